Background: an optimization exercise with open tools, aiming at small area. Do not read the settings as production practice. At most, simulation tests tie the RTL to the original design; equivalence was not proved. The runs stand in the order in which they began. Some may have run side by side, so a run need not build on the results above it, and the first need not be the original design. Some runs may be left out. An edit can pass the tests and still lose a function that they never use. Function not checked in run 2: the RTL went through the layout flow alone. No activity file was given, so power comes from the tool's default toggle rates.

[design/flow/design.v]
`timescale 1ns / 1ps
module LCA_32(
    input [31:0] A,
    input [31:0] B,
    input C0,
    output [31:0] F,
    output C2       );
    wire [2:0] C;
    reg [1:0] P, G;
    reg [7:0] P_t, G_t;
    wire [31:0] p,g;
    assign p = A | B;
    assign g = A & B;
    task cal_PG_4;
        input [3:0] p,g;
        output reg P,G;
        begin
            P = p[3] & p[2] & p[1] & p[0];
            G = g[3] | p[3] & g[2] | p[3] & p[2] & g[1] | p[3] & p[2] & p[1] & g[0];
        end
    endtask
    always @* begin
        cal_PG_4(p[3:0],g[3:0],P_t[0],G_t[0]);
        cal_PG_4(p[7:4],g[7:4],P_t[1],G_t[1]);
        cal_PG_4(p[11:8],g[11:8],P_t[2],G_t[2]);
        cal_PG_4(p[15:12],g[15:12],P_t[3],G_t[3]);
        cal_PG_4(p[19:16],g[19:16],P_t[4],G_t[4]);
        cal_PG_4(p[23:20],g[23:20],P_t[5],G_t[5]);
        cal_PG_4(p[27:24],g[27:24],P_t[6],G_t[6]);
        cal_PG_4(p[31:28],g[31:28],P_t[7],G_t[7]);
        cal_PG_4(P_t[3:0],G_t[3:0],P[0],G[0]);
        cal_PG_4(P_t[7:4],G_t[7:4],P[1],G[1]);
    end
    assign C[0] = C0;
    assign C[1] = G[0] | P[0] & C[0];
    assign C[2] = G[1] | P[1] & G[0] | P[1] & P[0] & C[0];
    LCA_16 uu1(A[15:0], B[15:0], C[0], F[15:0], );
    LCA_16 uu2(A[31:16], B[31:16], C[1], F[31:16], );
    assign C2 = C[2];
endmodule
module LCA_16(    
    input [15:0] A,
    input [15:0] B,
    input C0,
    output [15:0] F,
    output C4       );
    wire [4:0] C;
    reg [3:0] P, G;
    wire [15:0] p, g;
    assign p = A | B;
    assign g = A & B;
    task cal_PG;
        input [3:0] p,g;
        output reg P,G;
        begin
            P = p[3] & p[2] & p[1] & p[0];
            G = g[3] | p[3] & g[2] | p[3] & p[2] & g[1] | p[3] & p[2] & p[1] & g[0];
        end
    endtask
    always @* begin
        cal_PG(p[3:0],g[3:0],P[0],G[0]);
        cal_PG(p[7:4],g[7:4],P[1],G[1]);
        cal_PG(p[11:8],g[11:8],P[2],G[2]);
        cal_PG(p[15:12],g[15:12],P[3],G[3]);        
    end    
    assign C[0] = C0;
    assign C[1] = G[0] | P[0] & C[0];
    assign C[2] = G[1] | P[1] & G[0] | P[1] & P[0] & C[0];
    assign C[3] = G[2] | P[2] & G[1] | P[2] & P[1] & G[0] | P[2] & P[1] & P[0] & C[0];
    assign C[4] = G[3] | P[3] & G[2] | P[3] & P[2] & G[1] | P[3] & P[2] & P[1] & G[0] | P[3] & P[2] & P[1] & P[0] & C[0];
    LCA_Adder uu1(A[3:0], B[3:0], C[0], F[3:0], );
    LCA_Adder uu2(A[7:4], B[7:4], C[1], F[7:4], );
    LCA_Adder uu3(A[11:8], B[11:8], C[2], F[11:8], );
    LCA_Adder uu4(A[15:12], B[15:12], C[3], F[15:12], );
    assign C4 = C[4];
endmodule
module LCA_Adder(
    input [3:0] A,
    input [3:0] B,
    input C0,
    output [3:0] F,
    output C4       );
    wire [4:0] C;
    wire [3:0] P, G;
    assign P = A | B;
    assign G = A & B;
    assign C[0] = C0;
    assign C[1] = G[0] | P[0] & C[0];
    assign C[2] = G[1] | P[1] & G[0] | P[1] & P[0] & C[0];
    assign C[3] = G[2] | P[2] & G[1] | P[2] & P[1] & G[0] | P[2] & P[1] & P[0] & C[0];
    assign C[4] = G[3] | P[3] & G[2] | P[3] & P[2] & G[1] | P[3] & P[2] & P[1] & G[0] | P[3] & P[2] & P[1] & P[0] & C[0];
    full_adder uu1(A[0], B[0], C[0], F[0], );
    full_adder uu2(A[1], B[1], C[1], F[1], );
    full_adder uu3(A[2], B[2], C[2], F[2], );
    full_adder uu4(A[3], B[3], C[3], F[3], );
    assign C4 = C[4];
endmodule
module full_adder(A, B, Cin, Sum, Cout);
    input A, B, Cin;
    output Sum, Cout;
    wire S1, T1, T2, T3;
    xor uu1(S1, A, B);
    xor uu2(Sum, S1, Cin);
    and uu3(T1, A, B);
    and uu4(T2, A, Cin);
    and uu5(T3, B, Cin);
    or  uu6(Cout, T1, T2, T3);
endmodule
`timescale 1ns / 1ps
module ALU(
    input [3:0] ALU_OP,
    input [31:0] A,
    input [31:0] B,
    output [31:0] F,
    output ZF,
    output OF,
    output SF,
    output CF,
    output PF
    );
    reg [31:0] F_reg;
    reg Cout, OF_reg;
    wire C0_add, C0_sub;
    wire Cout_add, Cout_sub;
    wire [31:0] F_add, F_sub;
    assign C0_add = 1'b0;
    assign C0_sub = 1'b1;
    always @* begin
        Cout = 1'b0;
        OF_reg = 1'b0;
        F_reg = 32'h0000_0000;
        case(ALU_OP)
            4'b0000: F_reg = A & B;   
            4'b0001: F_reg = A | B;    
            4'b0010: F_reg = A ^ B;    
            4'b0011: F_reg = ~(A | B);    
            4'b0100: begin F_reg = F_add; Cout = Cout_add; OF_reg = A[31]^B[31]^F_add[31]^Cout_add; end    
            4'b0101: begin F_reg = F_sub; Cout = Cout_sub; OF_reg = A[31]^(~B[31])^F_sub[31]^Cout_sub; end    
            4'b0110: F_reg = (A < B);    
            4'b0111: F_reg = B << A;    
            default: ;
        endcase
    end
    LCA_32 Adder(.A(A), .B(B), .C0(C0_add), .F(F_add), .C2(Cout_add));
    LCA_32 Suber(.A(A), .B(~B), .C0(C0_sub), .F(F_sub), .C2(Cout_sub));
    assign F = F_reg;
    assign ZF = (F==32'h0000_0000);
    assign OF = OF_reg;
    assign SF = A[31];
    assign CF = Cout;
    assign PF = ~^F;
endmodule
`timescale 1ns / 1ps
module RegisterFile(
    input [4:0] R_Addr_A,
    input [4:0] R_Addr_B,
    input [4:0] W_Addr,
    input [31:0] W_Data,
    input reset,
    input clk,
    input Write_Reg,
    output [31:0] R_Data_A,
    output [31:0] R_Data_B
    );
    reg [31:0] REG_Files[0:31];
    integer i;
    always  @(posedge clk or posedge reset) begin
        if(reset)
            for (i=0;i<=31;i=i+1)
                REG_Files[i] <= 32'h0000_0000;
        else begin
            if (Write_Reg && W_Addr!=0)
                REG_Files[W_Addr] <= W_Data;
        end
    end
    assign R_Data_A = REG_Files[R_Addr_A];
    assign R_Data_B = REG_Files[R_Addr_B];
endmodule
`timescale 1ns / 1ps
module decode(
    input [5:0] OP,
    input [5:0] func,
    output [3:0] ALU_OP,
    output Write_Wire
    );
    reg Write_Reg;
    reg [3:0] ALU_OP_reg;
    always @* begin
        ALU_OP_reg = 4'b0000;
        Write_Reg = 0;
        if(OP == 6'b000000) begin
            case(func)
                6'b100000: begin ALU_OP_reg = 4'b0100; Write_Reg = 1; end
                6'b100010: begin ALU_OP_reg = 4'b0101; Write_Reg = 1; end
                6'b100100: begin ALU_OP_reg = 4'b0000; Write_Reg = 1; end
                6'b100101: begin ALU_OP_reg = 4'b0001; Write_Reg = 1; end
                6'b100110: begin ALU_OP_reg = 4'b0010; Write_Reg = 1; end
                6'b100111: begin ALU_OP_reg = 4'b0011; Write_Reg = 1; end
                6'b101011: begin ALU_OP_reg = 4'b0110; Write_Reg = 1; end
                6'b000100: begin ALU_OP_reg = 4'b0111; Write_Reg = 1; end
                default: ;
            endcase
        end
    end
    assign ALU_OP = ALU_OP_reg;
    assign Write_Wire = Write_Reg;
endmodule
`timescale 1ns / 1ps
module fetch(
    input clk,
    input reset,
    output [31:0] PC
    );
    reg [31:0] PC_reg;
    always @(posedge clk or posedge reset) begin
        if (reset) begin
            PC_reg <= 0;
        end
        else begin
            PC_reg <= PC_reg + 4;
        end
    end
    assign PC = PC_reg;
endmodule
`timescale 1ns / 1ps
module R_CPU(
    input clk,
    input reset,
    input [31:0] Inst_code,
    output [31:0] PC,
    output [31:0] ALU_F,
    output OF,
    output ZF
    );
    wire [5:0] OP, func;
    wire [4:0] rs, rt, rd;
    wire [31:0] ALU_A, ALU_B, F_wire;
    wire [3:0] ALU_OP;
    wire Write_Wire, OF_wire, ZF_wire;
    assign OP = Inst_code[31:26];
    assign rs = Inst_code[25:21];
    assign rt = Inst_code[20:16];
    assign rd = Inst_code[15:11];
    assign func = Inst_code[5:0];
    fetch fetch_inst(
        .clk(clk),
        .reset(reset),
        .PC(PC)
    );
    decode decode_inst(
        .OP(OP),
        .func(func),
        .ALU_OP(ALU_OP),
        .Write_Wire(Write_Wire)
    );
    RegisterFile RF_inst(
        .R_Addr_A(rs),
        .R_Addr_B(rt),
        .W_Addr(rd),
        .W_Data(F_wire),
        .reset(reset),
        .clk(clk),
        .Write_Reg(Write_Wire),
        .R_Data_A(ALU_A),
        .R_Data_B(ALU_B)
    );
    ALU ALU_inst(
        .ALU_OP(ALU_OP),
        .A(ALU_A),
        .B(ALU_B),
        .F(F_wire),
        .OF(OF_wire),
        .ZF(ZF_wire)
    );
    assign ALU_F = F_wire;
    assign OF = OF_wire;
    assign ZF = ZF_wire;
endmodule
[design/flow/run.sh]
#!/bin/bash
# synth_recipe.tcl (not shown) runs the flow's synth.tcl, then flattens the netlist and writes it again
# the make line also repeats each setting of config.mk as NAME=value (left out here)
make -C /OpenROAD-flow-scripts/flow DESIGN_CONFIG=/design/flow/config.mk WORK_HOME=/design/flow/orfs CLKGATE_MAP_FILE= SYNTH_SCRIPT=/design/flow/synth_recipe.tcl finish
[design/flow/config.mk]
export PLATFORM = sky130hd
export DESIGN_NAME = R_CPU
export DESIGN_NICKNAME = R_CPU
export VERILOG_FILES = /design/flow/design.v
export SDC_FILE = /design/flow/constraint.sdc
export NUM_CORES = 4
export LEC_CHECK = 0
export ABC_CLOCK_PERIOD_IN_PS = 10000
export CAP_MARGIN = 20
export CORE_MARGIN = 2
export CORE_UTILIZATION = 40
export SLEW_MARGIN = 20
[design/flow/constraint.sdc]
create_clock -name core_clock -period 14.0 [get_ports {clk}]
set_input_delay 2.8000 -clock core_clock [delete_from_list [all_inputs] [get_ports {clk}]]
set_output_delay 2.8000 -clock core_clock [all_outputs]
set_load 0.01 [all_outputs]
==> impl_metrics.csv, run 1 <==
group,metric,value,unit
status,status,"timing/DRC/antenna clean",
setup_path,cp.required,11.20,ns
global_route,antenna_found_initial,39,
global_route,grt_pass1_vias,62450,
sta,min_period_over_period,0.9693,
final_layout,drive_gt1_frac,0.1967,
route,drtIter0Drc,11220,
sta,finalSetupViolCount,0,
route,vias_per_cell,6.878,
setup_path,cp.depth,32,
final_layout,multi_input_area,32420,µm²
route,drt-total-wl,353900,µm
cts,cts_hold_buf,0,
placement,dp_slack,-0.6396,ns
cts,cts-root-buf,"clkbuf_16",
pwr,vdd_ir_drop_max,0.0001128,V
pwr,powerDensity,93.56,nW/µm²
final_layout,fillers,14530,
final_layout,fin_area,74830,µm²
logic_synthesis,synth-seq-cells,1054,
final_layout,regArea,26380,µm²
logic_synthesis,synth.avg_cell_area,8.517,µm²
logic_synthesis,ys.warnings.count,7,
cts,htree_levels,3,
route,route.detailed.wl_per_inst,36.32,µm
global_route,grt_pass1_wl,488500,µm
pwr,finalPower,7.001,mW
setup_path,cp_top_family,"simple AND/OR/NAND/NOR gates",
global_route,grt.total_usage,0.4409,
cts,cts_tree,"built",
placement,io_buffers,92,
route,num_vias,67020,
setup_path,end_kind,"output pin",
logic_synthesis,netlist_area,61000,µm²
flow_run,max_cap_viol_count,0,
logic_synthesis,synth.distinct_cells,98,
setup_path,crit_start,"Inst_code[19]",
setup_path,critPathLaunchType,"primary input",
logic_synthesis,netlist_instances,7163,
cts,clock_sinks,1054,
sta,tightestPinTransition,1.157,ns
setup_path,max_stage_delay,0.62,ns
setup_path,crit_type,"in -> out",
global_route,grt_overflow,0,
sta,fin_worst_skew,0.09179,ns
logic_synthesis,yosysSeqAreaShare,0.4323,
setup_path,rr_worst_depth,30,
floorplanning,start_util,0.4021,
sta,slew_violations,0,
final_layout,finish.net_count,7760,
sta,hold_ws,0.4035,ns
floorplanning,io_pins,100,
cts,clock_latency,0.86,ns
sta,finalHoldViolations,0,
setup_path,rr_endpoint,"RF_inst.REG_Files[25][28]",
sta,clock.fmax,0.07369,GHz
placement,place_inst,9494,
final_layout,final_cell_mix,"dfrtp_1, nor2_1, a21oi_1, buf_4, nand3_1",
logic_synthesis,synth_top_flop_cell,"dfrtp_1",
setup_path,path_common_cell,"buf_4",
sta,rsz0062_at_grt,"no",
setup_path,crit_path_end,"ZF",
worst_hold_path,whs_path_depth,0,
sta,layout_setup_ws,0.4296,ns
cts,cts_buffer_depth,3,
floorplanning,die_h,394.5,µm
setup_path,r2r_slack,7.13,ns
floorplanning,core-area,151700,µm²
setup_path,worst_ep_arrival_time,10.77,ns
pwr,total_leakage_power,35.79,nW
final_layout,synthToLayoutAreaGrowth,22.66,%
final_layout,final_common_cell,"dfrtp_1",
setup_path,cp_max_fo,12,
placement,placed_cell_area,70200,µm²
setup_path,reg2reg_from,"RF_inst.REG_Files[15][0]",
setup_path,crit_slowest_cell,"nor4_1",
cts,cts.reportedPaths.clkPinSlew,0.07,ns
floorplanning,die-area,155700,µm²
sta,relSlewSlack,0.2284,
logic_synthesis,synth_enable_flop_cells,0,
floorplanning,num_rows,143,
logic_synthesis,ys_async_sr_fraction,1.000,
cts,cts_buffers,111,
final_layout,largest_register_ffs,1024,
setup_path,path_buf_inv,9,
placement,post-dp-hpwl,245500,µm
floorplanning,die_x,394.5,µm
route,postRouteAntennaNets,0,
global_route,grt_max_degree,186,
placement,gp_congestion,1.059,
sta,fin_crit,13.57,ns
route,post-route-drc-count,0,
route,dr.pass1.iters,7,
worst_hold_path,hp-class,"reg -> reg",
final_layout,fin_cells,9743,
[how the worst min path moves through the flow]
stage	from	end	slack (ns)
6_report	RF_inst.REG_Files[0][24]	RF_inst.REG_Files[0][24]	0.40
3_3_place_gp	RF_inst.REG_Files[0][6]	RF_inst.REG_Files[0][6]	0.38
5_1_grt	RF_inst.REG_Files[0][26]	RF_inst.REG_Files[0][26]	0.42
3_5_place_dp	RF_inst.REG_Files[0][24]	RF_inst.REG_Files[0][24]	0.39
2_1_floorplan	RF_inst.REG_Files[0][8]	RF_inst.REG_Files[0][8]	0.44
4_1_cts	RF_inst.REG_Files[0][24]	RF_inst.REG_Files[0][24]	0.40
[cell type report]
cell class	count	share of cell area
flip-flops and latches	1054	0.3525
multi-input cells	5249	0.4332
clock inverters	50	0.009699
inverters	155	0.007826
clock buffers	156	0.04339
well taps	2030	0.03394
diodes	31	0.001037
repair buffers	1018	0.1184
[power breakdown]
| part | switching [mW] | internal [mW] |
|---|---|---|
| registers | 0.0120 | 3.06 |
| logic | 0.475 | 0.187 |
| clock network | 1.43 | 1.84 |
[per-stage QoR]
stage / util / TNS [ns]
after floorplan: - / -3513.57
after global placement: 0.4627 / -0.6365
after detailed placement: 0.4627 / -0.6396
after CTS: 0.4899 / 0
after global routing: 0.4927 / 0
final: 0.4932 / 0
[routing by layer]
metal,vias up,routed length (µm),global-route usage
li1,27070,-,-
met1,32230,123600,0.5394
met2,5899,143500,0.6203
met3,1793,52290,0.1733
met4,28,34230,0.3370
met5,-,335,0.001232
[Yosys cell counts (all sizes together), types with 29 or more instances]
cell	count	area share
or3	34	0.0035
a21oi	1024	0.084
ha	121	0.025
inv	154	0.0095
mux2i	38	0.0062
nor3	52	0.0043
buf	89	0.0071
a22oi	305	0.038
nand2	183	0.011
and2	31	0.0032
mux2	148	0.027
dfrtp	1054	0.43
and4	29	0.0042
nor2	1119	0.069
nand3	570	0.047
clkbuf	617	0.038
o21ai	95	0.0078
nand4	204	0.021
nor4	65	0.0068
a2111oi	137	0.020
a221oi	51	0.0073
a211oi	40	0.0050
and3	476	0.049
[worst reg2reg max path: cells and delay by family (launching register included)]
| kind | cells | cell delay, ns |
|---|---|---|
| DFF | 1 | 0.44 |
| and+or+nand+nor | 6 | 0.89 |
| adders and majority gates | 2 | 0.62 |
| buffers and inverters | 6 | 1.22 |
| AOI/OAI and AO/OA | 16 | 3.60 |
[repair_timing]
| action | CTS | global route |
|---|---|---|
| setup endpoints to repair | 1 | 1 |
| hold endpoints to repair | 0 | 0 |
| gates resized for setup | 42 | 81 |
| buffers inserted | 2 | 8 |
| pin swaps | 4 | 9 |
[logic make-up (layout without fill, tap and decap cells)]
logic type / count (synthesis) / in the layout / synth area share
adders and majority gates: 141 / 141 / 0.03074
other: 1 / 33 / 0.00006147
buffers and inverters: 861 / 1379 / 0.05456
muxes: 187 / 187 / 0.03392
AOI/OAI and AO/OA: 1958 / 1958 / 0.2044
xor gates and xnor gates: 34 / 34 / 0.004881
and+or+nand+nor: 2927 / 2927 / 0.2391
DFF: 1054 / 1054 / 0.4323
==> run 2, diff against run 1 <==
==> design/flow/design.v (replaced) <==
`timescale 1ns / 1ps
module LCA_32(
    input [31:0] A,
    input [31:0] B,
    input C0,
    output [31:0] F,
    output C2
    );
    assign {C2, F} = A + B + C0;
endmodule
`timescale 1ns / 1ps
module ALU(
    input op_add,
    input op_sub,
    input op_and,
    input op_or,
    input op_xor,
    input op_nor,
    input op_sltu,
    input op_sll,
    input [31:0] A,
    input [31:0] B,
    output [31:0] F,
    output ZF,
    output OF
    );
    wire sub = op_sub | op_sltu;
    wire [31:0] Bx = B ^ {32{sub}};
    wire [31:0] S;
    wire cout;
    LCA_32 adder(.A(A), .B(Bx), .C0(sub), .F(S), .C2(cout));
    wire [31:0] sh = (|A[31:5]) ? 32'd0 : (B << A[4:0]);
    assign F = ({32{op_add | op_sub}} & S)
             | ({32{op_and}} & (A & B))
             | ({32{op_or}}  & (A | B))
             | ({32{op_xor}} & (A ^ B))
             | ({32{op_nor}} & ~(A | B))
             | {31'd0, op_sltu & ~cout}
             | ({32{op_sll}} & sh);
    assign OF = (op_add | op_sub) & (A[31] == Bx[31]) & (S[31] != A[31]);
    assign ZF = ~|F;
endmodule
`timescale 1ns / 1ps
module RegisterFile(
    input [4:0] R_Addr_A, input [4:0] R_Addr_B, input [4:0] W_Addr, input [31:0] W_Data,
    input reset, input clk, input Write_Reg, output [31:0] R_Data_A, output [31:0] R_Data_B);
    reg [31:0] valid;
    wire [31:0] wsel = Write_Reg ? (32'd1 << W_Addr) : 32'd0;
    always @(posedge clk or posedge reset)
        if (reset) valid <= 32'd0; else valid <= valid | {wsel[31:1], 1'b0};
    wire [31:0] q [0:31];
    assign q[0] = 32'd0;
    genvar i;
    generate for (i = 1; i < 32; i = i + 1) begin : r
        reg [31:0] d;
        always @(posedge clk) if (wsel[i]) d <= W_Data;
        assign q[i] = d;
    end endgenerate
    assign R_Data_A = valid[R_Addr_A] ? q[R_Addr_A] : 32'd0;
    assign R_Data_B = valid[R_Addr_B] ? q[R_Addr_B] : 32'd0;
endmodule
`timescale 1ns / 1ps
module decode(
    input [5:0] OP,
    input [5:0] func,
    output op_add,
    output op_sub,
    output op_and,
    output op_or,
    output op_xor,
    output op_nor,
    output op_sltu,
    output op_sll,
    output Write_Wire
    );
    wire r = (OP == 6'b000000);
    assign op_add  = r & (func == 6'b100000);
    assign op_sub  = r & (func == 6'b100010);
    assign op_and  = r & (func == 6'b100100);
    assign op_or   = r & (func == 6'b100101);
    assign op_xor  = r & (func == 6'b100110);
    assign op_nor  = r & (func == 6'b100111);
    assign op_sltu = r & (func == 6'b101011);
    assign op_sll  = r & (func == 6'b000100);
    assign Write_Wire = op_add | op_sub | op_and | op_or | op_xor | op_nor | op_sltu | op_sll;
endmodule
`timescale 1ns / 1ps
module fetch(
    input clk,
    input reset,
    output [31:0] PC
    );
    reg [31:2] PC_reg;
    always @(posedge clk or posedge reset) begin
        if (reset)
            PC_reg <= 30'd0;
        else
            PC_reg <= PC_reg + 30'd1;
    end
    assign PC = {PC_reg, 2'b00};
endmodule
`timescale 1ns / 1ps
module R_CPU(
    input clk,
    input reset,
    input [31:0] Inst_code,
    output [31:0] PC,
    output [31:0] ALU_F,
    output OF,
    output ZF
    );
    wire [4:0] rs = Inst_code[25:21];
    wire [4:0] rt = Inst_code[20:16];
    wire [4:0] rd = Inst_code[15:11];
    wire [31:0] A, B, F;
    wire op_add, op_sub, op_and, op_or, op_xor, op_nor, op_sltu, op_sll, wr;
    fetch fetch_inst(.clk(clk), .reset(reset), .PC(PC));
    decode decode_inst(
        .OP(Inst_code[31:26]), .func(Inst_code[5:0]),
        .op_add(op_add), .op_sub(op_sub), .op_and(op_and), .op_or(op_or),
        .op_xor(op_xor), .op_nor(op_nor), .op_sltu(op_sltu), .op_sll(op_sll),
        .Write_Wire(wr)
    );
    RegisterFile RF_inst(
        .R_Addr_A(rs), .R_Addr_B(rt), .W_Addr(rd), .W_Data(F),
        .reset(reset), .clk(clk), .Write_Reg(wr),
        .R_Data_A(A), .R_Data_B(B)
    );
    ALU ALU_inst(
        .op_add(op_add), .op_sub(op_sub), .op_and(op_and), .op_or(op_or),
        .op_xor(op_xor), .op_nor(op_nor), .op_sltu(op_sltu), .op_sll(op_sll),
        .A(A), .B(B), .F(F), .OF(OF), .ZF(ZF)
    );
    assign ALU_F = F;
endmodule
==> design/flow/flow/run.sh (new file) <==
#!/bin/bash
# Layout flow: the standard flow, except that synthesis maps the combinational
# logic with the area-oriented ABC script in flow/abc.script (flow/synth.tcl is
# synth_recipe.tcl with only that change). Each tool's output goes to a log here.
set -euo pipefail
W=$(pwd)
export MY_ABC_SCRIPT=$W/flow/abc.script
make -C "$FLOW_HOME" DESIGN_CONFIG=$W/config.mk WORK_HOME=$W/orfs CLKGATE_MAP_FILE= \
    SYNTH_SCRIPT=$W/flow/synth.tcl synth > $W/synth.log 2>&1
bash standard.sh > $W/layout.log 2>&1
==> design/flow/flow/abc.script (new file) <==
&get -n
&st
&dch
&nf -R 1000
&put
==> design/flow/flow/synth.tcl (new file) <==
# The standard flow's synthesis (synth_recipe.tcl) with one change: the ABC script that maps the
# combinational logic is the one in the file named by MY_ABC_SCRIPT.
proc synth {args} { yosys synth -nofsm -noshare {*}$args }
proc abc {args} {
  set i [lsearch -exact $args -script]
  if { $i >= 0 } {
    set args [lreplace $args [expr {$i + 1}] [expr {$i + 1}] $::env(MY_ABC_SCRIPT)]
  }
  set j [lsearch -exact $args -D]
  if { $j >= 0 } {
    set args [lreplace $args $j [expr {$j + 1}]]
  }
  yosys abc {*}$args
}
source $::env(SCRIPTS_DIR)/synth.tcl
# left out here: clear keep_hierarchy, flatten, clean up, hide names made inside functions, write 1_2_yosys.v
==> design/flow/standard.sh (new file) <==
#!/bin/bash
# synth_recipe.tcl (not shown) runs the flow's synth.tcl, then flattens the netlist and writes it again
# the make line also repeats each setting of config.mk as NAME=value (left out here)
make -C /OpenROAD-flow-scripts/flow DESIGN_CONFIG=/design/flow/config.mk WORK_HOME=/design/flow/orfs CLKGATE_MAP_FILE= SYNTH_SCRIPT=/design/flow/synth_recipe.tcl "${@:-finish}"
removed: design/flow/run.sh
==> run 2 against run 1 <==
Still clean. Area after synthesis shrank 22%. Clock power shrank 13%. Die area shrank 22%. Critical path depth shrank 2. Largest cell class is now flip-flops and latches.
==> impl_metrics.csv, run 2 <==
group,metric,value,unit
status,status,"timing/DRC/antenna clean",
global_route,grt_pass1_vias,37910,
sta,fin_worst_skew,0.05003,ns
cts,cts_hold_buf,0,
setup_path,max_stage_delay,0.62,ns
sta,finalHoldViolations,0,
worst_hold_path,hp-class,"reg -> reg",
logic_synthesis,synth-seq-cells,1053,
pwr,power_frac_clock,0.428,
sta,min_period_over_period,0.9811,
pwr,vdd_ir_drop_max,0.00009685,V
pwr,finalPower,6.674,mW
pwr,powerDensity,116.6,nW/µm²
pwr,p_comb_frac,0.056,
sta,clock.fmax,0.07281,GHz
logic_synthesis,synth_top_flop_cell,"edfxtp_1",
final_layout,fin_area,57230,µm²
route,dr.pass1.iters,12,
route,route.detailed.wl_per_inst,36.87,µm
cts,cts.reportedPaths.clkPinSlew,0.07,ns
placement,gp_congestion,0.9673,
logic_synthesis,synth_top_area_share,0.6252,
route,drt-total-wl,204600,µm
setup_path,worst_ep_arrival_time,10.94,ns
final_layout,finish.net_count,4054,
final_layout,synthToLayoutAreaGrowth,20.11,%
final_layout,largest_register_ffs,992,
floorplanning,die_h,349.1,µm
setup_path,crit_type,"in -> out",
pwr,seq_power_share,0.515,
floorplanning,die-area,121900,µm²
pwr,intPower,5.171,mW
route,postRouteAntennaNets,0,
pwr,sw_frac_of_total,0.2252,
global_route,grt_pass1_wl,282700,µm
logic_synthesis,ys_top_cells_by_count,"edfxtp_1, a222oi_1, a22oi_1",
route,post-route-drc-count,0,
logic_synthesis,netlist_area,47650,µm²
setup_path,end_kind,"output pin",
sta,relSlewSlack,0.1367,
final_layout,final_common_cell,"edfxtp_1",
logic_synthesis,ys.warnings.count,2,
flow_run,max_cap_viol_count,0,
cts,clock_latency,0.71,ns
sta,finalSetupViolCount,0,
sta,fin_crit,13.74,ns
placement,post-dp-hpwl,132900,µm
logic_synthesis,synth_most_common_cell,"edfxtp_1",
logic_synthesis,yosysSeqAreaShare,0.6572,
pwr,power.net_switching,1.503,mW
logic_synthesis,synth_enable_flop_cells,992,
cts,cts-root-buf,"clkbuf_16",
setup_path,cp.required,11.20,ns
cts,cts_buffers,105,
global_route,grt_overflow,0,
route,vias_per_cell,7.209,
final_layout,final_util,0.4847,
route,drtIter0Drc,8147,
global_route,grt_max_degree,62,
logic_synthesis,ys_async_sr_fraction,0.05793,
floorplanning,io_pins,100,
setup_path,path_common_cell,"nand3_1",
final_layout,drive_gt1_frac,0.1451,
logic_synthesis,netlist_instances,3438,
worst_hold_path,whs_path_depth,1,
setup_path,crit_slowest_cell,"a21boi_0",
floorplanning,start_util,0.4035,
setup_path,critPathLaunchType,"primary input",
cts,htree_levels,3,
logic_synthesis,yosys.area.top_type,"edfxtp_1",
route,num_vias,40000,
cts,cts_buffer_depth,3,
global_route,antenna_found_initial,3,
sta,tightestPinTransition,1.285,ns
cts,clock_sinks,1053,
setup_path,rr_worst_depth,24,
placement,io_buffers,92,
setup_path,cp_max_fo,17,
logic_synthesis,synth.distinct_cells,59,
floorplanning,core-area,118100,µm²
cts,cts_tree,"built",
floorplanning,num_rows,126,
final_layout,final_cell_mix,"edfxtp_1, a222oi_1, buf_4, a22oi_1, nand2_1",
placement,placed_cell_area,53750,µm²
pwr,total_leakage_power,20.65,nW
logic_synthesis,synth.area.top_cells,"edfxtp_1, a222oi_1, a22oi_1, dfrtp_1, ha_1",
sta,slew_violations,0,
floorplanning,die_x,349.1,µm
logic_synthesis,synth.avg_cell_area,13.86,µm²
global_route,grt.total_usage,0.3268,
## run 2: cell types whose count changed after synthesis, moves of 322 or more
cell | previous run | this run
clkbuf_1 | 617 | 0
nand3_1 | 570 | 136
dfrtp_1 | 1054 | 61
a21oi_1 | 1023 | 116
a222oi_1 | 8 | 330
and3_1 | 476 | 19
nor2_1 | 1115 | 196
edfxtp_1 | 0 | 992
## run 2: worst max-delay path, delay by kind of cell
kind / cells / cell delay, ns
fa+ha+maj: 1 / 0.39
buf+inv: 5 / 1.75
simple gates: 18 / 4.43
xor+xnor: 1 / 0.22
compound gates: 5 / 1.29
## run 2: power by group through the flow
| stage | Sequential, mW | Combinational, mW | Clock (mW) |
|---|---|---|---|
| floorplan | 3.51 | 0.168 | 0 |
| global placement | 3.51 | 0.356 | 0 |
| detailed placement | 3.51 | 0.358 | 0 |
| CTS | 3.44 | 0.359 | 2.87 |
| global route | 3.44 | 0.388 | 2.99 |
| finish | 3.44 | 0.375 | 2.86 |
## run 2: repair_timing
action / CTS / global route
endpoints found under the setup margin: 0 / 1
buffers inserted: 0 / 0
resized for setup: 0 / 7
hold endpoints to repair: 0 / 0
## run 2: area by class of cell
cell class	instances	area, µm²
inverter	77	290.3
clock buffer	124	2761
fill	10150	60850
sequential	1053	31320
multi-input combinational	2307	17060
timing repair buffer	378	3188
clock inverter	71	683.2
antenna	3	7.507
tap	1536	1922
## run 2: path summary, 6_finish.rpt
check                           slack, ns                    end                  start
worst max-delay path                 0.26                     ZF          Inst_code[19]
worst min-delay path                 0.48  fetch_inst.PC_reg[31]  fetch_inst.PC_reg[31]
worst max register to register       7.87    RF_inst.r[18].d[30]     RF_inst.r[20].d[3]
worst min register to register       0.48  fetch_inst.PC_reg[31]  fetch_inst.PC_reg[31]
max in group asynchronous           10.83       RF_inst.valid[8]                  reset
min in group asynchronous            2.64  fetch_inst.PC_reg[31]                  reset
## run 2: kinds of logic after synthesis
kind of cell	Yosys count	synth area share
fa+ha+maj	98	0.02589
compound gates	1149	0.1924
buf+inv	79	0.006381
simple gates	941	0.09522
mux	44	0.009375
xor+xnor	73	0.01342
flops	1053	0.6572
other cells	1	0.00007870
## run 2: per-stage QoR
stage | TNS, ns | cells | setup slack, ns | hold slack [ns]
2_1_floorplan | 0 | 3439 | 0.2925 | 0.4665
3_3_place_gp | 0 | 5351 | 0.1973 | 0.4614
3_5_place_dp | 0 | 5351 | 0.3121 | 0.4750
4_1_cts | 0 | 5546 | 0.2629 | 0.4877
5_1_grt | -0.03951 | 5546 | -0.03951 | 0.4980
6_report | 0 | 5549 | 0.2647 | 0.4822
## run 2: metal layers
metal	vias up	routed length [µm]	share of wire	global-route usage
met2	3522	86720	0.42	0.4856
li1	15990	-	-	-
met3	844	30370	0.15	0.1057
met1	19650	73230	0.36	0.4223
met5	-	0	0	0
met4	0	14290	0.070	0.1802
==> run 3, diff against run 2 <==
--- a/design/flow/design.v
+++ b/design/flow/design.v
@@ -1,11 +1,38 @@
 `timescale 1ns / 1ps
 module LCA_32(
-    input [31:0] A,
-    input [31:0] B,
+    input [31:0] g,
+    input [31:0] t,
     input C0,
-    output [31:0] F,
-    output C2
+    output [32:0] c
     );
-    assign {C2, F} = A + B + C0;
+    wire [7:0] G, P;
+    assign c[0] = C0;
+    genvar i, j;
+    generate
+        for (j = 0; j < 8; j = j + 1) begin : grp
+            assign G[j] = g[4*j+3] | (t[4*j+3] & g[4*j+2]) | (t[4*j+3] & t[4*j+2] & g[4*j+1])
+                        | (t[4*j+3] & t[4*j+2] & t[4*j+1] & g[4*j]);
+            assign P[j] = t[4*j+3] & t[4*j+2] & t[4*j+1] & t[4*j];
+            for (i = 0; i < 3; i = i + 1) begin : b
+                assign c[4*j+i+1] = g[4*j+i] | (t[4*j+i] & c[4*j+i]);
+            end
+        end
+    endgenerate
+    wire G10 = G[1] | (P[1] & G[0]);
+    wire P10 = P[1] & P[0];
+    wire G32 = G[3] | (P[3] & G[2]);
+    wire P32 = P[3] & P[2];
+    wire G54 = G[5] | (P[5] & G[4]);
+    wire P54 = P[5] & P[4];
+    wire G76 = G[7] | (P[7] & G[6]);
+    wire P76 = P[7] & P[6];
+    assign c[4]  = G[0] | (P[0] & c[0]);
+    assign c[8]  = G10 | (P10 & c[0]);
+    assign c[12] = G[2] | (P[2] & c[8]);
+    assign c[16] = G32 | (P32 & c[8]);
+    assign c[20] = G[4] | (P[4] & c[16]);
+    assign c[24] = G54 | (P54 & c[16]);
+    assign c[28] = G[6] | (P[6] & c[24]);
+    assign c[32] = G76 | (P76 & c[24]);
 endmodule
 `timescale 1ns / 1ps
@@ -26,17 +53,23 @@
     );
     wire sub = op_sub | op_sltu;
+    wire arith = op_add | op_sub;
     wire [31:0] Bx = B ^ {32{sub}};
-    wire [31:0] S;
-    wire cout;
-    LCA_32 adder(.A(A), .B(Bx), .C0(sub), .F(S), .C2(cout));
-    wire [31:0] sh = (|A[31:5]) ? 32'd0 : (B << A[4:0]);
-    assign F = ({32{op_add | op_sub}} & S)
-             | ({32{op_and}} & (A & B))
-             | ({32{op_or}}  & (A | B))
-             | ({32{op_xor}} & (A ^ B))
-             | ({32{op_nor}} & ~(A | B))
-             | {31'd0, op_sltu & ~cout}
-             | ({32{op_sll}} & sh);
-    assign OF = (op_add | op_sub) & (A[31] == Bx[31]) & (S[31] != A[31]);
+    wire [31:0] g = A & Bx;
+    wire [31:0] t = A | Bx;
+    wire [31:0] p = A ^ Bx;
+    wire [32:0] c;
+    LCA_32 carry(.g(g), .t(t), .C0(sub), .c(c));
+    wire big = |A[31:5];
+    wire [31:0] s0 = A[0] ? {B[30:0], 1'b0} : B;
+    wire [31:0] s1 = A[1] ? {s0[29:0], 2'b0} : s0;
+    wire [31:0] s2 = A[2] ? {s1[27:0], 4'b0} : s1;
+    wire [31:0] s3 = A[3] ? {s2[23:0], 8'b0} : s2;
+    wire [31:0] s4 = A[4] ? {s3[15:0], 16'b0} : s3;
+    wire shen = op_sll & ~big;
+    wire xa = arith | op_xor;
+    assign F = ({32{xa}} & (p ^ ({32{arith}} & c[31:0])))
+             | ({32{op_and}} & g) | ({32{op_or}} & t) | ({32{op_nor}} & ~t)
+             | ({32{shen}} & s4) | {31'd0, op_sltu & ~c[32]};
+    assign OF = arith & (A[31] == Bx[31]) & (p[31] ^ c[31] ^ A[31]);
     assign ZF = ~|F;
 endmodule
==> design/flow/flow/run.sh (replaced) <==
#!/bin/bash
# Layout flow: the standard ORFS flow with these changes:
#  - synthesis maps the combinational logic with the area-oriented ABC script
#    flow/abc.script (flow/synth.tcl is synth_recipe.tcl with only that change),
#    and does not pre-map full/half adders (ADDER_MAP_FILE empty);
#  - clock tree synthesis uses the buffers in flow/cts_bufs and no dummy loads.
# Each tool's output goes to a log file in this folder.
set -euo pipefail
W=$(pwd)
export MY_ABC_SCRIPT=$W/flow/abc.script
CTS_BUFS=$(cat $W/flow/cts_bufs)
make -C "$FLOW_HOME" DESIGN_CONFIG=$W/config.mk WORK_HOME=$W/orfs CLKGATE_MAP_FILE= \
    SYNTH_SCRIPT=$W/flow/synth.tcl ADDER_MAP_FILE= synth > $W/synth.log 2>&1
make -C "$FLOW_HOME" DESIGN_CONFIG=$W/config.mk WORK_HOME=$W/orfs CLKGATE_MAP_FILE= \
    SYNTH_SCRIPT=$W/flow/synth.tcl ADDER_MAP_FILE= \
    CTS_ARGS="-sink_clustering_enable -repair_clock_nets -dont_use_dummy_load -buf_list {$CTS_BUFS}" \
    finish > $W/layout.log 2>&1
R=$W/orfs/results/sky130hd/R_CPU/base
: # left out here: write the final layout as DEF
==> design/flow/flow/cts_bufs (new file) <==
sky130_fd_sc_hd__clkbuf_4 sky130_fd_sc_hd__clkbuf_8
--- a/design/flow/config.mk
+++ b/design/flow/config.mk
@@ -9,4 +9,4 @@
 export CAP_MARGIN = 20
 export CORE_MARGIN = 2
-export CORE_UTILIZATION = 40
+export CORE_UTILIZATION = 55
 export SLEW_MARGIN = 20
==> run 3 against run 2 <==
Cell count decreased by 12%. Combinational power rose by about 20%. Still clean on timing, DRC and antenna. First-iteration DRC count grew 1.4%. Non-clock buffer count fell by 7. Core utilization rose by 16 points. Synthesized cell count shrank 4.6%. Die area shrank 29%.
==> impl_metrics.csv, run 3 <==
group,metric,value,unit
floorplanning,num_rows,106,
final_layout,finish.net_count,3855,
flow_run,max_cap_viol_count,0,
cts,cts.reportedPaths.clkPinSlew,0.05,ns
final_layout,fin_cells,4906,
setup_path,worst_ep_arrival_time,11.00,ns
sta,tightestPinTransition,1.186,ns
cts,clock_latency,0.86,ns
global_route,grt_overflow,0,
logic_synthesis,synth_most_common_cell,"edfxtp_1",
pwr,p_comb_frac,0.074,
sta,clock.fmax,0.07248,GHz
setup_path,crit_slowest_cell,"nor3_2",
logic_synthesis,ys_top_cells_by_count,"edfxtp_1, a222oi_1, nand2_1",
pwr,powerDensity,111.8,nW/µm²
logic_synthesis,synth.avg_cell_area,14.12,µm²
sta,fin_crit,13.80,ns
worst_hold_path,whs_path_depth,1,
cts,cts_buffers,168,
final_layout,final_cell_mix,"edfxtp_1, a222oi_1, nand2_1, buf_4, a22oi_1",
floorplanning,core-area,83560,µm²
cts,cts_tree,"built",
pwr,finalPower,6.047,mW
cts,cts-root-buf,"clkbuf_8",
floorplanning,die_h,294.2,µm
setup_path,max_stage_delay,0.83,ns
pwr,vdd_ir_drop_max,0.0001137,V
pwr,intPower,4.640,mW
setup_path,cp_max_fo,16,
final_layout,largest_register_ffs,992,
pwr,total_leakage_power,18.85,nW
placement,place_inst,4731,
final_layout,fillers,6175,
route,num_vias,38150,
placement,gp_congestion,1.039,
setup_path,cp.required,11.20,ns
final_layout,final_common_cell,"edfxtp_1",
setup_path,path_common_cell,"buf_4",
logic_synthesis,ys.warnings.count,2,
floorplanning,start_util,0.5543,
cts,clock_sinks,1053,
pwr,seq_power_share,0.573,
global_route,antenna_found_initial,21,
global_route,grt_pass1_vias,36730,
route,drt-total-wl,183400,µm
setup_path,crit_type,"in -> out",
route,drtIter0Drc,8263,
global_route,grt_pass1_wl,256400,µm
placement,placed_cell_area,51710,µm²
sta,finalHoldViolations,0,
logic_synthesis,ys_async_sr_fraction,0.05793,
sta,relSlewSlack,0.2023,
logic_synthesis,netlist_area,46320,µm²
cts,htree_levels,4,
floorplanning,die_x,294.2,µm
logic_synthesis,synth_enable_flop_cells,992,
global_route,grt.total_usage,0.4182,
final_layout,drive_gt1_frac,0.1472,
route,postRouteAntennaNets,0,
logic_synthesis,synth_top_area_share,0.6431,
setup_path,end_kind,"output pin",
pwr,power.net_switching,1.407,mW
pwr,power_frac_clock,0.352,
worst_hold_path,hp-class,"reg -> reg",
setup_path,rr_worst_depth,23,
logic_synthesis,synth.distinct_cells,56,
logic_synthesis,yosys.area.top_type,"edfxtp_1",
cts,cts_buffer_depth,3,
sta,fin_worst_skew,0.09131,ns
setup_path,critPathLaunchType,"primary input",
sta,rsz0062_at_grt,"no",
placement,io_buffers,92,
placement,post-dp-hpwl,122800,µm
sta,min_period_over_period,0.9855,
global_route,grt_max_degree,62,
floorplanning,io_pins,100,
final_layout,fin_area,54080,µm²
logic_synthesis,synth-seq-cells,1053,
sta,finalSetupViolCount,0,
logic_synthesis,netlist_instances,3281,
floorplanning,die-area,86550,µm²
route,post-route-drc-count,0,
logic_synthesis,synth.area.top_cells,"edfxtp_1, a222oi_1, a22oi_1, dfrtp_1, a221oi_1",
route,dr.pass1.iters,13,
sta,tns,0,ns
setup_path,r2r_slack,7.70,ns
logic_synthesis,synth_top_flop_cell,"edfxtp_1",
sta,slew_violations,0,
route,vias_per_cell,7.776,
final_layout,synthToLayoutAreaGrowth,16.75,%
logic_synthesis,yosysSeqAreaShare,0.6761,
route,route.detailed.wl_per_inst,37.38,µm
pwr,sw_frac_of_total,0.2326,
status,status,"timing/DRC/antenna clean",
run 3: area by class of cell:
cell class	count	area, µm²	area share
antenna	7	17.52	0.0003239
tap	1080	1351	0.02499
clock buffer	168	2312	0.04276
sequential	1053	31320	0.5791
multi-input combinational	2206	15650	0.2894
inverter	21	78.83	0.001458
timing repair buffer	371	3353	0.06201
run 3: cell families (layout without fill, tap and decap cells):
family | after synthesis | after routing | share of synthesized area
buffers and inverters | 23 | 560 | 0.002026
AND/OR/NAND/NOR | 959 | 959 | 0.1007
XOR/XNOR | 67 | 67 | 0.01267
flip-flops | 1053 | 1053 | 0.6761
multiplexers | 62 | 62 | 0.01351
other | 1 | 9 | 0.00008096
AO/OA/AOI/OAI | 1116 | 1116 | 0.1950
run 3: power groups by stage:
stage | Sequential (mW) | Clock, mW | Combinational, mW
2_1_floorplan | 3.54 | 0 | 0.188
6_report | 3.47 | 2.13 | 0.449
3_3_place_gp | 3.53 | 0 | 0.416
3_5_place_dp | 3.53 | 0 | 0.427
5_1_grt | 3.47 | 2.25 | 0.461
4_1_cts | 3.47 | 2.13 | 0.428
run 3: stage by stage:
stage / setup WS, ns / hold WS [ns] / util
floorplan: 0.1895 / 0.4665 / -
global placement: 0.2843 / 0.4664 / 0.6189
detailed placement: 0.3371 / 0.4726 / 0.6189
CTS: 0.3170 / 0.4826 / 0.6465
global route: 0.004086 / 0.5029 / 0.6470
finish: 0.2027 / 0.4759 / 0.6472
run 3: worst max-delay path, delay by kind of cell:
kind                   cells  cell delay (ns)
AND/OR/NAND/NOR            7             2.97
buffers and inverters      8             2.71
AO/OA/AOI/OAI             11             2.50
run 3: routing by layer:
layer,track usage,part of all wire,vias up
li1,-,-,15410
met1,0.5353,0.34,18610
met2,0.6355,0.44,3431
met3,0.1513,0.16,678
met4,0.2000,0.052,18
met5,0,0.00066,-
run 3: worst paths after layout:
path | start | to
worst max-delay path | Inst_code[21] | ZF
worst min-delay path | fetch_inst.PC_reg[31] | fetch_inst.PC_reg[31]
worst max register to register | RF_inst.r[22].d[6] | RF_inst.r[11].d[31]
worst min register to register | fetch_inst.PC_reg[31] | fetch_inst.PC_reg[31]
max in group asynchronous | reset | RF_inst.valid[5]
min in group asynchronous | reset | fetch_inst.PC_reg[7]
run 3: repair_timing:
action,4_1_cts,5_1_grt
gates resized for setup,0,7
setup endpoints to repair,0,1
setup buffers,0,0
hold buffers,0,0
==> run 4, diff against run 3 <==
==> design/flow/flow/run.sh (replaced) <==
#!/bin/bash
# Layout flow: the standard ORFS flow with these changes:
#  - synthesis maps the combinational logic with the area-oriented ABC script
#    flow/abc.script (flow/synth.tcl is synth_recipe.tcl with only that change),
#    and does not pre-map full/half adders (ADDER_MAP_FILE empty);
#  - clock tree synthesis takes its arguments from flow/cts_args (small
#    buffers, small sink clusters, no dummy loads);
#  - ports are buffered with the cell named in flow/port_buf.
# Each tool's output goes to a log file in this folder.
set -euo pipefail
W=$(pwd)
export MY_ABC_SCRIPT=$W/flow/abc.script
CTS=$(cat $W/flow/cts_args)
PBUF=$(cat $W/flow/port_buf)
make -C "$FLOW_HOME" DESIGN_CONFIG=$W/config.mk WORK_HOME=$W/orfs CLKGATE_MAP_FILE= \
    SYNTH_SCRIPT=$W/flow/synth.tcl ADDER_MAP_FILE= synth > $W/synth.log 2>&1
make -C "$FLOW_HOME" DESIGN_CONFIG=$W/config.mk WORK_HOME=$W/orfs CLKGATE_MAP_FILE= \
    SYNTH_SCRIPT=$W/flow/synth.tcl ADDER_MAP_FILE= \
    CTS_ARGS="$CTS" BUFFER_PORTS_ARGS="-buffer_cell $PBUF" \
    finish > $W/layout.log 2>&1
R=$W/orfs/results/sky130hd/R_CPU/base
: # left out here: write the final layout as DEF
==> design/flow/flow/cts_args (new file) <==
-sink_clustering_enable -repair_clock_nets -dont_use_dummy_load -buf_list {sky130_fd_sc_hd__clkbuf_4} -sink_clustering_size 9 -sink_clustering_max_diameter 45
==> design/flow/flow/port_buf (new file) <==
sky130_fd_sc_hd__buf_1
removed: design/flow/flow/cts_bufs
==> run 4 against run 3 <==
Die area stayed put. Sequential power hardly changed. Wire length is 0.59% higher. Area after synthesis stayed put. Critical path depth is 4 higher. Worst setup slack better by 0.16 ns. Worst hold slack better by 0.032 ns. Global-route usage is 0.43 points higher. Critical endpoint unchanged. Clock skew is 0.087 ns higher. Combinational power is 5.3% lower. Still clean. Via count is 0.52% higher.
==> impl_metrics.csv, run 4 <==
group,metric,value,unit
sta,finalSetupViolCount,0,
worst_hold_path,hp-class,"reg -> reg",
route,drt-total-wl,184500,µm
final_layout,final_util,0.6219,
final_layout,fillers,6375,
logic_synthesis,netlist_area,46320,µm²
cts,cts.reportedPaths.clkPinSlew,0.10,ns
flow_run,max_cap_viol_count,0,
placement,place_inst,4697,
final_layout,drive_gt1_frac,0.1348,
setup_path,cp.required,11.20,ns
floorplanning,io_pins,100,
placement,placed_cell_area,50820,µm²
pwr,total_leakage_power,17.90,nW
worst_hold_path,whs_path_depth,1,
floorplanning,die_h,294.2,µm
final_layout,fin_cells,4851,
final_layout,finish.net_count,3798,
floorplanning,start_util,0.5543,
final_layout,final_cell_mix,"edfxtp_1, a222oi_1, nand2_1, a22oi_1, buf_4",
setup_path,max_stage_delay,0.75,ns
worst_hold_path,hp-start,"fetch_inst.PC_reg[20]",
route,route.detailed.wl_per_inst,38.03,µm
setup_path,reg2reg_from,"RF_inst.r[22].d[6]",
sta,clock.fmax,0.07335,GHz
route,num_vias,38350,
cts,htree_levels,4,
logic_synthesis,synth_top_flop_cell,"edfxtp_1",
global_route,grt_pass1_vias,36190,
setup_path,rr_endpoint,"RF_inst.r[15].d[31]",
setup_path,crit_type,"in -> out",
setup_path,end_kind,"output pin",
floorplanning,num_rows,106,
setup_path,rr_worst_depth,20,
logic_synthesis,yosysSeqAreaShare,0.6761,
logic_synthesis,synth-seq-cells,1053,
logic_synthesis,ys_async_sr_fraction,0.05793,
setup_path,crit_slowest_cell,"nor4_1",
setup_path,cp_max_fo,23,
placement,dp_slack,0.6419,ns
logic_synthesis,yosys.area.top_type,"edfxtp_1",
route,postRouteAntennaNets,0,
cts,cts_hold_buf,0,
worst_hold_path,min_to,"fetch_inst.PC_reg[20]",
pwr,vdd_ir_drop_max,0.0001008,V
logic_synthesis,synth_most_common_cell,"edfxtp_1",
route,vias_per_cell,7.905,
final_layout,synthToLayoutAreaGrowth,12.19,%
sta,fin_crit,13.63,ns
pwr,powerDensity,102.9,nW/µm²
floorplanning,die_x,294.2,µm
logic_synthesis,synth.avg_cell_area,14.12,µm²
cts,cts-root-buf,"clkbuf_4",
global_route,grt.total_usage,0.4225,
sta,layout_setup_ws,0.3671,ns
placement,post-dp-hpwl,120000,µm
sta,min_period_over_period,0.9738,
final_layout,fin_area,51960,µm²
logic_synthesis,synth.area.top_cells,"edfxtp_1, a222oi_1, a22oi_1, dfrtp_1, a221oi_1",
logic_synthesis,synth_enable_flop_cells,992,
floorplanning,core-area,83560,µm²
cts,cts_buffers,143,
route,drtIter0Drc,8207,
sta,finalHoldViolations,0,
logic_synthesis,synth_top_area_share,0.6431,
final_layout,final_common_cell,"edfxtp_1",
cts,cts_buffer_depth,3,
sta,rsz0062_at_grt,"no",
floorplanning,die-area,86550,µm²
setup_path,r2r_slack,7.51,ns
cts,clock_sinks,1053,
logic_synthesis,synth.distinct_cells,56,
global_route,grt_overflow,0,
setup_path,worst_ep_arrival_time,10.83,ns
global_route,antenna_found_initial,12,
global_route,grt_max_degree,62,
sta,tns,0,ns
global_route,grt_pass1_wl,258200,µm
cts,cts_setup_buffers,0,
route,post-route-drc-count,0,
setup_path,crit_start,"Inst_code[16]",
setup_path,critPathLaunchType,"primary input",
logic_synthesis,netlist_instances,3281,
sta,tightestPinTransition,1.298,ns
sta,relSlewSlack,0.1124,
status,status,"timing/DRC/antenna clean",
sta,slew_violations,0,
placement,gp_congestion,1.024,
logic_synthesis,ys.warnings.count,2,
logic_synthesis,ys_top_cells_by_count,"edfxtp_1, a222oi_1, nand2_1",
placement,io_buffers,92,
sta,fin_worst_skew,0.1779,ns
cts,cts_tree,"built",
route,dr.pass1.iters,11,
final_layout,largest_register_ffs,992,
cts,clock_latency,1.10,ns
## run 4: power breakdown
| group | internal [mW] | leakage, nW | total (mW) | switching [mW] |
|---|---|---|---|---|
| sequential | 3.46 | 11.4 | 3.46 | 0.000410 |
| clock | 0.469 | 0.658 | 1.46 | 0.992 |
| combinational | 0.102 | 5.79 | 0.425 | 0.323 |
| total | 4.03 | 17.9 | 5.35 | 1.32 |
## run 4: worst max path at each step
stage | endpoint | slack, ns | depth (start not counted)
after floorplan | ZF | 0.19 | 23
after global placement | ZF | 0.68 | 32
after detailed placement | ZF | 0.64 | 32
after CTS | ZF | 0.63 | 32
after global routing | ZF | 0.13 | 30
final | ZF | 0.37 | 30
## run 4: metal layers
| metal | share of wire | vias to the layer above | GRT usage |
|---|---|---|---|
| met3 | 0.17 | 602 | 0.1730 |
| met4 | 0.044 | 14 | 0.1702 |
| met2 | 0.44 | 3521 | 0.6313 |
| met1 | 0.35 | 18850 | 0.5501 |
| met5 | 0.00053 | - | 0 |
| li1 | - | 15370 | - |
## run 4: final cells by class
class | instances | area (µm²) | share of cell area
inverter | 21 | 78.83 | 0.001517
antenna | 9 | 22.52 | 0.0004334
tap | 1080 | 1351 | 0.02601
timing repair buffer | 339 | 2441 | 0.04698
multi-input combinational | 2206 | 15680 | 0.3018
clock buffer | 143 | 1074 | 0.02066
sequential | 1053 | 31320 | 0.6026
## run 4: repair_timing
action                                  4_1_cts  5_1_grt
hold endpoints to repair                      0        0
resized for setup                             0        1
endpoints found under the setup margin        0        1
## run 4: cells by family after synthesis
kind of cell | synth area share
compound gates | 0.1950
xor+xnor | 0.01267
buf+inv | 0.002026
flops | 0.6761
mux | 0.01351
other cells | 0.00008096
simple gates | 0.1007
## run 4: metrics by stage
step / total power, mW / hold slack, ns
finish: 5.346 / 0.5079
detailed placement: 3.935 / 0.4896
global placement: 3.926 / 0.4796
floorplan: 3.724 / 0.4665
global route: 5.473 / 0.5368
CTS: 5.323 / 0.5094
## run 4: worst max-delay path: cells and delay by family
family	cells	cell delay [ns]
AO/OA/AOI/OAI	9	2.09
XOR/XNOR	2	0.37
buffers and inverters	5	1.24
AND/OR/NAND/NOR	14	4.29
==> run 5, diff against run 4 <==
--- a/design/flow/design.v
+++ b/design/flow/design.v
@@ -65,10 +65,12 @@
     wire [31:0] s2 = A[2] ? {s1[27:0], 4'b0} : s1;
     wire [31:0] s3 = A[3] ? {s2[23:0], 8'b0} : s2;
-    wire [31:0] s4 = A[4] ? {s3[15:0], 16'b0} : s3;
     wire shen = op_sll & ~big;
+    wire sh16 = shen & A[4];
+    wire sh00 = shen & ~A[4];
+    wire [31:0] s4 = ({32{sh16}} & {s3[15:0], 16'b0}) | ({32{sh00}} & s3);
     wire xa = arith | op_xor;
     assign F = ({32{xa}} & (p ^ ({32{arith}} & c[31:0])))
              | ({32{op_and}} & g) | ({32{op_or}} & t) | ({32{op_nor}} & ~t)
-             | ({32{shen}} & s4) | {31'd0, op_sltu & ~c[32]};
+             | s4 | {31'd0, op_sltu & ~c[32]};
     assign OF = arith & (A[31] == Bx[31]) & (p[31] ^ c[31] ^ A[31]);
     assign ZF = ~|F;
==> design/flow/flow/run.sh (replaced) <==
#!/bin/bash
# Layout flow: the standard ORFS flow with these changes:
#  - synthesis maps the combinational logic with the area-oriented ABC script
#    flow/abc.script (flow/synth.tcl is synth_recipe.tcl with only that change),
#    and does not pre-map full/half adders (ADDER_MAP_FILE empty);
#  - the ORFS variables in flow/make_vars (one NAME=value per line) are set
#    for every step: clock tree arguments (small buffers, small sink clusters,
#    no dummy loads), the port buffer cell, and area recovery after global
#    routing.
# Each tool's output goes to a log file in this folder.
set -euo pipefail
W=$(pwd)
export MY_ABC_SCRIPT=$W/flow/abc.script
VARS=()
while IFS= read -r line; do
    [[ -z "$line" || "$line" == \#* ]] && continue
    VARS+=("$line")
done < $W/flow/make_vars
make -C "$FLOW_HOME" DESIGN_CONFIG=$W/config.mk WORK_HOME=$W/orfs CLKGATE_MAP_FILE= \
    SYNTH_SCRIPT=$W/flow/synth.tcl ADDER_MAP_FILE= synth > $W/synth.log 2>&1
make -C "$FLOW_HOME" DESIGN_CONFIG=$W/config.mk WORK_HOME=$W/orfs CLKGATE_MAP_FILE= \
    SYNTH_SCRIPT=$W/flow/synth.tcl ADDER_MAP_FILE= "${VARS[@]}" \
    finish > $W/layout.log 2>&1
R=$W/orfs/results/sky130hd/R_CPU/base
: # left out here: write the final layout as DEF
==> design/flow/flow/make_vars (new file) <==
CTS_ARGS=-sink_clustering_enable -repair_clock_nets -dont_use_dummy_load -buf_list {sky130_fd_sc_hd__clkbuf_4} -sink_clustering_size 9 -sink_clustering_max_diameter 45
BUFFER_PORTS_ARGS=-buffer_cell sky130_fd_sc_hd__buf_1
RECOVER_POWER=100
removed: design/flow/flow/cts_args
removed: design/flow/flow/port_buf
==> run 5 against run 4 <==
Now fails the layout checks on max-capacitance violations, max-slew violations. Cell count decreased by 1.7%. Critical path type unchanged. Maximum frequency decreased by 0.88%. Register-to-register slack got worse by 1.6 ns. Sequential share of layout area increased by 0.59 points.
==> impl_metrics.csv, run 5 <==
group,metric,value,unit
logic_synthesis,synth_compound_area_frac,0.1900,
logic_synthesis,synth_top_flop_cell,"edfxtp_1",
logic_synthesis,synth_top_family_by_area,"compound AO/OA/AOI/OAI gates",
sta,rsz0062_at_grt,"no",
sta,slew_violations,1688,
cts,htree_levels,4,
logic_synthesis,synth_enable_flop_cells,992,
floorplanning,start_util,0.5531,
placement,post-dp-hpwl,119700,µm
route,postRouteAntennaNets,0,
logic_synthesis,yosys.area_share.simple,0.09849,
setup_path,r2r_slack,5.90,ns
setup_path,cp.required,11.20,ns
cts,cts_hold_buf,0,
final_layout,fillers,6369,
logic_synthesis,synth-seq-cells,1053,
global_route,grt.total_usage,0.4281,
setup_path,crit_type,"in -> out",
sta,tightestPinTransition,3.492,ns
placement,io_buffers,92,
status,check.faults,"max-capacitance violations, max-slew violations",
global_route,grt_overflow,0,
setup_path,worst_ep_arrival_time,10.95,ns
setup_path,critPathLaunchType,"primary input",
setup_path,crit_start,"Inst_code[25]",
placement,dp_slack,0.9009,ns
final_layout,multi_input_area,15380,µm²
logic_synthesis,netlist_instances,3217,
logic_synthesis,yosysSeqAreaShare,0.6787,
placement,gp_congestion,0.9961,
final_layout,drive_gt1_frac,0.1104,
logic_synthesis,synth.area.top_cells,"edfxtp_1, a222oi_1, a22oi_1, dfrtp_1, nand2_1",
floorplanning,die_x,293.6,µm
final_layout,final_util,0.6169,
floorplanning,die_h,293.6,µm
sta,layout_setup_ws,0.2461,ns
placement,placed_cell_area,50650,µm²
logic_synthesis,netlist_area,46140,µm²
floorplanning,num_rows,106,
final_layout,largest_register_ffs,992,
cts,cts_setup_buffers,0,
pwr,vdd_ir_drop_max,0.00008032,V
sta,finalSetupViolCount,0,
final_layout,fin_area,51460,µm²
sta,clock.fmax,0.07271,GHz
route,route.detailed.wl_per_inst,39.09,µm
flow_run,max_cap_viol_count,51,
logic_synthesis,yosys.area.top_type,"edfxtp_1",
pwr,powerDensity,103.3,nW/µm²
logic_synthesis,synth_top_area_share,0.6456,
route,num_vias,37820,
route,dr.pass1.iters,13,
setup_path,rr_worst_depth,23,
final_layout,final_cell_mix,"edfxtp_1, a222oi_1, nand2_1, a22oi_1, clkbuf_4",
sta,finalHoldViolations,0,
worst_hold_path,hp-class,"reg -> reg",
route,drt-total-wl,186300,µm
worst_hold_path,whs_path_depth,1,
route,post-route-drc-count,0,
global_route,grt_max_degree,62,
setup_path,rr_endpoint,"RF_inst.r[16].d[29]",
logic_synthesis,synthAdderAreaFrac,0,
route,vias_per_cell,7.934,
sta,fin_worst_skew,0.1149,ns
sta,min_period_over_period,0.9824,
sta,relSlewSlack,-1.328,
floorplanning,die-area,86230,µm²
pwr,total_leakage_power,17.44,nW
final_layout,finish.net_count,3706,
logic_synthesis,synth.distinct_cells,56,
cts,cts.reportedPaths.clkPinSlew,0.09,ns
route,drtIter0Drc,8400,
floorplanning,io_pins,100,
cts,cts_tree,"built",
logic_synthesis,synth.avg_cell_area,14.34,µm²
cts,cts_buffers,143,
setup_path,crit_path_end,"ZF",
logic_synthesis,ys_async_sr_fraction,0.05793,
global_route,grt_pass1_wl,260700,µm
final_layout,regArea,31320,µm²
cts,clock_latency,1.13,ns
logic_synthesis,synth_most_common_cell,"edfxtp_1",
setup_path,cp_max_fo,23,
cts,cts-root-buf,"clkbuf_4",
global_route,grt_pass1_vias,35920,
global_route,antenna_found_initial,12,
status,status,"finished with violations",
final_layout,synthToLayoutAreaGrowth,11.53,%
final_layout,final_common_cell,"edfxtp_1",
cts,cts-resized-gates,0,
sta,hold_ws,0.5026,ns
cts,clock_sinks,1053,
floorplanning,core-area,83420,µm²
sta,fin_crit,13.75,ns
logic_synthesis,ys_top_cells_by_count,"edfxtp_1, a222oi_1, nand2_1",
logic_synthesis,synth_xor_area_frac,0.01215,
logic_synthesis,synth_mux_area_frac,0.01887,
setup_path,reg2reg_from,"RF_inst.r[22].d[0]",
cts,cts_buffer_depth,3,
sta,tns,0,ns
logic_synthesis,ys.warnings.count,2,
setup_path,end_kind,"output pin",
## run 5: cells by family (layout without fill, tap and decap cells)
logic type      count (synthesis)  count (layout)
compound gates               1060            1060
xor+xnor                       64              64
buf+inv                        19             471
flops                        1053            1053
mux                            86              86
other cells                     1              19
simple gates                  934             934
## run 5: report_power, final
part           internal [mW]  total (mW)  leakage, nW  switching, mW
clock network          0.469        1.45        0.658          0.982
logic                 0.0920       0.408         5.25          0.316
registers               3.45        3.45         11.5       0.000385
## run 5: layout make-up
class                   count  area share
diodes                     17   0.0008266
clock buffers             143     0.02086
inverters                  17    0.001240
multi-input cells        2146      0.2988
flip-flops and latches   1053      0.6085
well taps                1080     0.02626
repair buffers            311     0.04350
## run 5: through the flow
stage | power (mW) | std cells
global route | 5.443 | 4759
floorplan | 3.704 | 3218
finish | 5.313 | 4767
global placement | 3.909 | 4607
detailed placement | 3.917 | 4607
CTS | 5.298 | 4750
## run 5: worst min-delay path by stage
stage	startpoint	end	slack [ns]
after floorplan	RF_inst.valid[1]	RF_inst.valid[1]	0.47
after global placement	fetch_inst.PC_reg[31]	fetch_inst.PC_reg[31]	0.46
after detailed placement	fetch_inst.PC_reg[16]	fetch_inst.PC_reg[16]	0.49
after CTS	fetch_inst.PC_reg[30]	fetch_inst.PC_reg[30]	0.50
after global routing	fetch_inst.PC_reg[21]	fetch_inst.PC_reg[21]	0.52
final	fetch_inst.PC_reg[30]	fetch_inst.PC_reg[30]	0.50
## run 5: worst max-delay path, cell delays in order
cell       delay [ns]
clkbuf_1         0.40
buf_4            0.38
and3_1           0.19
buf_4            0.28
clkbuf_1         0.39
a222oi_1         0.37
nand3_1          0.31
a2111oi_2        1.07
a41oi_1          0.43
nor4_1           0.65
nand2_1          0.15
nor4_1           0.41
nor2b_1          1.02
buf_4            0.43
nand3_1          0.12
nand2_1          0.09
a21oi_1          0.04
o31ai_1          0.23
nor3_1           0.14
nand4b_1         0.15
or3_1            0.17
nor4_1           0.08
nand3_1          0.18
nor4_2           0.05
buf_4            0.22
buf_1            0.14
## run 5: metal layers
metal  track usage  wire length (µm)
met5             0                 0
met4        0.1747              8967
met3        0.1628             31680
met2        0.6316             80770
met1        0.5727             64930
==> run 6, diff against run 5 <==
--- a/design/flow/design.v
+++ b/design/flow/design.v
@@ -77,21 +77,64 @@
 endmodule
 `timescale 1ns / 1ps
+module rf_sel3(
+    input s0, input d0,
+    input s1, input d1,
+    input s2, input d2,
+    output y
+    );
+    assign y = ~((s0 & d0) | (s1 & d1) | (s2 & d2));
+endmodule
+module rf_join(
+    input [9:0] y,
+    input s31, input d31,
+    output o
+    );
+    assign o = ~(&y) | (s31 & d31);
+endmodule
 module RegisterFile(
-    input [4:0] R_Addr_A, input [4:0] R_Addr_B, input [4:0] W_Addr, input [31:0] W_Data,
-    input reset, input clk, input Write_Reg, output [31:0] R_Data_A, output [31:0] R_Data_B);
-    reg [31:0] valid;
+    input [4:0] R_Addr_A,
+    input [4:0] R_Addr_B,
+    input [4:0] W_Addr,
+    input [31:0] W_Data,
+    input reset,
+    input clk,
+    input Write_Reg,
+    output [31:0] R_Data_A,
+    output [31:0] R_Data_B
+    );
+    reg [31:1] valid;
     wire [31:0] wsel = Write_Reg ? (32'd1 << W_Addr) : 32'd0;
-    always @(posedge clk or posedge reset)
-        if (reset) valid <= 32'd0; else valid <= valid | {wsel[31:1], 1'b0};
-    wire [31:0] q [0:31];
-    assign q[0] = 32'd0;
-    genvar i;
-    generate for (i = 1; i < 32; i = i + 1) begin : r
-        reg [31:0] d;
-        always @(posedge clk) if (wsel[i]) d <= W_Data;
-        assign q[i] = d;
-    end endgenerate
-    assign R_Data_A = valid[R_Addr_A] ? q[R_Addr_A] : 32'd0;
-    assign R_Data_B = valid[R_Addr_B] ? q[R_Addr_B] : 32'd0;
+    wire [31:0] asel = (32'd1 << R_Addr_A) & {valid, 1'b0};
+    wire [31:0] bsel = (32'd1 << R_Addr_B) & {valid, 1'b0};
+    always @(posedge clk or posedge reset) begin
+        if (reset)
+            valid <= 31'd0;
+        else
+            valid <= valid | wsel[31:1];
+    end
+    wire [31:0] q [1:31];
+    genvar i, k;
+    generate
+        for (i = 1; i < 32; i = i + 1) begin : r
+            reg [31:0] d;
+            always @(posedge clk)
+                if (wsel[i])
+                    d <= W_Data;
+            assign q[i] = d;
+        end
+        for (k = 0; k < 32; k = k + 1) begin : bt
+            wire [9:0] ya, yb;
+            for (i = 0; i < 10; i = i + 1) begin : g
+                rf_sel3 ua(.s0(asel[3*i+1]), .d0(q[3*i+1][k]),
+                           .s1(asel[3*i+2]), .d1(q[3*i+2][k]),
+                           .s2(asel[3*i+3]), .d2(q[3*i+3][k]), .y(ya[i]));
+                rf_sel3 ub(.s0(bsel[3*i+1]), .d0(q[3*i+1][k]),
+                           .s1(bsel[3*i+2]), .d1(q[3*i+2][k]),
+                           .s2(bsel[3*i+3]), .d2(q[3*i+3][k]), .y(yb[i]));
+            end
+            rf_join ja(.y(ya), .s31(asel[31]), .d31(q[31][k]), .o(R_Data_A[k]));
+            rf_join jb(.y(yb), .s31(bsel[31]), .d31(q[31][k]), .o(R_Data_B[k]));
+        end
+    endgenerate
 endmodule
 `timescale 1ns / 1ps
--- a/design/flow/flow/run.sh
+++ b/design/flow/flow/run.sh
@@ -1,15 +1,17 @@
 #!/bin/bash
 # Layout flow: the standard ORFS flow with these changes:
-#  - synthesis maps the combinational logic with the area-oriented ABC script
-#    flow/abc.script (flow/synth.tcl is synth_recipe.tcl with only that change),
-#    and does not pre-map full/half adders (ADDER_MAP_FILE empty);
+#  - synthesis (flow/synth.tcl, synth_recipe.tcl with two changes) first turns
+#    the instances of the modules in flow/cellmap.v into the standard cells
+#    given there, then maps the rest of the combinational logic with the
+#    area-oriented ABC script flow/abc.script; it does not pre-map full/half
+#    adders (ADDER_MAP_FILE empty);
 #  - the ORFS variables in flow/make_vars (one NAME=value per line) are set
 #    for every step: clock tree arguments (small buffers, small sink clusters,
-#    no dummy loads), the port buffer cell, and area recovery after global
-#    routing.
+#    no dummy loads) and the port buffer cell.
 # Each tool's output goes to a log file in this folder.
 set -euo pipefail
 W=$(pwd)
 export MY_ABC_SCRIPT=$W/flow/abc.script
+export MY_CELLMAP=$W/flow/cellmap.v
 VARS=()
 while IFS= read -r line; do
==> design/flow/flow/cellmap.v (new file) <==
// Maps each rf_sel3 instance to one sky130 a222oi cell, which computes the
// same function: Y = !((A1 & A2) | (B1 & B2) | (C1 & C2)).
module rf_sel3(input s0, input d0, input s1, input d1, input s2, input d2, output y);
    sky130_fd_sc_hd__a222oi_1 _TECHMAP_REPLACE_ (
        .A1(d0), .A2(s0), .B1(d1), .B2(s1), .C1(d2), .C2(s2), .Y(y));
endmodule

// Maps each rf_join instance to four NANDs and an OR:
// o = !(y0&y1&y2&y3) | !(y4&y5&y6&y7) | !(y8 & y9 & !(s31&d31)).
module rf_join(input [9:0] y, input s31, input d31, output o);
    wire n31, t0, t1, t2;
    sky130_fd_sc_hd__nand2_1 u31 (.A(s31), .B(d31), .Y(n31));
    sky130_fd_sc_hd__nand4_1 u0 (.A(y[0]), .B(y[1]), .C(y[2]), .D(y[3]), .Y(t0));
    sky130_fd_sc_hd__nand4_1 u1 (.A(y[4]), .B(y[5]), .C(y[6]), .D(y[7]), .Y(t1));
    sky130_fd_sc_hd__nand3_1 u2 (.A(y[8]), .B(y[9]), .C(n31), .Y(t2));
    sky130_fd_sc_hd__or3_1 _TECHMAP_REPLACE_ (.A(t0), .B(t1), .C(t2), .X(o));
endmodule
==> design/flow/flow/make_vars (replaced) <==
CTS_ARGS=-sink_clustering_enable -repair_clock_nets -dont_use_dummy_load -buf_list {sky130_fd_sc_hd__clkbuf_4} -sink_clustering_size 8 -sink_clustering_max_diameter 45
BUFFER_PORTS_ARGS=-buffer_cell sky130_fd_sc_hd__buf_1
--- a/design/flow/flow/synth.tcl
+++ b/design/flow/flow/synth.tcl
@@ -1,5 +1,14 @@
-# The standard flow's synthesis (synth_recipe.tcl) with one change: the ABC script that maps the
+# The standard flow's synthesis (synth_recipe.tcl) with two changes: the instances of the
+# modules in the file named by MY_CELLMAP are mapped to the standard cells given
+# there before synthesis starts, and the ABC script that maps the rest of the
 # combinational logic is the one in the file named by MY_ABC_SCRIPT.
-proc synth {args} { yosys synth -nofsm -noshare {*}$args }
+set ::cellmap_done 0
+proc synth {args} {
+  if { !$::cellmap_done } {
+    yosys techmap -map $::env(MY_CELLMAP)
+    set ::cellmap_done 1
+  }
+  yosys synth -nofsm -noshare {*}$args
+}
 proc abc {args} {
   set i [lsearch -exact $args -script]
==> run 6 against run 5 <==
Worst hold slack worse by 0.024 ns. Sequential share of layout area is 2.3 points higher. Synthesized cell count is 7.9% lower. Largest cell class unchanged. Non-clock buffer count is 64 lower. The run now finishes clean.
==> impl_metrics.csv, run 6 <==
group,metric,value,unit
final_layout,finish.net_count,3398,
final_layout,final_cell_mix,"edfxtp_1, a222oi_1, nand2_1, buf_4, clkbuf_4",
route,postRouteAntennaNets,0,
logic_synthesis,yosysSeqAreaShare,0.6955,
floorplanning,core-area,80810,µm²
sta,relSlewSlack,0.3113,
logic_synthesis,synth_compound_area_frac,0.1742,
cts,htree_levels,4,
placement,place_inst,4268,
setup_path,cp_max_fo,32,
placement,post-dp-hpwl,111400,µm
logic_synthesis,ys_top_cells_by_count,"edfxtp_1, a222oi_1, nand2_1",
final_layout,drive_gt1_frac,0.1166,
logic_synthesis,synth.area.top_cells,"edfxtp_1, a222oi_1, dfrtp_1, nand4_1, nand2_1",
logic_synthesis,yosys.area_share.simple,0.1045,
cts,cts_setup_buffers,0,
sta,finalHoldViolations,0,
floorplanning,die-area,84160,µm²
setup_path,worst_ep_arrival_time,10.51,ns
cts,cts-root-buf,"clkbuf_4",
route,post-route-drc-count,0,
sta,clock.fmax,0.07511,GHz
logic_synthesis,synth_top_area_share,0.6616,
sta,fin_crit,13.31,ns
cts,cts-resized-gates,0,
sta,tns,0,ns
logic_synthesis,ys.warnings.count,2,
worst_hold_path,hp-class,"reg -> reg",
setup_path,reg2reg_from,"RF_inst.valid[4]",
logic_synthesis,synth_top_family_by_area,"compound AO/OA/AOI/OAI gates",
logic_synthesis,synth_mux_area_frac,0.01109,
cts,clock_sinks,1053,
global_route,grt_pass1_vias,35240,
final_layout,fin_area,49560,µm²
logic_synthesis,netlist_instances,2963,
logic_synthesis,ys_async_sr_fraction,0.05793,
logic_synthesis,synth.avg_cell_area,15.20,µm²
worst_hold_path,min_to,"fetch_inst.PC_reg[31]",
logic_synthesis,synth_enable_flop_cells,992,
worst_hold_path,hp-start,"fetch_inst.PC_reg[31]",
logic_synthesis,synth_xor_area_frac,0.01323,
logic_synthesis,synth_top_flop_cell,"edfxtp_1",
setup_path,crit_type,"in -> out",
route,route.detailed.wl_per_inst,40.48,µm
logic_synthesis,synth-seq-cells,1053,
sta,fin_worst_skew,0.1842,ns
placement,placed_cell_area,48380,µm²
flow_run,max_cap_viol_count,0,
route,drt-total-wl,179200,µm
setup_path,rr_endpoint,"RF_inst.r[23].d[31]",
global_route,antenna_found_initial,19,
global_route,grt_max_degree,62,
sta,tightestPinTransition,1.027,ns
global_route,grt_overflow,0,
cts,cts_buffers,153,
setup_path,end_kind,"output pin",
final_layout,fin_cells,4427,
logic_synthesis,synthAdderAreaFrac,0,
sta,rsz0062_at_grt,"no",
final_layout,largest_register_ffs,992,
floorplanning,die_x,290.1,µm
route,num_vias,36110,
logic_synthesis,synth.distinct_cells,60,
sta,min_period_over_period,0.9510,
worst_hold_path,whs_path_depth,1,
floorplanning,io_pins,100,
logic_synthesis,synth_most_common_cell,"edfxtp_1",
sta,slew_violations,0,
final_layout,synthToLayoutAreaGrowth,10.08,%
placement,gp_congestion,0.9771,
cts,cts.reportedPaths.clkPinSlew,0.08,ns
route,dr.pass1.iters,15,
setup_path,r2r_slack,6.74,ns
final_layout,fillers,6176,
cts,cts_buffer_depth,3,
floorplanning,start_util,0.5572,
setup_path,critPathLaunchType,"primary input",
placement,io_buffers,92,
setup_path,cp.required,11.20,ns
status,status,"timing/DRC/antenna clean",
sta,finalSetupViolCount,0,
route,drtIter0Drc,8658,
setup_path,rr_worst_depth,25,
logic_synthesis,yosys.area.top_type,"edfxtp_1",
final_layout,final_common_cell,"edfxtp_1",
cts,cts_hold_buf,0,
cts,clock_latency,1.10,ns
floorplanning,die_h,290.1,µm
floorplanning,num_rows,104,
cts,cts_tree,"built",
global_route,grt_pass1_wl,250700,µm
route,vias_per_cell,8.157,
global_route,grt.total_usage,0.4189,
logic_synthesis,netlist_area,45020,µm²
## run 6: cell types whose count changed after synthesis, sizes merged, moves of 53 or more
| cell | delta |
|---|---|
| a22oi | -215 |
| a22o | -93 |
| nand4 | +73 |
| nand2 | -69 |
| mux2i | -54 |
| or3 | +71 |
| nor3 | -53 |
| a222oi | +299 |
| a221oi | -100 |
## run 6: worst max path at each step
stage,cells after the start,endpoint,startpoint
finish,27,ZF,Inst_code[19]
global route,29,ZF,Inst_code[19]
CTS,27,ZF,Inst_code[19]
detailed placement,27,ZF,Inst_code[19]
global placement,29,ZF,Inst_code[19]
floorplan,22,ZF,Inst_code[22]
## run 6: area by class of cell
cell class,count,area [µm²],share of cell area
antenna,5,12.51,0.0002525
timing repair buffer,247,1511,0.03050
multi-input combinational,1897,14200,0.2865
inverter,12,45.04,0.0009089
tap,1060,1326,0.02676
sequential,1053,31320,0.6319
clock buffer,153,1149,0.02318
## run 6: per-stage QoR
stage / hold WS [ns] / util / setup WS, ns
2_1_floorplan: 0.4493 / - / 0.3257
3_3_place_gp: 0.4658 / 0.5987 / 0.9887
3_5_place_dp: 0.4626 / 0.5987 / 0.9480
4_1_cts: 0.4813 / 0.6130 / 0.9355
5_1_grt: 0.4933 / 0.6132 / 0.3262
6_report: 0.4790 / 0.6133 / 0.6860
## run 6: logic make-up (layout without fill, tap and decap cells)
kind of cell,after synthesis,count (layout)
compound gates,865,865
xor+xnor,68,68
buf+inv,14,412
flops,1053,1053
mux,45,45
other cells,1,7
simple gates,917,917
## run 6: worst max-delay path, cell delays in order
cell,delay [ns]
buf_1,0.65
nor2_1,0.22
and3_1,0.24
buf_4,0.28
a222oi_1,0.46
nand4_1,0.27
or3_1,0.65
xor2_1,0.26
nor2_1,0.25
o21a_1,0.27
or3_1,0.13
o211ai_1,0.16
nand3_1,0.14
o21ai_0,0.14
nand2_1,0.15
o2bb2ai_1,0.36
nor4_1,0.14
nor4_1,0.61
o21a_1,0.24
nor2_1,0.08
a2111oi_0,0.70
o31ai_4,0.22
nor4_1,0.33
nand4b_1,0.14
nor3_1,0.19
buf_4,0.21
buf_1,0.18
## run 6: layer usage
metal  global-route usage  vias up  wire [µm]
li1                     -    14400          -
met1               0.5432    17600      59830
met2               0.6277     3420      78490
met3               0.1232      683      28230
met4               0.2530       10      12600
met5                    0        -         66
Power of run 6 is not shown: the default activity estimate is doubtful for this run.
==> run 7, diff against run 6 <==
--- a/design/flow/config.mk
+++ b/design/flow/config.mk
@@ -7,6 +7,7 @@
 export LEC_CHECK = 0
 export ABC_CLOCK_PERIOD_IN_PS = 10000
-export CAP_MARGIN = 20
+export CAP_MARGIN = 10
 export CORE_MARGIN = 2
 export CORE_UTILIZATION = 55
-export SLEW_MARGIN = 20
+export PLACE_DENSITY = 0.7
+export SLEW_MARGIN = 10
==> run 7 against run 6 <==
Clock skew fell by 0.067 ns. Sequential share of layout area about the same. Global-route usage fell by 2.5 points. Flip-flop and latch count did not move. Largest cell class unchanged. Area after synthesis unchanged. Still clean on timing, DRC and antenna.
==> impl_metrics.csv, run 7 <==
group,metric,value,unit
status,status,"timing/DRC/antenna clean",
setup_path,cp.required,11.20,ns
sta,tns,0,ns
logic_synthesis,netlist_area,45020,µm²
logic_synthesis,synth_top_area_share,0.6616,
global_route,grt_pass1_vias,34500,
logic_synthesis,synth.area.top_cells,"edfxtp_1, a222oi_1, dfrtp_1, nand4_1, nand2_1",
setup_path,critPathLaunchType,"primary input",
cts,cts-root-buf,"clkbuf_4",
route,post-route-drc-count,0,
floorplanning,num_rows,104,
flow_run,max_cap_viol_count,0,
cts,cts_hold_buf,0,
floorplanning,start_util,0.5572,
placement,io_buffers,92,
route,postRouteAntennaNets,0,
setup_path,cp_max_fo,15,
route,drtIter0Drc,9430,
global_route,grt_max_degree,62,
setup_path,max_stage_delay,0.78,ns
sta,tightestPinTransition,1.153,ns
global_route,grt_overflow,0,
logic_synthesis,ys_top_cells_by_count,"edfxtp_1, a222oi_1, nand2_1",
sta,finalHoldViolations,0,
logic_synthesis,synth_top_flop_cell,"edfxtp_1",
floorplanning,core-area,80810,µm²
sta,finalSetupViolCount,0,
floorplanning,die_h,290.1,µm
logic_synthesis,netlist_instances,2963,
logic_synthesis,yosysSeqAreaShare,0.6955,
route,route.detailed.wl_per_inst,38.33,µm
logic_synthesis,synth-seq-cells,1053,
floorplanning,io_pins,100,
placement,gp_congestion,0.9977,
sta,fin_crit,13.58,ns
logic_synthesis,ys.warnings.count,2,
setup_path,cp_top_family,"simple AND/OR/NAND/NOR gates",
cts,clock_latency,1.06,ns
final_layout,final_cell_mix,"edfxtp_1, a222oi_1, nand2_1, buf_4, clkbuf_4",
sta,rsz0062_at_grt,"no",
cts,htree_levels,4,
sta,clock.fmax,0.07365,GHz
global_route,grt_pass1_wl,238500,µm
cts,cts-resized-gates,0,
final_layout,synthToLayoutAreaGrowth,10.05,%
setup_path,worst_ep_arrival_time,10.78,ns
route,dr.pass1.iters,13,
cts,cts_setup_buffers,0,
sta,slew_violations,0,
worst_hold_path,hp-class,"reg -> reg",
route,vias_per_cell,8.128,
setup_path,end_kind,"output pin",
setup_path,crit_slowest_cell,"nor2_2",
setup_path,path_buf_inv,4,
cts,cts_tree,"built",
final_layout,finish.net_count,3406,
logic_synthesis,synth_most_common_cell,"edfxtp_1",
cts,cts_buffer_depth,3,
sta,relSlewSlack,0.2316,
logic_synthesis,synth.avg_cell_area,15.20,µm²
sta,min_period_over_period,0.9699,
setup_path,crit_type,"in -> out",
placement,post-dp-hpwl,106700,µm
cts,cts_buffers,152,
logic_synthesis,synth_enable_flop_cells,992,
floorplanning,die-area,84160,µm²
cts,cts.reportedPaths.clkPinSlew,0.08,ns
cts,clock_sinks,1053,
global_route,antenna_found_initial,10,
sta,fin_worst_skew,0.1175,ns
final_layout,largest_register_ffs,992,
route,drt-total-wl,170200,µm
final_layout,final_common_cell,"edfxtp_1",
logic_synthesis,ys_async_sr_fraction,0.05793,
logic_synthesis,yosys.area.top_type,"edfxtp_1",
final_layout,drive_gt1_frac,0.1184,
logic_synthesis,synth.distinct_cells,60,
route,num_vias,36100,
floorplanning,die_x,290.1,µm
global_route,grt.total_usage,0.3942,
==> run 7: cells by family after synthesis <==
| family | Yosys count | synth area share |
|---|---|---|
| DFF | 1053 | 0.6955 |
| and+or+nand+nor | 917 | 0.1045 |
| AOI/OAI and AO/OA | 865 | 0.1742 |
| xor gates and xnor gates | 68 | 0.01323 |
| muxes | 45 | 0.01109 |
| buffers and inverters | 14 | 0.001334 |
| other | 1 | 0.00008329 |
==> run 7: worst reg2reg max path, stage by stage, from the launching register on <==
cell	delay, ns
dfrtp_1	0.40
and3b_1	0.49
buf_4	0.40
a222oi_1	0.55
nand4_1	0.41
or3_1	0.53
xor2_1	0.21
nor2_1	0.38
o21ai_0	0.16
o21ai_0	0.09
a31o_1	0.23
nor2b_1	0.15
o2bb2ai_1	0.24
nor4_1	0.13
nor4_1	0.57
o22ai_1	0.25
o21ai_0	0.16
nand2_1	0.11
a21boi_0	0.24
o21ai_0	0.21
a21oi_1	0.17
o21ai_0	0.10
nand3_1	0.17
buf_4	0.38
==> run 7: worst paths after layout <==
kind                                  startpoint                     to  slack (ns)  depth (start not counted)
min reg2reg                fetch_inst.PC_reg[12]  fetch_inst.PC_reg[12]        0.49                          1
max                                Inst_code[18]                     ZF        0.42                         29
min in group asynchronous                  reset   fetch_inst.PC_reg[6]        1.98                          3
max in group asynchronous                  reset  fetch_inst.PC_reg[24]       11.47                          3
min                        fetch_inst.PC_reg[12]  fetch_inst.PC_reg[12]        0.49                          1
max reg2reg                    RF_inst.valid[13]     RF_inst.r[2].d[31]        6.98                         23
==> run 7: through the flow <==
| step | util | instances | cell area, µm² | worst slack [ns] | hold slack [ns] |
|---|---|---|---|---|---|
| 6_report | 0.6132 | 4441 | 49550 | 0.4215 | 0.4895 |
| 3_5_place_dp | 0.5987 | 4278 | 48380 | 0.7202 | 0.4727 |
| 5_1_grt | 0.6129 | 4433 | 49530 | 0.05666 | 0.5044 |
| 3_3_place_gp | 0.5987 | 4278 | 48380 | 0.7477 | 0.4643 |
| 4_1_cts | 0.6128 | 4430 | 49520 | 0.6705 | 0.4917 |
| 2_1_floorplan | - | 2964 | 45030 | 0.3257 | 0.4493 |
==> run 7: final cells by class <==
type                       count  area [µm²]
multi-input combinational   1897       14090
inverter                      12       45.04
timing repair buffer         256        1604
fill                        6044       31260
antenna                       11       27.53
sequential                  1053       31320
clock buffer                 152        1141
tap                         1060        1326
==> run 7: layer usage <==
| layer | vias to the layer above | wire (µm) | GRT usage |
|---|---|---|---|
| met5 | - | 37 | 0 |
| met4 | 6 | 11560 | 0.2282 |
| met3 | 567 | 30090 | 0.1360 |
| met2 | 3748 | 73290 | 0.5794 |
| met1 | 17360 | 55260 | 0.5115 |
| li1 | 14410 | - | - |
Power of run 7 is not shown: the default activity estimate is doubtful for this run.
==> run 8, diff against run 7 <==
--- a/design/flow/design.v
+++ b/design/flow/design.v
@@ -104,7 +104,25 @@
     );
     reg [31:1] valid;
-    wire [31:0] wsel = Write_Reg ? (32'd1 << W_Addr) : 32'd0;
-    wire [31:0] asel = (32'd1 << R_Addr_A) & {valid, 1'b0};
-    wire [31:0] bsel = (32'd1 << R_Addr_B) & {valid, 1'b0};
+    wire [3:0] alo = 4'd1 << R_Addr_A[1:0];
+    wire [7:0] ahi = 8'd1 << R_Addr_A[4:2];
+    wire [3:0] blo = 4'd1 << R_Addr_B[1:0];
+    wire [7:0] bhi = 8'd1 << R_Addr_B[4:2];
+    wire [3:0] wlo = 4'd1 << W_Addr[1:0];
+    wire [7:0] whi = Write_Reg ? (8'd1 << W_Addr[4:2]) : 8'd0;
+    wire [31:0] wsel, asel, bsel;
+    genvar i, k;
+    generate
+        for (i = 0; i < 32; i = i + 1) begin : dec
+            if (i == 0) begin
+                assign wsel[0] = 1'b0;
+                assign asel[0] = 1'b0;
+                assign bsel[0] = 1'b0;
+            end else begin
+                assign wsel[i] = wlo[i % 4] & whi[i / 4];
+                assign asel[i] = alo[i % 4] & ahi[i / 4] & valid[i];
+                assign bsel[i] = blo[i % 4] & bhi[i / 4] & valid[i];
+            end
+        end
+    endgenerate
     always @(posedge clk or posedge reset) begin
         if (reset)
@@ -114,5 +132,4 @@
     end
     wire [31:0] q [1:31];
-    genvar i, k;
     generate
         for (i = 1; i < 32; i = i + 1) begin : r
@@ -164,4 +181,13 @@
 endmodule
 `timescale 1ns / 1ps
+module pc_ha(
+    input a,
+    input b,
+    output s,
+    output c
+    );
+    assign s = a ^ b;
+    assign c = a & b;
+endmodule
 module fetch(
     input clk,
@@ -169,12 +195,23 @@
     output [31:0] PC
     );
-    reg [31:2] PC_reg;
+    reg [31:2] q;
+    wire [31:2] n;
+    wire [32:3] t;
+    assign n[2] = ~q[2];
+    assign t[3] = q[2];
+    genvar i;
+    generate
+        for (i = 3; i < 31; i = i + 1) begin : inc
+            pc_ha h(.a(q[i]), .b(t[i]), .s(n[i]), .c(t[i+1]));
+        end
+    endgenerate
+    assign n[31] = q[31] ^ t[31];
     always @(posedge clk or posedge reset) begin
         if (reset)
-            PC_reg <= 30'd0;
+            q <= 30'd0;
         else
-            PC_reg <= PC_reg + 30'd1;
+            q <= n;
     end
-    assign PC = {PC_reg, 2'b00};
+    assign PC = {q, 2'b00};
 endmodule
 `timescale 1ns / 1ps
--- a/design/flow/flow/cellmap.v
+++ b/design/flow/flow/cellmap.v
@@ -16,2 +16,7 @@
     sky130_fd_sc_hd__or3_1 _TECHMAP_REPLACE_ (.A(t0), .B(t1), .C(t2), .X(o));
 endmodule
+
+// Maps each pc_ha instance to one sky130 half adder: SUM = A ^ B, COUT = A & B.
+module pc_ha(input a, input b, output s, output c);
+    sky130_fd_sc_hd__ha_1 _TECHMAP_REPLACE_ (.A(a), .B(b), .SUM(s), .COUT(c));
+endmodule
--- a/design/flow/config.mk
+++ b/design/flow/config.mk
@@ -7,7 +7,6 @@
 export LEC_CHECK = 0
 export ABC_CLOCK_PERIOD_IN_PS = 10000
-export CAP_MARGIN = 10
+export CAP_MARGIN = 20
 export CORE_MARGIN = 2
 export CORE_UTILIZATION = 55
-export PLACE_DENSITY = 0.7
-export SLEW_MARGIN = 10
+export SLEW_MARGIN = 20
==> run 8 against run 7 <==
Still clean on timing, DRC and antenna. Non-clock buffer count rose by 4. Critical path depth fell by 4. Flip-flop and latch count did not move. Final area fell by 0.43%. Core utilization fell by 0.066 points. Global-route usage rose by 2.5 points. First-iteration DRC count fell by 10%.
==> impl_metrics.csv, run 8 <==
group,metric,value,unit
floorplanning,die_x,289.4,µm
logic_synthesis,ys_async_sr_fraction,0.05793,
logic_synthesis,synth_top_flop_cell,"edfxtp_1",
final_layout,final_common_cell,"edfxtp_1",
route,vias_per_cell,8.200,
final_layout,final_cell_mix,"edfxtp_1, a222oi_1, nand2_1, buf_4, clkbuf_4",
sta,clock.fmax,0.07483,GHz
setup_path,critPathLaunchType,"primary input",
global_route,grt_max_degree,62,
logic_synthesis,yosys.area.top_type,"edfxtp_1",
placement,gp_congestion,1.056,
logic_synthesis,ys_top_cells_by_count,"edfxtp_1, a222oi_1, nand2_1",
cts,cts_tree,"built",
logic_synthesis,netlist_instances,2905,
sta,fin_worst_skew,0.1436,ns
cts,clock_sinks,1053,
logic_synthesis,netlist_area,44790,µm²
sta,slew_violations,0,
placement,io_buffers,92,
worst_hold_path,hp-class,"reg -> reg",
logic_synthesis,synth.area.top_cells,"edfxtp_1, a222oi_1, dfrtp_1, nand4_1, nand2_1",
sta,finalSetupViolCount,0,
sta,tightestPinTransition,1.180,ns
global_route,antenna_found_initial,15,
cts,cts-resized-gates,0,
final_layout,finish.net_count,3381,
final_layout,drive_gt1_frac,0.1203,
final_layout,top_register,"RF_inst.r.d",
setup_path,crit_slowest_cell,"and3_1",
setup_path,worst_ep_arrival_time,10.56,ns
setup_path,path_buf_inv,5,
placement,post-dp-hpwl,113100,µm
global_route,grt.total_usage,0.4189,
sta,finalHoldViolations,0,
worst_hold_path,hp-start,"fetch_inst.q[31]",
logic_synthesis,synth_enable_flop_cells,992,
final_layout,synthToLayoutAreaGrowth,10.15,%
final_layout,largest_register_ffs,992,
cts,cts-root-buf,"clkbuf_4",
placement,placed_cell_area,48160,µm²
setup_path,cp.required,11.20,ns
cts,cts_buffer_depth,3,
final_layout,fin_area,49330,µm²
floorplanning,die-area,83740,µm²
setup_path,end_kind,"output pin",
sta,min_period_over_period,0.9546,
sta,relSlewSlack,0.2135,
global_route,grt_pass1_wl,245600,µm
setup_path,reg2reg_from,"RF_inst.valid[2]",
route,drtIter0Drc,8461,
setup_path,cp_top_family,"simple AND/OR/NAND/NOR gates",
setup_path,crit_start,"Inst_code[17]",
route,route.detailed.wl_per_inst,40.41,µm
floorplanning,io_pins,100,
setup_path,rr_worst_depth,24,
sta,rsz0062_at_grt,"no",
logic_synthesis,synth.avg_cell_area,15.42,µm²
worst_hold_path,min_to,"fetch_inst.q[31]",
cts,cts_setup_buffers,0,
global_route,grt_pass1_vias,34560,
route,post-route-drc-count,0,
cts,cts_buffers,154,
worst_hold_path,whs_path_depth,1,
logic_synthesis,synth_top_area_share,0.6651,
flow_run,max_cap_viol_count,0,
sta,fin_crit,13.36,ns
logic_synthesis,ys.warnings.count,2,
floorplanning,die_h,289.4,µm
route,dr_wl_met2,76450,µm
setup_path,path_common_cell,"nor2_1",
cts,clock_latency,1.09,ns
floorplanning,start_util,0.5561,
route,top_layer_used,"met5",
route,dr_wl_met3,29170,µm
global_route,grt_overflow,0,
route,met1_length,60080,µm
logic_synthesis,synth_most_common_cell,"edfxtp_1",
setup_path,rr_endpoint,"RF_inst.r[3].d[31]",
status,status,"timing/DRC/antenna clean",
floorplanning,core-area,80550,µm²
setup_path,r2r_slack,6.94,ns
cts,htree_levels,4,
route,drt-total-wl,177200,µm
logic_synthesis,yosysSeqAreaShare,0.6991,
setup_path,crit_type,"in -> out",
route,num_vias,35960,
floorplanning,num_rows,104,
cts,cts_hold_buf,0,
logic_synthesis,synth.distinct_cells,57,
route,postRouteAntennaNets,0,
cts,cts.reportedPaths.clkPinSlew,0.08,ns
setup_path,max_stage_delay,0.80,ns
route,dr.pass1.iters,14,
sta,tns,0,ns
setup_path,cp_max_fo,13,
logic_synthesis,synth-seq-cells,1053,
## run 8: cell types whose count changed after synthesis, moves of 17 or more
cell      previous run  this run
and3_1              40        68
clkinv_1            12        37
ha_1                 0        28
nor2_1             187       127
nor3_1              36        19
xor2_1              49         5
## run 8: final cells by class
type / count / area (µm²)
Sequential cell: 1053 / 31320
Timing Repair Buffer: 260 / 1632
Multi-Input combinational cell: 1813 / 13750
Clock buffer: 154 / 1156
Inverter: 37 / 138.9
Tap cell: 1060 / 1326
Antenna cell: 8 / 20.02
Fill cell: 6199 / 31210
## run 8: layer usage
layer | up-vias | track usage
met5 | - | 0
met1 | 17580 | 0.5613
met4 | 12 | 0.2365
li1 | 14200 | -
met2 | 3546 | 0.6087
met3 | 620 | 0.1312
## run 8: kinds of logic (layout without fill, tap and decap cells)
| logic type | Yosys count | count (layout) | synth area share |
|---|---|---|---|
| flops | 1053 | 1053 | 0.6991 |
| other cells | 1 | 10 | 0.00008372 |
| compound gates | 885 | 885 | 0.1774 |
| fa+ha+maj | 28 | 28 | 0.007822 |
| simple gates | 813 | 813 | 0.09358 |
| xor+xnor | 39 | 39 | 0.007626 |
| buf+inv | 40 | 451 | 0.003603 |
| mux | 46 | 46 | 0.01070 |
## run 8: worst max path at each step
stage               endpoint  slack [ns]  cells past startpoint
floorplan                 ZF        1.12                     20
global placement          ZF        1.01                     26
detailed placement        ZF        0.93                     25
CTS                       ZF        0.87                     25
global route              ZF        0.42                     25
finish                    ZF        0.64                     25
## run 8: per-stage QoR
stage                     utilization  instances  setup slack [ns]  hold slack (ns)
final                          0.6125       4385            0.6357           0.4738
after global placement         0.5979       4223             1.006           0.4552
after detailed placement       0.5979       4223            0.9252           0.4603
after global routing           0.6124       4382            0.4232           0.4970
after floorplan                     -       2906             1.119           0.4474
after CTS                      0.6122       4377            0.8692           0.4830
## run 8: worst reg2reg max path: stages (launching register included)
cell and delay, ns:
dfrtp_1 0.41, and3_1 0.54, a222oi_1 0.52, nand4_1 0.29, or3_2 0.59, clkinv_1 0.14
nand2_1 0.12, o21ai_0 0.16, o21ai_0 0.21, a21oi_1 0.69, o21ai_0 0.19, buf_4 0.20
a311oi_1 0.50, buf_4 0.25, o21ai_0 0.17, a41oi_1 0.43, nor2_1 0.16, nor2_1 0.16
o21ai_0 0.13, nand2_1 0.10, nand2_1 0.07, a21oi_1 0.14, o21ai_0 0.09, nand2_1 0.09
buf_4 0.38
Power of run 8 is not shown: the default activity estimate is doubtful for this run.
==> run 9, diff against run 8 <==
--- a/design/flow/design.v
+++ b/design/flow/design.v
@@ -70,6 +70,10 @@
     wire [31:0] s4 = ({32{sh16}} & {s3[15:0], 16'b0}) | ({32{sh00}} & s3);
     wire xa = arith | op_xor;
-    assign F = ({32{xa}} & (p ^ ({32{arith}} & c[31:0])))
-             | ({32{op_and}} & g) | ({32{op_or}} & t) | ({32{op_nor}} & ~t)
+    wire l00 = op_nor;
+    wire l01 = op_or | xa;
+    wire l10 = op_or | xa;
+    wire l11 = op_and | op_or;
+    wire [31:0] lg = (~A & ~Bx & {32{l00}}) | (~A & Bx & {32{l01}}) | (A & ~Bx & {32{l10}}) | (A & Bx & {32{l11}});
+    assign F = (lg ^ ({32{arith}} & c[31:0]))
              | s4 | {31'd0, op_sltu & ~c[32]};
     assign OF = arith & (A[31] == Bx[31]) & (p[31] ^ c[31] ^ A[31]);
==> run 9 against run 8 <==
Die area is 0.60% lower. Register-to-register slack barely moved. Synthesized cell count fell by 2.2%. Final area fell by 0.61%. First-iteration DRC count is 1.1% higher. Critical path depth unchanged. Worst setup slack got worse by 0.17 ns. Highest routed layer unchanged.
==> impl_metrics.csv, run 9 <==
group,metric,value,unit
global_route,grt.total_usage,0.4120,
floorplanning,io_pins,100,
final_layout,finish.net_count,3327,
sta,tightestPinTransition,0.9580,ns
setup_path,critPathLaunchType,"primary input",
cts,cts_tree,"built",
cts,clock_sinks,1053,
worst_hold_path,hp-class,"reg -> reg",
final_layout,fillers,6089,
logic_synthesis,ys_async_sr_fraction,0.05793,
logic_synthesis,ys.warnings.count,2,
setup_path,cp_max_fo,11,
setup_path,max_stage_delay,0.71,ns
sta,tns,0,ns
logic_synthesis,yosys.area.top_type,"edfxtp_1",
global_route,grt_pass1_wl,240900,µm
logic_synthesis,synth_top_area_share,0.6691,
placement,gp_congestion,0.9684,
route,met1_length,57550,µm
final_layout,final_util,0.6107,
setup_path,cp.required,11.20,ns
route,dr.pass1.iters,14,
global_route,antenna_found_initial,23,
cts,cts_buffer_depth,3,
logic_synthesis,synth_most_common_cell,"edfxtp_1",
cts,htree_levels,4,
setup_path,end_kind,"output pin",
logic_synthesis,synth.avg_cell_area,15.68,µm²
route,drt-total-wl,172300,µm
route,route.detailed.wl_per_inst,39.80,µm
logic_synthesis,synth.area.top_cells,"edfxtp_1, a222oi_1, dfrtp_1, nand4_1, nand2_1",
route,num_vias,35260,
floorplanning,die_x,288.5,µm
floorplanning,die-area,83230,µm²
placement,io_buffers,92,
setup_path,crit_type,"in -> out",
route,dr_wl_met2,74570,µm
logic_synthesis,netlist_instances,2840,
cts,cts-resized-gates,0,
global_route,grt_overflow,0,
logic_synthesis,netlist_area,44520,µm²
sta,relSlewSlack,0.3613,
global_route,grt_max_degree,63,
sta,fin_worst_skew,0.1924,ns
cts,cts-root-buf,"clkbuf_4",
floorplanning,start_util,0.5545,
logic_synthesis,synth.distinct_cells,50,
sta,clock.fmax,0.07387,GHz
final_layout,final_cell_mix,"edfxtp_1, a222oi_1, buf_4, nand2_1, clkbuf_4",
final_layout,drive_gt1_frac,0.1214,
route,postRouteAntennaNets,0,
cts,clock_latency,1.09,ns
status,status,"timing/DRC/antenna clean",
logic_synthesis,synth_enable_flop_cells,992,
sta,finalSetupViolCount,0,
logic_synthesis,ys_top_cells_by_count,"edfxtp_1, a222oi_1, nand2_1",
sta,slew_violations,0,
placement,post-dp-hpwl,109600,µm
final_layout,largest_register_ffs,992,
sta,min_period_over_period,0.9670,
cts,cts_hold_buf,0,
route,top_layer_used,"met5",
logic_synthesis,synth-seq-cells,1053,
cts,cts.reportedPaths.clkPinSlew,0.09,ns
flow_run,max_cap_viol_count,0,
final_layout,top_register,"RF_inst.r.d",
route,dr_wl_met3,27840,µm
cts,cts_setup_buffers,0,
sta,fin_crit,13.54,ns
final_layout,synthToLayoutAreaGrowth,10.14,%
route,drtIter0Drc,8553,
floorplanning,num_rows,104,
setup_path,crit_slowest_cell,"or3_1",
route,post-route-drc-count,0,
sta,rsz0062_at_grt,"no",
setup_path,r2r_slack,6.93,ns
final_layout,final_common_cell,"edfxtp_1",
route,vias_per_cell,8.143,
sta,finalHoldViolations,0,
floorplanning,die_h,288.5,µm
global_route,grt_pass1_vias,33790,
cts,cts_buffers,155,
logic_synthesis,synth_top_flop_cell,"edfxtp_1",
floorplanning,core-area,80290,µm²
setup_path,worst_ep_arrival_time,10.74,ns
logic_synthesis,yosysSeqAreaShare,0.7034,
==> run 9: final timing paths <==
| kind | startpoint | cells past startpoint | endpoint |
|---|---|---|---|
| max | Inst_code[16] | 25 | ZF |
| min | fetch_inst.q[31] | 1 | fetch_inst.q[31] |
| max reg2reg | RF_inst.valid[4] | 25 | RF_inst.r[17].d[31] |
| min reg2reg | fetch_inst.q[31] | 1 | fetch_inst.q[31] |
| max in group asynchronous | reset | 3 | RF_inst.valid[5] |
| min in group asynchronous | reset | 3 | RF_inst.valid[4] |
==> run 9: cells by family (layout without fill, tap and decap cells) <==
family / count (synthesis) / count (layout) / share of synthesized area
flops: 1053 / 1053 / 0.7034
compound gates: 862 / 862 / 0.1754
simple gates: 792 / 792 / 0.09292
xor+xnor: 48 / 48 / 0.009443
mux: 39 / 39 / 0.009219
fa+ha+maj: 28 / 28 / 0.007870
buf+inv: 17 / 439 / 0.001686
other cells: 1 / 9 / 0.00008424
==> run 9: through the flow <==
stage / setup WS (ns) / cell area (µm²) / std cells / hold slack, ns
2_1_floorplan: 1.640 / 44520 / 2841 / 0.4474
3_3_place_gp: 0.7630 / 47850 / 4168 / 0.4511
3_5_place_dp: 0.7759 / 47850 / 4168 / 0.4664
4_1_cts: 0.7041 / 49020 / 4323 / 0.4859
5_1_grt: 0.2814 / 49030 / 4328 / 0.5063
6_report: 0.4626 / 49030 / 4330 / 0.4855
==> run 9: layout make-up <==
type,instances,area [µm²],share of cell area
timing repair buffer,270,1707,0.03481
multi-input combinational,1771,13450,0.2743
clock buffer,155,1164,0.02373
inverter,14,52.55,0.001072
antenna,7,17.52,0.0003572
sequential,1053,31320,0.6386
tap,1060,1326,0.02705
==> run 9: worst max-delay path: cells and delay by family <==
family	cells	cell delay, ns
AO/OA/AOI/OAI	8	2.73
buffers and inverters	4	0.79
AND/OR/NAND/NOR	12	4.29
XOR/XNOR	1	0.10
==> run 9: layer usage <==
metal | up-vias | global-route usage
li1 | 14010 | -
met4 | 22 | 0.2544
met2 | 3442 | 0.5992
met5 | - | 0
met3 | 605 | 0.1272
met1 | 17180 | 0.5447
Power of run 9 is not shown: the default activity estimate is doubtful for this run.
==> run 10, diff against run 9 <==
--- a/design/flow/design.v
+++ b/design/flow/design.v
@@ -89,4 +89,16 @@
     assign y = ~((s0 & d0) | (s1 & d1) | (s2 & d2));
 endmodule
+module rf_sel_and3(
+    input a, input b, input c,
+    output y
+    );
+    assign y = a & b & c;
+endmodule
+module rf_sel_and2(
+    input a, input b,
+    output y
+    );
+    assign y = a & b;
+endmodule
 module rf_join(
     input [9:0] y,
@@ -123,7 +135,7 @@
                 assign bsel[0] = 1'b0;
             end else begin
-                assign wsel[i] = wlo[i % 4] & whi[i / 4];
-                assign asel[i] = alo[i % 4] & ahi[i / 4] & valid[i];
-                assign bsel[i] = blo[i % 4] & bhi[i / 4] & valid[i];
+                rf_sel_and2 dw(.a(wlo[i % 4]), .b(whi[i / 4]), .y(wsel[i]));
+                rf_sel_and3 da(.a(alo[i % 4]), .b(ahi[i / 4]), .c(valid[i]), .y(asel[i]));
+                rf_sel_and3 db(.a(blo[i % 4]), .b(bhi[i / 4]), .c(valid[i]), .y(bsel[i]));
             end
         end
--- a/design/flow/flow/cellmap.v
+++ b/design/flow/flow/cellmap.v
@@ -21,2 +21,12 @@
     sky130_fd_sc_hd__ha_1 _TECHMAP_REPLACE_ (.A(a), .B(b), .SUM(s), .COUT(c));
 endmodule
+
+// Maps each register select to one AND cell strong enough to drive its
+// 32 loads: Y = A & B & C, Y = A & B.
+module rf_sel_and3(input a, input b, input c, output y);
+    sky130_fd_sc_hd__and3_2 _TECHMAP_REPLACE_ (.A(a), .B(b), .C(c), .X(y));
+endmodule
+
+module rf_sel_and2(input a, input b, output y);
+    sky130_fd_sc_hd__and2_2 _TECHMAP_REPLACE_ (.A(a), .B(b), .X(y));
+endmodule
--- a/design/flow/flow/synth.tcl
+++ b/design/flow/flow/synth.tcl
@@ -2,5 +2,6 @@
 # modules in the file named by MY_CELLMAP are mapped to the standard cells given
 # there before synthesis starts, and the ABC script that maps the rest of the
-# combinational logic is the one in the file named by MY_ABC_SCRIPT.
+# combinational logic is the one in the file named by MY_ABC_SCRIPT, run without
+# a delay target.
 set ::cellmap_done 0
 proc synth {args} {
==> run 10 against run 9 <==
First-iteration DRC count is 4.6% lower. Final area is 1.1% lower. Count of clock-buffer cells in the layout is 1 higher. Critical endpoint unchanged. Area after synthesis is 0.14% higher. Largest cell class unchanged. Clock skew is 0.072 ns lower. Critical path type unchanged. Maximum frequency is 0.54% higher. Critical path depth is 2 higher.
==> impl_metrics.csv, run 10 <==
group,metric,value,unit
status,status,"timing/DRC/antenna clean",
logic_synthesis,synth.avg_cell_area,15.85,µm²
logic_synthesis,ys_async_sr_fraction,0.05793,
sta,tightestPinTransition,1.176,ns
final_layout,final_util,0.6030,
logic_synthesis,yosysSeqAreaShare,0.7024,
route,drt-total-wl,163200,µm
cts,cts_hold_buf,0,
global_route,grt.total_usage,0.3870,
floorplanning,die-area,83350,µm²
sta,clock.fmax,0.07427,GHz
final_layout,fillers,6196,
logic_synthesis,synth.area.top_cells,"edfxtp_1, a222oi_1, dfrtp_1, nand4_1, nand2_1",
global_route,antenna_found_initial,2,
final_layout,regArea,31320,µm²
setup_path,critPathLaunchType,"primary input",
route,post-route-drc-count,0,
cts,htree_levels,4,
logic_synthesis,synth_top_flop_cell,"edfxtp_1",
setup_path,cp.required,11.20,ns
cts,cts_buffer_depth,3,
route,dr.pass1.iters,12,
floorplanning,start_util,0.5544,
cts,cts-resized-gates,0,
route,drtIter0Drc,8162,
worst_hold_path,hp-class,"reg -> reg",
floorplanning,die_x,288.7,µm
final_layout,multi_input_area,13270,µm²
route,postRouteAntennaNets,0,
logic_synthesis,synth_most_common_cell,"edfxtp_1",
sta,rsz0062_at_grt,"no",
floorplanning,core-area,80420,µm²
logic_synthesis,yosys.area.top_type,"edfxtp_1",
final_layout,final_cell_mix,"edfxtp_1, a222oi_1, nand2_1, clkbuf_4, buf_4",
final_layout,final_common_cell,"edfxtp_1",
cts,cts_setup_buffers,0,
final_layout,largest_register_ffs,992,
global_route,grt_pass1_wl,228200,µm
placement,post-dp-hpwl,99460,µm
sta,fin_crit,13.46,ns
route,num_vias,34380,
logic_synthesis,synth_top_area_share,0.6682,
sta,slew_violations,0,
setup_path,cp_max_fo,32,
logic_synthesis,netlist_area,44580,µm²
placement,io_buffers,92,
sta,finalSetupViolCount,0,
setup_path,crit_type,"in -> out",
placement,gp_congestion,1.015,
final_layout,finish.net_count,3257,
sta,relSlewSlack,0.2161,
route,route.detailed.wl_per_inst,38.30,µm
sta,tns,0,ns
setup_path,worst_ep_arrival_time,10.66,ns
final_layout,synthToLayoutAreaGrowth,8.768,%
sta,hold_ws,0.4857,ns
cts,clock_latency,1.06,ns
sta,fin_worst_skew,0.1201,ns
global_route,grt_max_degree,62,
final_layout,drive_gt1_frac,0.1237,
logic_synthesis,synth_enable_flop_cells,992,
logic_synthesis,ys_top_cells_by_count,"edfxtp_1, a222oi_1, nand2_1",
cts,cts_buffers,156,
floorplanning,die_h,288.7,µm
route,vias_per_cell,8.069,
sta,finalHoldViolations,0,
floorplanning,num_rows,104,
logic_synthesis,synth-seq-cells,1053,
flow_run,max_cap_viol_count,0,
final_layout,top_register,"RF_inst.r.d",
global_route,grt_pass1_vias,33350,
logic_synthesis,netlist_instances,2813,
logic_synthesis,ys.warnings.count,2,
cts,cts_tree,"built",
logic_synthesis,synth.distinct_cells,54,
setup_path,end_kind,"output pin",
floorplanning,io_pins,100,
sta,min_period_over_period,0.9618,
cts,cts-root-buf,"clkbuf_4",
cts,clock_sinks,1053,
global_route,grt_overflow,0,
cts,cts.reportedPaths.clkPinSlew,0.08,ns
## run 10: cell families (layout without fill, tap and decap cells)
logic type	after synthesis	in the layout	synth area share
other cells	1	10	0.00008412
fa+ha+maj	28	28	0.007858
compound gates	850	850	0.1734
simple gates	779	779	0.09551
buf+inv	12	391	0.001263
xor+xnor	44	44	0.008644
flops	1053	1053	0.7024
mux	46	46	0.01086
## run 10: path summary, 6_finish.rpt
kind	slack [ns]	cells after the start	start	endpoint
worst max-delay path	0.54	27	Inst_code[21]	ZF
worst min-delay path	0.49	1	fetch_inst.q[31]	fetch_inst.q[31]
worst max register to register	6.98	25	RF_inst.valid[24]	RF_inst.r[10].d[31]
worst min register to register	0.49	1	fetch_inst.q[31]	fetch_inst.q[31]
max in group asynchronous	11.42	3	reset	fetch_inst.q[28]
min in group asynchronous	1.95	3	reset	fetch_inst.q[9]
## run 10: layout make-up
type	count	share of cell area
diodes	8	0.0004128
clock buffers	156	0.02415
inverters	9	0.0006967
multi-input cells	1749	0.2737
flip-flops and latches	1053	0.6458
well taps	1060	0.02735
repair buffers	226	0.02787
## run 10: stage by stage
stage	cells	setup WS (ns)	area [µm²]
global placement	4097	0.7686	47300
finish	4261	0.5350	48490
global route	4256	0.2237	48480
CTS	4253	0.6990	48470
floorplan	2814	1.108	44590
detailed placement	4097	0.6740	47300
## run 10: critical path, stage by stage
cell and delay [ns]:
buf_1 0.13, nor2b_1 0.83, and3_2 1.09, a222oi_1 0.28, nand4_1 0.25, or3_1 0.23, clkinv_1 0.08, buf_4 0.20
nand2b_1 0.13, nand2_1 0.11, nor3_1 0.14, nor2_1 0.11, o21ai_0 0.50, nand3_1 0.25, and2_0 0.22, nor2_1 0.14
o22ai_1 0.10, a21o_1 0.18, or4_1 0.50, or3_1 0.32, nor3_1 0.15, or4b_1 0.51, or4_1 0.51, nor4_1 0.21
nor4bb_1 0.33, buf_4 0.18, buf_1 0.16
## run 10: per-layer routing
| metal | wire length, µm | global-route usage | vias to the layer above |
|---|---|---|---|
| li1 | - | - | 13840 |
| met1 | 56680 | 0.5222 | 16970 |
| met2 | 72350 | 0.5727 | 3076 |
| met3 | 23620 | 0.09700 | 501 |
| met4 | 10570 | 0.2289 | 0 |
| met5 | 0 | 0 | - |
Power of run 10 is not shown: the default activity estimate is doubtful for this run.
==> run 11, diff against run 10 <==
--- a/design/flow/design.v
+++ b/design/flow/design.v
@@ -37,4 +37,10 @@
 endmodule
 `timescale 1ns / 1ps
+module zf_nor32(
+    input [31:0] x,
+    output z
+    );
+    assign z = ~|x;
+endmodule
 module ALU(
     input op_add,
@@ -78,5 +84,5 @@
              | s4 | {31'd0, op_sltu & ~c[32]};
     assign OF = arith & (A[31] == Bx[31]) & (p[31] ^ c[31] ^ A[31]);
-    assign ZF = ~|F;
+    zf_nor32 zf(.x(F), .z(ZF));
 endmodule
 `timescale 1ns / 1ps
--- a/design/flow/flow/cellmap.v
+++ b/design/flow/flow/cellmap.v
@@ -31,2 +31,17 @@
     sky130_fd_sc_hd__and2_2 _TECHMAP_REPLACE_ (.A(a), .B(b), .X(y));
 endmodule
+
+// Maps the zero flag to a balanced tree: eight NOR4s, two NAND4s, one NOR2.
+module zf_nor32(input [31:0] x, output z);
+    wire [7:0] m;
+    wire [1:0] n;
+    genvar j;
+    generate
+        for (j = 0; j < 8; j = j + 1) begin : l1
+            sky130_fd_sc_hd__nor4_1 u (.A(x[4*j]), .B(x[4*j+1]), .C(x[4*j+2]), .D(x[4*j+3]), .Y(m[j]));
+        end
+    endgenerate
+    sky130_fd_sc_hd__nand4_1 n0 (.A(m[0]), .B(m[1]), .C(m[2]), .D(m[3]), .Y(n[0]));
+    sky130_fd_sc_hd__nand4_1 n1 (.A(m[4]), .B(m[5]), .C(m[6]), .D(m[7]), .Y(n[1]));
+    sky130_fd_sc_hd__nor2_1 _TECHMAP_REPLACE_ (.A(n[0]), .B(n[1]), .Y(z));
+endmodule
==> run 11 against run 10 <==
Worst setup slack improved by 0.12 ns. Critical path depth increased by 4. Flip-flop and latch count is the same. Non-clock buffer count up 16. Synthesized cell count barely moved. Area after synthesis barely moved. Count of clock-buffer cells in the layout is 1 lower. First-iteration DRC count grew 2.3%. Worst hold slack got worse by 0.012 ns. Wire length grew 3.5%. Critical path type unchanged.
==> impl_metrics.csv, run 11 <==
group,metric,value,unit
final_layout,synthToLayoutAreaGrowth,9.155,%
sta,finalHoldViolations,0,
sta,min_period_over_period,0.9530,
logic_synthesis,synth_top_area_share,0.6680,
placement,post-dp-hpwl,107500,µm
logic_synthesis,ys.warnings.count,2,
setup_path,crit_slowest_cell,"and3_2",
cts,cts_setup_buffers,0,
logic_synthesis,ys_top_cells_by_count,"edfxtp_1, a222oi_1, nand2_1",
logic_synthesis,synth_enable_flop_cells,992,
route,drtIter0Drc,8346,
sta,hold_ws,0.4734,ns
placement,gp_congestion,0.9897,
cts,cts-resized-gates,0,
worst_hold_path,min_to,"fetch_inst.q[31]",
cts,cts_tree,"built",
logic_synthesis,netlist_area,44590,µm²
floorplanning,io_pins,100,
route,drt-total-wl,169000,µm
worst_hold_path,whs_path_depth,1,
route,post-route-drc-count,0,
sta,finalSetupViolCount,0,
cts,clock_sinks,1053,
worst_hold_path,hp-class,"reg -> reg",
sta,tightestPinTransition,1.163,ns
floorplanning,die_x,288.7,µm
global_route,grt_pass1_vias,32850,
logic_synthesis,yosys.area.top_type,"edfxtp_1",
logic_synthesis,synth.area.top_cells,"edfxtp_1, a222oi_1, dfrtp_1, nand4_1, nand2_1",
setup_path,r2r_slack,7.01,ns
setup_path,crit_type,"in -> out",
global_route,antenna_found_initial,7,
floorplanning,die-area,83370,µm²
setup_path,cp_max_fo,18,
worst_hold_path,hp-start,"fetch_inst.q[31]",
setup_path,critPathLaunchType,"primary input",
sta,tns,0,ns
setup_path,rr_worst_depth,25,
logic_synthesis,synth.avg_cell_area,15.85,µm²
setup_path,path_common_cell,"buf_4",
global_route,grt_pass1_wl,234500,µm
route,postRouteAntennaNets,0,
cts,cts_buffer_depth,3,
logic_synthesis,ys_async_sr_fraction,0.05793,
global_route,grt_overflow,0,
route,num_vias,34750,
sta,clock.fmax,0.07495,GHz
status,status,"timing/DRC/antenna clean",
cts,cts_buffers,155,
sta,rsz0062_at_grt,"no",
route,vias_per_cell,8.135,
final_layout,top_register,"RF_inst.r.d",
setup_path,cp.required,11.20,ns
setup_path,rr_endpoint,"RF_inst.r[22].d[30]",
logic_synthesis,synth_top_flop_cell,"edfxtp_1",
route,dr.pass1.iters,12,
final_layout,finish.net_count,3273,
sta,slew_violations,0,
setup_path,reg2reg_from,"RF_inst.valid[5]",
cts,cts.reportedPaths.clkPinSlew,0.08,ns
cts,cts_hold_buf,0,
setup_path,worst_ep_arrival_time,10.54,ns
final_layout,final_common_cell,"edfxtp_1",
logic_synthesis,synth.distinct_cells,50,
cts,cts-root-buf,"clkbuf_4",
final_layout,final_cell_mix,"edfxtp_1, a222oi_1, nand2_1, clkbuf_4, buf_4",
logic_synthesis,synth-seq-cells,1053,
cts,htree_levels,4,
setup_path,crit_start,"Inst_code[16]",
sta,relSlewSlack,0.2250,
setup_path,end_kind,"output pin",
floorplanning,core-area,80420,µm²
route,route.detailed.wl_per_inst,39.56,µm
final_layout,drive_gt1_frac,0.1318,
logic_synthesis,netlist_instances,2814,
logic_synthesis,synth_most_common_cell,"edfxtp_1",
setup_path,max_stage_delay,0.82,ns
sta,fin_worst_skew,0.1800,ns
global_route,grt_max_degree,62,
final_layout,largest_register_ffs,992,
global_route,grt.total_usage,0.3998,
placement,io_buffers,92,
logic_synthesis,yosysSeqAreaShare,0.7022,
sta,fin_crit,13.34,ns
floorplanning,num_rows,104,
floorplanning,start_util,0.5545,
floorplanning,die_h,288.7,µm
flow_run,max_cap_viol_count,0,
cts,clock_latency,1.07,ns
final_layout,fillers,6225,
## run 11: changes by cell type after synthesis, sizes merged, moves of 5 or more
| cell | change |
|---|---|
| o22ai | -10 |
| a211oi | +7 |
| a221oi | +6 |
| nand3 | +7 |
| xor2 | -9 |
| o21ai | +15 |
| nand2 | -17 |
| nor4 | +6 |
| o211ai | -5 |
## run 11: how the worst max path moves through the flow
stage	end	slack (ns)	cells past startpoint
after floorplan	ZF	1.04	22
after global placement	ZF	1.08	32
after detailed placement	ZF	0.95	32
after CTS	ZF	0.91	30
after global routing	ZF	0.39	32
final	ZF	0.66	31
## run 11: final cells by class
cell class | instances | area, µm² | share of cell area
diodes | 3 | 7.507 | 0.0001542
clock buffers | 155 | 1164 | 0.02391
inverters | 11 | 41.29 | 0.0008483
multi-input cells | 1748 | 13310 | 0.2735
flip-flops and latches | 1053 | 31320 | 0.6433
well taps | 1060 | 1326 | 0.02725
repair buffers | 242 | 1509 | 0.03100
## run 11: routing by layer
layer  share of wire  GRT usage
met2            0.43     0.5761
met1            0.35     0.5463
met3            0.16     0.1089
met4           0.070     0.2381
met5        0.000077          0
## run 11: stage by stage
| step | instance area, µm² | instances | setup slack [ns] | util |
|---|---|---|---|---|
| after global routing | 48670 | 4271 | 0.3872 | 0.6053 |
| after floorplan | 44600 | 2815 | 1.042 | - |
| after detailed placement | 47480 | 4113 | 0.9539 | 0.5904 |
| final | 48680 | 4272 | 0.6576 | 0.6053 |
| after global placement | 47480 | 4113 | 1.080 | 0.5904 |
| after CTS | 48650 | 4268 | 0.9121 | 0.6049 |
## run 11: worst max-delay path: cells and delay by family
family / cells / cell delay (ns)
and+or+nand+nor: 16 / 4.47
xor gates and xnor gates: 1 / 0.18
buffers and inverters: 6 / 1.02
AOI/OAI and AO/OA: 8 / 2.04
## run 11: cell families (layout without fill, tap and decap cells)
kind of cell | Yosys count | in the layout | share of synthesized area
flops | 1053 | 1053 | 0.7022
fa+ha+maj | 29 | 29 | 0.008081
simple gates | 771 | 771 | 0.09498
compound gates | 867 | 867 | 0.1757
buf+inv | 14 | 408 | 0.001431
xor+xnor | 33 | 33 | 0.006482
other cells | 1 | 5 | 0.00008409
mux | 46 | 46 | 0.01097
Power of run 11 is not shown: the default activity estimate is doubtful for this run.
==> run 12, diff against run 11 <==
--- a/design/flow/design.v
+++ b/design/flow/design.v
@@ -42,4 +42,11 @@
     );
     assign z = ~|x;
+endmodule
+module alu_or2(
+    input a,
+    input b,
+    output y
+    );
+    assign y = a | b;
 endmodule
 module ALU(
@@ -81,6 +88,9 @@
     wire l11 = op_and | op_or;
     wire [31:0] lg = (~A & ~Bx & {32{l00}}) | (~A & Bx & {32{l01}}) | (A & ~Bx & {32{l10}}) | (A & Bx & {32{l11}});
-    assign F = (lg ^ ({32{arith}} & c[31:0]))
-             | s4 | {31'd0, op_sltu & ~c[32]};
+    wire [31:0] u = (lg ^ ({32{arith}} & c[31:0])) | {31'd0, op_sltu & ~c[32]};
+    genvar m;
+    generate for (m = 0; m < 32; m = m + 1) begin : fo
+        alu_or2 o(.a(u[m]), .b(s4[m]), .y(F[m]));
+    end endgenerate
     assign OF = arith & (A[31] == Bx[31]) & (p[31] ^ c[31] ^ A[31]);
     zf_nor32 zf(.x(F), .z(ZF));
--- a/design/flow/flow/cellmap.v
+++ b/design/flow/flow/cellmap.v
@@ -46,2 +46,7 @@
     sky130_fd_sc_hd__nor2_1 _TECHMAP_REPLACE_ (.A(n[0]), .B(n[1]), .Y(z));
 endmodule
+
+// Maps each final result OR to an OR2 strong enough for the write-data net.
+module alu_or2(input a, input b, output y);
+    sky130_fd_sc_hd__or2_2 _TECHMAP_REPLACE_ (.A(a), .B(b), .X(y));
+endmodule
==> design/flow/flow/make_vars (replaced) <==
CTS_ARGS=-sink_clustering_enable -repair_clock_nets -dont_use_dummy_load -buf_list {sky130_fd_sc_hd__clkbuf_4} -sink_clustering_size 9 -sink_clustering_max_diameter 45
BUFFER_PORTS_ARGS=-buffer_cell sky130_fd_sc_hd__buf_1
==> run 12 against run 11 <==
Still clean on timing, DRC and antenna. Global-route usage rose by 1.2 points. Flip-flop and latch count stayed put. Final area is 0.28% higher. Via count up 1.2%. Worst setup slack improved by 0.16 ns. Clock skew decreased by 0.0038 ns. Count of clock-buffer cells in the layout down 14. First-iteration DRC count increased by 8.8%. Area after synthesis grew 0.50%. Critical path depth down 2.
==> impl_metrics.csv, run 12 <==
group,metric,value,unit
sta,relSlewSlack,0.2152,
floorplanning,num_rows,104,
setup_path,cp.required,11.20,ns
floorplanning,die-area,83780,µm²
setup_path,cp_max_fo,23,
global_route,grt_max_degree,62,
logic_synthesis,synth_most_common_cell,"edfxtp_1",
cts,cts_buffer_depth,3,
logic_synthesis,ys.warnings.count,2,
logic_synthesis,synth_enable_flop_cells,992,
setup_path,path_buf_inv,3,
route,dr.pass1.iters,13,
final_layout,top_register,"RF_inst.r.d",
floorplanning,die_x,289.5,µm
final_layout,finish.net_count,3321,
logic_synthesis,synth-seq-cells,1053,
cts,cts.reportedPaths.clkPinSlew,0.09,ns
cts,cts-root-buf,"clkbuf_4",
final_layout,multi_input_area,13390,µm²
setup_path,worst_ep_arrival_time,10.38,ns
route,post-route-drc-count,0,
setup_path,end_kind,"output pin",
final_layout,fin_cells,4323,
global_route,grt.total_usage,0.4120,
setup_path,path_common_cell,"nor2_1",
placement,post-dp-hpwl,110500,µm
route,vias_per_cell,8.135,
final_layout,final_cell_mix,"edfxtp_1, a222oi_1, buf_4, clkbuf_4, nand4_1",
route,drtIter0Drc,9084,
placement,dp_slack,1.091,ns
logic_synthesis,netlist_instances,2860,
route,num_vias,35170,
final_layout,synthToLayoutAreaGrowth,8.909,%
floorplanning,io_pins,100,
placement,place_inst,4176,
floorplanning,start_util,0.5564,
cts,clock_sinks,1053,
sta,min_period_over_period,0.9415,
sta,fin_worst_skew,0.1761,ns
global_route,antenna_found_initial,13,
floorplanning,core-area,80550,µm²
cts,cts_buffers,141,
logic_synthesis,yosys.area.top_type,"edfxtp_1",
setup_path,max_stage_delay,0.69,ns
final_layout,largest_register_ffs,992,
cts,htree_levels,4,
route,postRouteAntennaNets,0,
route,route.detailed.wl_per_inst,40.24,µm
setup_path,crit_slowest_cell,"or3_1",
logic_synthesis,netlist_area,44820,µm²
floorplanning,die_h,289.5,µm
placement,io_buffers,92,
final_layout,regArea,31320,µm²
sta,finalHoldViolations,0,
flow_run,max_cap_viol_count,0,
global_route,grt_overflow,0,
logic_synthesis,synth_top_flop_cell,"edfxtp_1",
sta,layout_setup_ws,0.8184,ns
sta,rsz0062_at_grt,"no",
sta,tns,0,ns
worst_hold_path,hp-class,"reg -> reg",
route,drt-total-wl,174000,µm
setup_path,critPathLaunchType,"primary input",
final_layout,fillers,6234,
logic_synthesis,ys_top_cells_by_count,"edfxtp_1, a222oi_1, nand4_1",
sta,fin_crit,13.18,ns
cts,cts-resized-gates,0,
sta,tightestPinTransition,1.177,ns
logic_synthesis,yosysSeqAreaShare,0.6987,
placement,gp_congestion,0.9485,
logic_synthesis,synth.area.top_cells,"edfxtp_1, a222oi_1, dfrtp_1, nand4_1, nand2_1",
logic_synthesis,synth_top_area_share,0.6647,
sta,hold_ws,0.4826,ns
final_layout,drive_gt1_frac,0.1348,
logic_synthesis,synth.distinct_cells,48,
status,status,"timing/DRC/antenna clean",
logic_synthesis,synth.avg_cell_area,15.67,µm²
global_route,grt_pass1_vias,33260,
cts,clock_latency,1.05,ns
sta,slew_violations,0,
setup_path,cp_top_family,"simple AND/OR/NAND/NOR gates",
global_route,grt_pass1_wl,239800,µm
final_layout,final_common_cell,"edfxtp_1",
cts,cts_tree,"built",
logic_synthesis,ys_async_sr_fraction,0.05793,
sta,clock.fmax,0.07586,GHz
sta,finalSetupViolCount,0,
cts,cts_hold_buf,0,
setup_path,crit_type,"in -> out",
cts,cts_setup_buffers,0,
[run 12: stage by stage]
stage                       util  area, µm²
after floorplan                -      44820
after global placement    0.5926      47730
after detailed placement  0.5926      47730
after CTS                 0.6057      48790
after global routing      0.6058      48800
final                     0.6060      48810
[run 12: layer usage]
layer,up-vias,GRT usage,part of all wire
met5,-,0.002273,0.00020
met1,17240,0.5560,0.34
met3,568,0.1380,0.17
met2,3438,0.5841,0.42
met4,4,0.2402,0.068
li1,13920,-,-
[run 12: path summary, 6_finish.rpt]
path / startpoint / slack [ns] / endpoint / cells past startpoint
min in group asynchronous: reset / 1.98 / fetch_inst.q[6] / 3
hold reg to reg: fetch_inst.q[31] / 0.48 / fetch_inst.q[31] / 1
max in group asynchronous: reset / 11.44 / fetch_inst.q[30] / 3
hold / removal: fetch_inst.q[31] / 0.48 / fetch_inst.q[31] / 1
setup reg to reg: RF_inst.valid[11] / 7.01 / RF_inst.r[3].d[31] / 23
setup / recovery: Inst_code[16] / 0.82 / ZF / 29
[run 12: area by class of cell]
type,count,area share
Antenna cell,6,0.0003076
Clock buffer,141,0.02169
Inverter,31,0.002384
Multi-Input combinational cell,1774,0.2743
Sequential cell,1053,0.6416
Tap cell,1060,0.02717
Timing Repair Buffer,258,0.03261
[run 12: logic make-up (layout without fill, tap and decap cells)]
family	Yosys count	count (layout)	share of synthesized area
AOI/OAI and AO/OA	791	791	0.1645
xor gates and xnor gates	65	65	0.01270
adders and majority gates	28	28	0.007817
buffers and inverters	34	430	0.003099
DFF	1053	1053	0.6987
muxes	42	42	0.009911
other	1	8	0.00008367
and+or+nand+nor	846	846	0.1032
Power of run 12 is not shown: the default activity estimate is doubtful for this run.
==> run 13, diff against run 12 <==
--- a/design/flow/design.v
+++ b/design/flow/design.v
@@ -37,17 +37,4 @@
 endmodule
 `timescale 1ns / 1ps
-module zf_nor32(
-    input [31:0] x,
-    output z
-    );
-    assign z = ~|x;
-endmodule
-module alu_or2(
-    input a,
-    input b,
-    output y
-    );
-    assign y = a | b;
-endmodule
 module ALU(
     input op_add,
@@ -88,11 +75,8 @@
     wire l11 = op_and | op_or;
     wire [31:0] lg = (~A & ~Bx & {32{l00}}) | (~A & Bx & {32{l01}}) | (A & ~Bx & {32{l10}}) | (A & Bx & {32{l11}});
-    wire [31:0] u = (lg ^ ({32{arith}} & c[31:0])) | {31'd0, op_sltu & ~c[32]};
-    genvar m;
-    generate for (m = 0; m < 32; m = m + 1) begin : fo
-        alu_or2 o(.a(u[m]), .b(s4[m]), .y(F[m]));
-    end endgenerate
+    assign F = (lg ^ ({32{arith}} & c[31:0]))
+             | s4 | {31'd0, op_sltu & ~c[32]};
     assign OF = arith & (A[31] == Bx[31]) & (p[31] ^ c[31] ^ A[31]);
-    zf_nor32 zf(.x(F), .z(ZF));
+    assign ZF = ~|F;
 endmodule
 `timescale 1ns / 1ps
--- a/design/flow/flow/cellmap.v
+++ b/design/flow/flow/cellmap.v
@@ -31,22 +31,2 @@
     sky130_fd_sc_hd__and2_2 _TECHMAP_REPLACE_ (.A(a), .B(b), .X(y));
 endmodule
-
-// Maps the zero flag to a balanced tree: eight NOR4s, two NAND4s, one NOR2.
-module zf_nor32(input [31:0] x, output z);
-    wire [7:0] m;
-    wire [1:0] n;
-    genvar j;
-    generate
-        for (j = 0; j < 8; j = j + 1) begin : l1
-            sky130_fd_sc_hd__nor4_1 u (.A(x[4*j]), .B(x[4*j+1]), .C(x[4*j+2]), .D(x[4*j+3]), .Y(m[j]));
-        end
-    endgenerate
-    sky130_fd_sc_hd__nand4_1 n0 (.A(m[0]), .B(m[1]), .C(m[2]), .D(m[3]), .Y(n[0]));
-    sky130_fd_sc_hd__nand4_1 n1 (.A(m[4]), .B(m[5]), .C(m[6]), .D(m[7]), .Y(n[1]));
-    sky130_fd_sc_hd__nor2_1 _TECHMAP_REPLACE_ (.A(n[0]), .B(n[1]), .Y(z));
-endmodule
-
-// Maps each final result OR to an OR2 strong enough for the write-data net.
-module alu_or2(input a, input b, output y);
-    sky130_fd_sc_hd__or2_2 _TECHMAP_REPLACE_ (.A(a), .B(b), .X(y));
-endmodule
==> run 13 against run 12 <==
Still clean. Register-to-register slack worse by 0.07 ns. Core utilization is 0.41 points lower. Final area is 0.84% lower. Wire length is 6.2% lower. Sequential share of layout area is 0.54 points higher. Non-clock buffer count is 31 lower. Synthesized cell count is 1.6% lower. Largest cell class unchanged.
==> impl_metrics.csv, run 13 <==
group,metric,value,unit
floorplanning,die-area,83350,µm²
cts,cts.reportedPaths.clkPinSlew,0.09,ns
final_layout,final_util,0.6019,
global_route,grt_pass1_wl,227800,µm
final_layout,final_cell_mix,"edfxtp_1, a222oi_1, nand2_1, clkbuf_4, buf_4",
cts,clock_sinks,1053,
cts,clock_latency,1.07,ns
route,num_vias,34260,
logic_synthesis,synth_top_family_by_area,"compound AO/OA/AOI/OAI gates",
worst_hold_path,hp-class,"reg -> reg",
logic_synthesis,synth-seq-cells,1053,
placement,dp_slack,0.6740,ns
logic_synthesis,netlist_instances,2813,
placement,gp_congestion,1.015,
cts,cts_buffers,142,
logic_synthesis,netlist_area,44580,µm²
global_route,grt_max_degree,62,
floorplanning,io_pins,100,
setup_path,crit_start,"Inst_code[21]",
sta,rsz0062_at_grt,"no",
placement,post-dp-hpwl,99460,µm
sta,clock.fmax,0.07412,GHz
logic_synthesis,yosysSeqAreaShare,0.7024,
logic_synthesis,synth_top_flop_cell,"edfxtp_1",
worst_hold_path,min_to,"fetch_inst.q[31]",
sta,fin_worst_skew,0.1776,ns
cts,cts_buffer_depth,3,
status,status,"timing/DRC/antenna clean",
logic_synthesis,synth_xor_area_frac,0.008644,
logic_synthesis,ys_async_sr_fraction,0.05793,
sta,layout_setup_ws,0.5081,ns
logic_synthesis,synth_compound_area_frac,0.1734,
logic_synthesis,synth_enable_flop_cells,992,
route,route.detailed.wl_per_inst,38.44,µm
logic_synthesis,synth_most_common_cell,"edfxtp_1",
final_layout,drive_gt1_frac,0.1201,
floorplanning,die_h,288.7,µm
floorplanning,num_rows,104,
logic_synthesis,synth_top_area_share,0.6682,
setup_path,rr_worst_depth,25,
sta,tns,0,ns
setup_path,rr_endpoint,"RF_inst.r[25].d[31]",
global_route,grt_pass1_vias,33270,
setup_path,crit_type,"in -> out",
logic_synthesis,synth.avg_cell_area,15.85,µm²
setup_path,r2r_slack,6.94,ns
route,drt-total-wl,163200,µm
final_layout,final_common_cell,"edfxtp_1",
route,dr.pass1.iters,13,
logic_synthesis,yosys.area.top_type,"edfxtp_1",
cts,cts_setup_buffers,0,
placement,io_buffers,92,
setup_path,critPathLaunchType,"primary input",
setup_path,end_kind,"output pin",
setup_path,reg2reg_from,"RF_inst.valid[24]",
logic_synthesis,synth.area.top_cells,"edfxtp_1, a222oi_1, dfrtp_1, nand4_1, nand2_1",
floorplanning,core-area,80420,µm²
cts,cts-root-buf,"clkbuf_4",
sta,fin_crit,13.49,ns
global_route,grt_overflow,0,
cts,cts_hold_buf,0,
logic_synthesis,ys.warnings.count,2,
logic_synthesis,ys_top_cells_by_count,"edfxtp_1, a222oi_1, nand2_1",
cts,htree_levels,4,
setup_path,cp.required,11.20,ns
cts,cts-resized-gates,0,
setup_path,cp_max_fo,32,
final_layout,top_register,"RF_inst.r.d",
global_route,antenna_found_initial,2,
worst_hold_path,whs_path_depth,1,
floorplanning,die_x,288.7,µm
sta,finalHoldViolations,0,
logic_synthesis,synthAdderAreaFrac,0.007858,
sta,finalSetupViolCount,0,
global_route,grt.total_usage,0.3864,
sta,min_period_over_period,0.9637,
flow_run,max_cap_viol_count,0,
sta,slew_violations,0,
final_layout,finish.net_count,3244,
final_layout,largest_register_ffs,992,
logic_synthesis,synth_mux_area_frac,0.01086,
sta,tightestPinTransition,1.188,ns
cts,cts_tree,"built",
setup_path,worst_ep_arrival_time,10.69,ns
route,vias_per_cell,8.069,
floorplanning,start_util,0.5544,
logic_synthesis,yosys.area_share.simple,0.09551,
sta,relSlewSlack,0.2077,
logic_synthesis,synth.distinct_cells,54,
route,post-route-drc-count,0,
worst_hold_path,hp-start,"fetch_inst.q[31]",
route,postRouteAntennaNets,0,
route,drtIter0Drc,7925,
final_layout,synthToLayoutAreaGrowth,8.566,%
## run 13: changes by cell type in the layout (fill, tap and decap cells not counted), moves of 27 or more
cell      previous run  this run
or2_2               32         0
buf_4              166       134
nand2_1            132       183
o22ai_1              2        29
nor3_1              56        14
xnor2_1             45         2
or2_0               32        61
a221oi_1            32         3
nor2_1             127        71
## run 13: critical path: stages
cell and delay (ns):
buf_1 0.13, nor2b_1 0.83, and3_2 1.08, a222oi_1 0.27
nand4_1 0.25, or3_1 0.23, clkinv_1 0.08, buf_4 0.20
nand2b_1 0.14, nand2_1 0.11, nor3_1 0.15, nor2_1 0.11
o21ai_0 0.53, nand3_1 0.24, and2_0 0.22, nor2_1 0.15
o22ai_1 0.10, a21o_1 0.18, or4_1 0.50, or3_1 0.33
nor3_1 0.16, or4b_1 0.52, or4_1 0.51, nor4_1 0.20
nor4bb_1 0.32, buf_4 0.18, buf_1 0.16
## run 13: area by class of cell
type                            instances  area [µm²]
Fill cell                            6206       32020
Antenna cell                            6       15.01
Sequential cell                      1053       31320
Clock buffer                          142        1066
Multi-Input combinational cell       1749       13270
Timing Repair Buffer                  227        1371
Inverter                                9       33.78
Tap cell                             1060        1326
## run 13: metal layers
layer | track usage | vias up | wire (µm)
li1 | - | 13810 | -
met2 | 0.5732 | 3101 | 72020
met3 | 0.09779 | 482 | 24220
met5 | 0 | - | 0
met1 | 0.5199 | 16870 | 56380
met4 | 0.2273 | 0 | 10570
## run 13: worst max-delay path by stage
stage	to	slack, ns
6_report	ZF	0.51
5_1_grt	ZF	0.23
3_5_place_dp	ZF	0.67
2_1_floorplan	ZF	1.11
3_3_place_gp	ZF	0.77
4_1_cts	ZF	0.70
## run 13: per-stage QoR
stage | instances | area (µm²) | hold WS, ns
finish | 4246 | 48400 | 0.4876
global route | 4244 | 48400 | 0.5000
CTS | 4239 | 48360 | 0.4899
detailed placement | 4097 | 47300 | 0.4687
global placement | 4097 | 47300 | 0.4581
floorplan | 2814 | 44590 | 0.4474
## run 13: logic make-up (layout without fill, tap and decap cells)
logic type	after synthesis	in the layout
DFF	1053	1053
adders and majority gates	28	28
buffers and inverters	12	378
AOI/OAI and AO/OA	850	850
muxes	46	46
and+or+nand+nor	779	779
xor gates and xnor gates	44	44
other	1	8
Power of run 13 is not shown: the default activity estimate is doubtful for this run.

## port drivers added, routing unchanged
The flow's constraints put no driver on any port. The routed layouts listed below were extracted and timed again, unchanged, in two steps. Step 1: set_driving_cell puts a clkbuf_16 on clk and a buf_2 on each other input, an assumption about the parent block. Step 2 times the ports against the registers' clock, not the clock port: input delays grow and output delays shrink by t, the midpoint of the rising clock arrivals with the driver on. Three values: no drivers, after step 1, after step 2; two values: the first two.
run	shift t [ns]	slack for setup (ns)	worst register clock-pin slew, ns
run 1	0.892	0.430 / 0.329 / 0.329	0.07 / 0.07
run 2	0.762	0.265 / 0.241 / 0.241	0.07 / 0.07
run 3	0.879	0.203 / 0.180 / 0.180	0.06 / 0.06
run 4	1.075	0.367 / 0.343 / 0.343	0.11 / 0.11
run 5	1.142	0.246 / 0.223 / 0.223	0.11 / 0.11
run 6	1.069	0.686 / 0.657 / 0.657	0.10 / 0.10
run 7	1.066	0.421 / 0.383 / 0.383	0.10 / 0.10
run 8	1.091	0.636 / 0.613 / 0.613	0.10 / 0.10
run 9	1.064	0.463 / 0.437 / 0.437	0.10 / 0.10
run 10	1.062	0.535 / 0.510 / 0.510	0.10 / 0.10
run 11	1.055	0.658 / 0.626 / 0.626	0.10 / 0.10
run 12	1.030	0.818 / 0.796 / 0.796	0.11 / 0.11
run 13	1.043	0.508 / 0.483 / 0.483	0.11 / 0.11
For run 1, which loses most, drivers alone change the setup slack by -0.101 ns; drivers and shift together by -0.101 ns.
